What follows belongs to an exercise in optimizing a design on an open flow for small area; a production flow would make more cautious choices.
In this exercise RTL edits were held to simulation tests only and were not proved equivalent to the original.
Runs are listed by start time; runs that overlapped did not see each other's results, and the first one shown may already differ from the original design.
The series may have gaps, and a smaller design here may also do less where the tests do not look.
The clock input has no modelled driver; a real chip could not lean on it and would need a root buffer or a full tree.

==> design/flow/design.v <==
`default_nettype none
module fifo #(
   parameter DEPTH = 8,
   parameter WORD_WIDTH = 8
)(
   input wire clk,
   input wire rst,
   output wire wr_ready,
   input wire wr_valid,
   input wire [WORD_WIDTH-1:0] wr_data,
   input wire rd_ready,
   output wire rd_valid,
   output wire [WORD_WIDTH-1:0] rd_data
);
   localparam PTRLEN = $clog2(DEPTH);  
   reg [PTRLEN:0] rd_ptr, wr_ptr;
   wire [PTRLEN-1:0] rd_addr = rd_ptr[PTRLEN-1:0];
   wire [PTRLEN-1:0] wr_addr = wr_ptr[PTRLEN-1:0];
   reg [WORD_WIDTH-1:0] mem [0:DEPTH-1];
   wire [PTRLEN:0] level = wr_ptr - rd_ptr;
   wire empty = (level == 0);
   wire full = (level == {1'b1, {(PTRLEN){1'b0}}});
   always @(posedge clk or negedge rst) begin
      if (~rst) begin
         rd_ptr <= 0;
         wr_ptr <= 0;
         for (integer i = 0; i < DEPTH; i++) begin
            mem[i] <= 0;
         end
      end else begin
         if (rd_ready && rd_valid) begin
            rd_ptr <= rd_ptr + 1;
         end
         if (wr_ready && wr_valid) begin
            mem[wr_addr] <= wr_data;
            wr_ptr <= wr_ptr + 1;
         end
      end
   end
   assign rd_valid = !empty;
   assign wr_ready = !full;
   assign rd_data = mem[rd_addr];
endmodule
`default_nettype none
module serdes #(
   parameter WORD_WIDTH = 8,
   parameter PACKET_WIDTH = 9  
) (
   input wire clk,
   input wire rst,
   output reg ready,
   input wire valid,
   input wire [PACKET_WIDTH-1:0] data,
   output wire sd,
   output wire cs,
   output wire sck,
   output wire rs
);
localparam BIT_PTR_MAX = (1 << $clog2(WORD_WIDTH)) - 1;
localparam RSEL_MSB = PACKET_WIDTH-1;
reg [$clog2(WORD_WIDTH)-1:0] bit_ptr, bit_ptr_nxt;
reg [PACKET_WIDTH-1:0] frame, frame_nxt;
wire last_bit = bit_ptr == 0;
localparam IDLE = 2'b00;
localparam ACTIVE = 2'b01;
reg [1:0] state, state_nxt;
always @(posedge clk or negedge rst) begin
   if (~rst) begin
      bit_ptr <= BIT_PTR_MAX;  
      frame <= 0;
      state <= IDLE;
   end else begin
      bit_ptr <= bit_ptr_nxt;
      frame <= frame_nxt;
      state <= state_nxt;
   end
end
always @(*) begin
   state_nxt = state;
   frame_nxt = frame;
   bit_ptr_nxt = bit_ptr;
   ready = 1'b0;
   case (state)
      IDLE: begin
         ready = 1'b1;
         if (valid && ready) begin
            state_nxt = ACTIVE;
            frame_nxt = data;
         end
      end
      ACTIVE: begin
         if (last_bit) begin
            bit_ptr_nxt = BIT_PTR_MAX;
            ready = 1'b1;
            if (valid && ready)  
               frame_nxt = data;
            else
               state_nxt = IDLE;
         end else begin
            bit_ptr_nxt = bit_ptr - 1;
         end
      end
   endcase
end
assign sd = frame[bit_ptr];
assign rs = frame[RSEL_MSB];
assign cs = !(state == ACTIVE);
assign sck = ~cs;  
endmodule
`default_nettype none
module decoder #(
   parameter WORD_WIDTH = 8,
   parameter PACKET_WIDTH = 9
)(
   input wire clk,
   input wire rst,
   input wire en,
   input wire upstream_wait,
   input wire ready,
   output wire valid,
   output wire [PACKET_WIDTH-1:0] data,
   output wire last_page
);
localparam INITSEQ_SIZE  =  22;
localparam ARG_MSB       =  2;
localparam STALL_CTR_WIDTH = 24;
localparam [(INITSEQ_SIZE*8)-1:0] INITSEQ = {
   8'h01, (8'b1 << 7) ,
   8'h11 , (8'b1 << 7) ,
   8'h2A  , 8'd4     , 8'h00, 8'h28, 8'h01, 8'h17 ,
   8'h2B  , 8'd4     , 8'h00, 8'h35, 8'h00, 8'hbb,
   8'h21  , (8'b1 << 6),
   8'h13  , (8'b1 << 6),
   8'h29 , (8'b1 << 6)
};
localparam IDLE          = 3'b000;
localparam CMD           = 3'b001;
localparam ARGS          = 3'b010;
localparam STALL         = 3'b011;
localparam UPSTREAM_WAIT = 3'b100;
reg [2:0] state, state_nxt;
reg [ARG_MSB:0] arg_ctr, arg_ctr_nxt;
reg [$clog2(INITSEQ_SIZE)-1:0] ptr, ptr_nxt;
reg [STALL_CTR_WIDTH-1:0] stall_ctr, stall_ctr_nxt;
localparam PTR_WIDTH = $clog2(INITSEQ_SIZE);
localparam [((1 << PTR_WIDTH)*8)-1:0] INITSEQ_PAD = {{(((1 << PTR_WIDTH)-INITSEQ_SIZE)*8){1'b0}}, INITSEQ};
wire [PTR_WIDTH-1:0] meta_idx = ptr - 1'b1;
wire [PTR_WIDTH-1:0] arg_idx  = ptr - arg_ctr;
wire [WORD_WIDTH-1:0] meta               = INITSEQ_PAD[WORD_WIDTH*meta_idx+:WORD_WIDTH];
wire [$clog2(INITSEQ_SIZE)-1:0] ptr_page_end = ptr - 1 - meta[ARG_MSB:0];
wire stall                               = meta[7] | meta[6];
reg [PACKET_WIDTH-1:0] frame;
reg frame_valid;
always @(*) begin
   state_nxt = state;
   arg_ctr_nxt = arg_ctr;
   ptr_nxt = ptr;
   stall_ctr_nxt = stall_ctr;
   frame = 0;
   frame_valid = 1'b0;
   case (state)
      IDLE: if (en) state_nxt = CMD;
      CMD: begin
         frame = {1'b0, INITSEQ_PAD[WORD_WIDTH*ptr+:WORD_WIDTH]};
         frame_valid = 1'b1;
         if (meta[ARG_MSB:0] == 0) begin  
            state_nxt = UPSTREAM_WAIT;
         end else begin
            state_nxt = ARGS;
            arg_ctr_nxt = meta[ARG_MSB:0];
         end
      end
      ARGS: begin
         frame = {1'b1, INITSEQ_PAD[WORD_WIDTH*arg_idx+:WORD_WIDTH]};
         frame_valid = 1'b1;
         if (arg_ctr == 0) begin
            state_nxt = UPSTREAM_WAIT;
         end else
            arg_ctr_nxt = arg_ctr - 1;
      end
      STALL: begin
         stall_ctr_nxt = stall_ctr - 1;
         if (stall_ctr == 0) state_nxt = last_page ? IDLE : CMD;
      end
      UPSTREAM_WAIT: begin
         if (!upstream_wait) begin
            state_nxt = stall ? STALL : (last_page ? IDLE : CMD);
            stall_ctr_nxt = meta[7] ? 24'd600000 : (meta[6] ? 24'd30000 : 0);
            ptr_nxt = ptr_page_end - 1;  
         end
      end
   endcase
end
always @(posedge clk or negedge rst) begin
   if (~rst) begin
      state <= IDLE;
      arg_ctr <= 0;
      ptr <= INITSEQ_SIZE - 1;
      stall_ctr <= 0;
   end else begin
      state <= state_nxt;
      arg_ctr <= arg_ctr_nxt;
      ptr <= ptr_nxt;
      stall_ctr <= stall_ctr_nxt;
   end
end
assign data      = frame;
assign valid     = frame_valid;
assign last_page = ptr_page_end == 0;
endmodule
`default_nettype none
module stall #(
   parameter CTR_WIDTH = 24
) (
   input wire clk,
   input wire  rst,
   input wire [CTR_WIDTH-1:0] cycles,
   input wire en,
   output wire done
);
reg stalling;
reg [CTR_WIDTH-1:0] ctr;
wire last = ctr == 0;
always @(posedge clk or negedge rst) begin
   if (~rst) begin
      stalling <= 1'b0;
      ctr <= 0;
   end else begin
      if (en && (!stalling || last)) begin  
         stalling <= 1'b1;
         ctr <= cycles - 1;
      end else if (stalling) begin
         if (last)
            stalling <= 0;
         else
            ctr <= ctr - 1;
      end
   end
end
assign done = last && stalling;
endmodule
`default_nettype none
module ram_writer #(
   parameter WORD_WIDTH = 8,
   parameter PACKET_WIDTH = 9
)(
   input wire clk,
   input wire rst,
   output reg valid,
   input wire ready,
   output reg [PACKET_WIDTH-1:0] data,
   input wire en,
   output reg done
);
localparam IDLE = 2'b00;
localparam CMD = 2'b01;
localparam DATA = 2'b10;
localparam RED = {{6{1'b1}}, 2'b00};
localparam GREEN = {8{1'b0}};
localparam BLUE = {8{1'b0}};
localparam DATA_MAX_CNT = 3*135*120;  
reg [1:0] state, state_nxt;
reg [$clog2(DATA_MAX_CNT)-1:0] data_ctr, data_ctr_nxt;
always @(*) begin
   state_nxt = state;
   data_ctr_nxt = data_ctr;
   valid = 1'b1;
   done = 1'b0;
   data = 0;
   case (state)
      IDLE: begin
         if (en) state_nxt = CMD;
         valid = 1'b0;
      end
      CMD: begin
         if (ready) begin  
            state_nxt = DATA;
            data_ctr_nxt = DATA_MAX_CNT - 1;
            data = {1'b0, 8'h2C};  
         end
      end
      DATA: begin
         if (ready) begin
            data_ctr_nxt = data_ctr - 1;
            case (data_ctr % 3)
               2'b00: data = {1'b1, BLUE};
               2'b01: data = {1'b1, GREEN};
               2'b10: data = {1'b1, RED};
            endcase
         end
         if (data_ctr == 0) begin
            state_nxt = IDLE;
            done = 1'b1;
         end
      end
   endcase
end
always @(posedge clk or negedge rst) begin
   if (~rst) begin
      state <= IDLE;
      data_ctr <= 0;
   end else begin
      state <= state_nxt;
      data_ctr <= data_ctr_nxt;
   end
end
endmodule
`default_nettype none
module lcd_st7789v3 (
   input  wire clk,
   input  wire rst,
   output wire lcd_rst,
   output wire lcd_rs,
   output wire lcd_sd,
   output wire lcd_sck,
   output wire lcd_cs
);
localparam STALL_CTR_WIDTH = 24;
localparam WORD_WIDTH      = 9;
localparam DRIVER_RESET   = 3'b000;
localparam DRIVER_START   = 3'b001;
localparam DRIVER_HWRST   = 3'b010;
localparam DRIVER_INITSEQ = 3'b011;
localparam DRIVER_WRMEM   = 3'b100;
localparam DRIVER_IDLE    = 3'b101;
reg[2:0] state, state_nxt;
reg io_rst;
wire io_rs;
wire io_sd;
wire io_cs;
wire io_sck;
wire fifo_wr_ready;
wire fifo_rd_valid;
wire [WORD_WIDTH-1:0] fifo_rd_data;
wire serdes_ready;
wire decoder_valid;
wire decoder_last_page;
reg decoder_en;
wire decoder_upstream_wait = fifo_rd_valid || !serdes_ready;  
wire [WORD_WIDTH-1:0] decoder_data;
wire [WORD_WIDTH-1:0] ram_writer_data;
wire ram_writer_valid;
wire ram_writer_done;
reg ram_writer_en;
wire [WORD_WIDTH-1:0] fifo_wr_data = state == DRIVER_INITSEQ ? decoder_data : ram_writer_data;
wire fifo_wr_valid = state == DRIVER_INITSEQ ? decoder_valid : ram_writer_valid;
fifo #(.WORD_WIDTH(WORD_WIDTH)) f0 (
   .clk     (clk),
   .rst     (rst),
   .wr_ready(fifo_wr_ready),
   .wr_valid(fifo_wr_valid),
   .wr_data (fifo_wr_data),
   .rd_ready(serdes_ready),
   .rd_valid(fifo_rd_valid),
   .rd_data (fifo_rd_data)
);
serdes #(.PACKET_WIDTH(WORD_WIDTH)) ser0 (
   .clk  (clk),
   .rst  (rst),
   .ready(serdes_ready),
   .valid(fifo_rd_valid),
   .data (fifo_rd_data),
   .sd   (io_sd),
   .cs   (io_cs),
   .sck  (io_sck),
   .rs   (io_rs)
);
decoder #(.PACKET_WIDTH(WORD_WIDTH)) d0 (
.clk              (clk),
   .rst           (rst),
   .en            (decoder_en),
   .upstream_wait (decoder_upstream_wait),
   .valid         (decoder_valid),
   .ready         (fifo_wr_ready),
   .data          (decoder_data),
   .last_page     (decoder_last_page)
);
reg stall_en;
reg [STALL_CTR_WIDTH-1:0] stall_cycles;
wire stall_done;
stall s0 (
   .clk   (clk),
   .rst   (rst),
   .en    (stall_en),
   .cycles(stall_cycles),
   .done  (stall_done)
);
ram_writer #(.PACKET_WIDTH(WORD_WIDTH)) rw0 (
   .clk   (clk),
   .rst   (rst),
   .en    (ram_writer_en),
   .done  (ram_writer_done),
   .ready (fifo_wr_ready),
   .valid (ram_writer_valid),
   .data  (ram_writer_data)
);
always @(*) begin
   state_nxt = state;
   stall_en = 0;
   stall_cycles = 0;
   decoder_en = 1'b0;
   ram_writer_en = 1'b0;
   io_rst = 1'b1;
   case (state)
      DRIVER_RESET: begin
         state_nxt = DRIVER_START;
         stall_en = 1'b1;
         stall_cycles = 24'd600000;
      end
      DRIVER_START: begin
         if (stall_done) begin
            state_nxt = DRIVER_HWRST;
            stall_en = 1'b1;
            stall_cycles = 24'd60;
         end
      end
      DRIVER_HWRST: begin
         io_rst = 1'b0;
         if (stall_done) begin
            state_nxt = DRIVER_INITSEQ;
            decoder_en = 1'b1;
         end
      end
      DRIVER_INITSEQ: begin
         if (decoder_last_page && !decoder_upstream_wait) begin
            state_nxt = DRIVER_WRMEM;
            ram_writer_en = 1'b1;
         end
      end
      DRIVER_WRMEM: begin
         if (ram_writer_done) state_nxt = DRIVER_IDLE;
      end
      DRIVER_IDLE: begin
      end
   endcase
end
always @(posedge clk or negedge rst) begin
   if (~rst) begin
      state <= DRIVER_RESET;
   end else begin
      state <= state_nxt;
   end
end
assign lcd_rst = io_rst;
assign lcd_rs = io_rs;
assign lcd_sd = io_sd;
assign lcd_cs = io_cs;
assign lcd_sck = io_sck;
endmodule
==> design/flow/run.sh <==
#!/bin/bash
# synth_recipe.tcl (not shown) runs the flow's synth.tcl, then flattens the netlist and writes it again
# the make line also repeats each setting of config.mk as NAME=value (left out here)
make -C /OpenROAD-flow-scripts/flow DESIGN_CONFIG=/design/flow/config.mk WORK_HOME=/design/flow/orfs CLKGATE_MAP_FILE= SYNTH_SCRIPT=/design/flow/synth_recipe.tcl finish
==> design/flow/config.mk <==
export PLATFORM = sky130hd
export DESIGN_NAME = lcd_st7789v3
export DESIGN_NICKNAME = lcd_st7789v3
export VERILOG_FILES = /design/flow/design.v
export SDC_FILE = /design/flow/constraint.sdc
export NUM_CORES = 4
export LEC_CHECK = 0
export CAP_MARGIN = 20
export CORE_MARGIN = 2
export CORE_UTILIZATION = 40
export SLEW_MARGIN = 20
==> design/flow/constraint.sdc <==
create_clock -name core_clock -period 12.0 [get_ports {clk}]
set_input_delay 2.4000 -clock core_clock [delete_from_list [all_inputs] [get_ports {clk}]]
set_output_delay 2.4000 -clock core_clock [all_outputs]
set_load 0.01 [all_outputs]
==> tab_implementation.tex, run 1 <==
\begin{tabular}{lr}
\hline
Metric & Value \\
\hline
\multicolumn{2}{l}{\textbf{Clocking}} \\
\quad Number of H-tree branching levels & 4 \\
\quad Hold buffer count at CTS & 0 \\
\quad Root buffer cell & sky130\_fd\_sc\_hd\_\_clkbuf\_16 \\
\quad Clock net sink count & 174 \\
\quad Setup Buffers After CTS & 0 \\
\quad Clk Latency, worst-skew pair & 0.44 ns \\
\quad Clock Tree Buf Depth & 2 \\
\quad PostCTS Resize Cnt & 0 \\
\quad TritonCTS clock tree & done \\
\quad Inserted Clock Buffers & 17 \\
\quad Clock-pin transition on the worst setup and hold timing paths & 0.08 ns \\
\multicolumn{2}{l}{\textbf{Synthesis}} \\
\quad Syn. warnings & 7 \\
\quad Mean Syn Cell Area & 8.110 sq um \\
\quad Sequential fraction of the synthesis area & 31.99\% \\
\quad Unique masters post-synth & 108 \\
\quad Dominant combinational cell family by area after synthesis & simple AND/OR/NAND/NOR gates \\
\quad Count of state elements after synthesis & 174 \\
\quad Synthesized instance count & 1681 \\
\quad Area fraction in and, or, nand and nor cells after synthesis & 26.25\% \\
\quad Synthesized-area fraction occupied by ao, oa, aoi and oai cells & 23.59\% \\
\quad Post-synth net total & 1729 \\
\quad FFs w/ async S/R, synth & 100.0\% \\
\quad Post-synth EDFFs & 0 \\
\quad Proportion of synthesized area in mux cells & 4.763\% \\
\quad Commonest register cell after synthesis & sky130\_fd\_sc\_hd\_\_dfrtp\_1 \\
\quad Post-synthesis xor/xnor area fraction & 3.276\% \\
\quad Synth Area in Adders & 4.479\% \\
\quad Mapped Area & 0.01363 sq mm \\
\multicolumn{2}{l}{\textbf{Detailed routing}} \\
\quad Wire length per cell after detailed routing & 17.32 um \\
\quad Remaining routing DRC violations & 0 \\
\quad Total wirelength of the detailed-routed design & 35780 um \\
\quad Via density per instance & 5.901 \\
\quad Router iterations before antenna repair & 6 \\
\quad Post-route antenna net violation count & 0 \\
\quad Via count & 12190 \\
\quad Number of DRC violations after detailed-routing iteration 0 & 1178 \\
\multicolumn{2}{l}{\textbf{Layout}} \\
\quad Post-layout nets & 1653 \\
\quad Layout cells sized above 1 & 9.703\% \\
\quad Area added between synthesis and finish & 5.617\% \\
\quad Storage element area & 0.004362 sq mm \\
\quad Total area of multi-input combinational cells & 0.008503 sq mm \\
\quad Post-route design area & 0.01440 sq mm \\
\quad Filler instances & 3386 \\
\quad Antenna cell count & 0 \\
\quad Most frequent cells in the layout & sky130\_fd\_sc\_hd\_\_nand2\_1 (204), sky130\_fd\_sc\_hd\_\_nor2\_1 (178), sky130\_fd\_sc\_hd\_\_dfrtp\_1 (168), sky130\_fd\_sc\_hd\_\_a21oi\_1 (136), sky130\_fd\_sc\_hd\_\_o21ai\_0 (96) \\
\quad Commonest non-fill, non-tap cell in the layout & sky130\_fd\_sc\_hd\_\_nand2\_1 \\
\multicolumn{2}{l}{\textbf{Setup path}} \\
\quad Crit path launch type & flip-flop \\
\quad Standard cell with the maximum stage delay on the critical path & sky130\_fd\_sc\_hd\_\_dfrtp\_1 \\
\quad Setup slack, reg-to-reg & 1.95 ns \\
\quad CP required & 12.31 ns \\
\quad Number of cells on the worst reg-to-reg path & 28 \\
\quad Launch point of the worst path & rw0.data\_ctr[14] \\
\quad Worst-path maximum fanout & 26 \\
\quad Slowest Stage Delay on Critical Path & 0.76 ns \\
\quad Data arrival at the endpoint of the critical path & 10.36 ns \\
\quad CP Class & reg -> reg \\
\quad Capturing element type of the critical path & flip-flop \\
\quad Worst r2r dst & f0.mem[0][8] \\
\quad R2r startpoint & rw0.data\_ctr[14] \\
\quad Most numerous cell on the critical path & sky130\_fd\_sc\_hd\_\_ha\_1 \\
\multicolumn{2}{l}{\textbf{Placed design}} \\
\quad Detailed-placement wirelength estimate & 24840 um \\
\quad Port Buf Inserts & 6 \\
\quad Placer Congestion & 0.8461 \\
\quad Post-placement cell area & 0.01380 sq mm \\
\multicolumn{2}{l}{\textbf{Global routing}} \\
\quad Total gr overflow & 0 \\
\quad Pin count of the biggest net entering global routing & 79 \\
\quad Number of global-route vias before repair & 11900 \\
\quad First-pass GRT wire length & 60980 um \\
\quad Initial antenna violation count & 0 \\
\quad Total routing usage reported by global routing & 20.64\% \\
\multicolumn{2}{l}{\textbf{Floorplan}} \\
\quad Floorplan core area & 0.03353 sq mm \\
\quad Initial core utilization & 40.66\% \\
\quad DIE AREA & 0.03558 sq mm \\
\quad Die extent in y & 188.6 um \\
\quad Die outline width & 188.6 um \\
\quad Row Count & 67 \\
\quad Number of I/O pins & 7 \\
\multicolumn{2}{l}{\textbf{Hold path}} \\
\quad Hold WC Path Type & reg -> reg \\
\quad Depth of the worst hold-timing path & 2 \\
\quad Terminating pin of the worst hold path & f0.mem[6][1] \\
\quad Hold Path Origin & f0.mem[6][1] \\
\multicolumn{2}{l}{\textbf{Timing}} \\
\quad Largest clock skew in the final design & 0.01359 ns \\
\quad Final hold violation count & 0 \\
\quad Rel. slew slack & 29.73\% \\
\quad Setup Total Neg Slack & 0 ns \\
\quad Pin slew with the least headroom to its limit & 1.048 ns \\
\quad Fraction of the cycle the final worst path needs & 83.74\% \\
\quad Clock period minus final worst setup slack & 10.05 ns \\
\quad RSZ-0062 raised after global routing & false \\
\quad Setup-failing EPs final & 0 \\
\quad Final-report max-slew violation count & 0 \\
\quad Maximum achievable frequency & 99.51 MHz \\
\multicolumn{2}{l}{\textbf{Run status}} \\
\quad Run status & complete, no violations \\
\multicolumn{2}{l}{\textbf{Flow run}} \\
\quad Number of maximum-capacitance violations & 0 \\
\hline
\end{tabular}
kinds of logic (layout without fill, tap and decap cells):
kind of cell / count (synthesis) / after routing
AND/OR/NAND/NOR: 698 / 698
AO/OA/AOI/OAI: 479 / 479
flip-flops: 174 / 174
buffers and inverters: 172 / 109
multiplexers: 59 / 59
XOR/XNOR: 51 / 51
adder cells (fa/ha/maj): 48 / 48
routing by layer:
layer	vias up	track usage, %	routed length, um
li1	5953	-	-
met1	5918	28.21	16840
met2	278	33.88	16730
met3	43	2.663	1459
met4	0	6.641	745
met5	-	0	0
state kept, by name, summed over array words and instances, names as in the netlist, 3 cells and up:
signal and cells:
f0.mem 72, ser0.frame 9, d0.ptr 5, d0.stall_ctr 24
state 3, f0.wr_ptr 4, ser0.bit_ptr 3, d0.arg_ctr 3
rw0.data_ctr 16, f0.rd_ptr 4, s0.ctr 24, d0.state 3
layout make-up:
| type | instances | area share (%) |
|---|---|---|
| clock buffers | 18 | 2.981 |
| repair buffers | 19 | 1.104 |
| clock inverters | 14 | 1.164 |
| well taps | 448 | 3.893 |
| multi-input cells | 1335 | 59.05 |
| inverters | 58 | 1.512 |
| flip-flops and latches | 174 | 30.29 |
through the flow:
| stage | util [%] | instances | setup WS [ns] | hold slack (ns) |
|---|---|---|---|---|
| floorplan | - | 1681 | 3.633 | 0.4411 |
| global placement | 41.15 | 2034 | 2.048 | 0.4571 |
| detailed placement | 41.15 | 2034 | 1.789 | 0.4637 |
| CTS | 42.93 | 2066 | 1.744 | 0.4809 |
| global route | 42.94 | 2066 | 1.344 | 0.5059 |
| finish | 42.94 | 2066 | 1.951 | 0.4775 |
Yosys cell counts, drive strengths merged (17+ instances only):
cell type	number	area [sq um]
nand2	205	772.0
nor2	179	671.9
dfrtp	168	4204
a21oi	137	696.9
o21ai	131	655.6
nor3	78	531.8
clkbuf	76	285.3
nand3	62	345.3
inv	54	202.7
a211oi	45	377.9
ha	44	550.5
xnor2	43	376.6
buf	38	267.8
mux2i	30	300.3
and3	27	168.9
mux2	27	304.0
a31oi	20	146.4
nor4	18	112.6
and2	17	106.4
nand4	17	106.4
how the worst max path moves through the flow:
stage | end | slack (ns) | depth (start not counted)
3_5_place_dp | f0.mem[0][8] | 1.79 | 28
2_1_floorplan | f0.mem[0][3] | 3.63 | 38
5_1_grt | f0.mem[0][8] | 1.34 | 28
3_3_place_gp | f0.mem[4][8] | 2.05 | 28
4_1_cts | f0.mem[0][8] | 1.74 | 28
6_report | f0.mem[0][8] | 1.95 | 28
worst max-delay path, delay by kind of cell, from the launching register on:
kind,cells,cell delay (ns)
AO/OA/AOI/OAI,9,3.11
adder cells (fa/ha/maj),3,0.94
flip-flops,1,0.76
multiplexers,1,0.39
AND/OR/NAND/NOR,15,4.69
Power of run 1 is not shown: the default activity estimate is doubtful for this run.
==> run 2, diff against run 1 <==
==> design/flow/design.v (replaced) <==
`default_nettype none
module lcd_st7789v3 (input wire clk, input wire rst, output wire lcd_rst, output wire lcd_rs,
  output wire lcd_sd, output wire lcd_sck, output wire lcd_cs);
reg [17:0] V; reg [1:0] d; reg [2:0] L;
wire [22:0] c = {V,d,L};
wire run = ~V[17];
always @(posedge clk or negedge rst)
  if (~rst) begin V <= 18'd38613; d <= 2'd1; L <= 3'd1; end
  else if (run) begin
    L <= L + 3'd1;
    if (L == 3'd7) begin
      d <= (d == 2'd2) ? 2'd0 : d + 2'd1;
      if (d == 2'd2) V <= V + 1'b1;
    end
  end
wire pix = c >= 23'd3675912 && run;
wire cmd = (c >= 23'd2035712 && c <= 23'd2035719) || (c >= 23'd2835723 && c <= 23'd2835730) || (c >= 23'd3635734 && c <= 23'd3635797) || (c >= 23'd3635808 && c <= 23'd3635863) || (c >= 23'd3635874 && c <= 23'd3635881) || (c >= 23'd3675885 && c <= 23'd3675892) || (c >= 23'd3675904 && c <= 23'd3675911);
assign lcd_rst = ~(c >= 23'd2035626 && c <= 23'd2035701);
assign lcd_cs = ~(pix | cmd);
assign lcd_sck = ~lcd_cs;
reg csd, crs;
always @(*) begin
  case (c[8:0])
    9'd0: begin csd = 1'b0; crs = 1'b0; end
    9'd1: begin csd = 1'b0; crs = 1'b0; end
    9'd2: begin csd = 1'b0; crs = 1'b0; end
    9'd3: begin csd = 1'b0; crs = 1'b0; end
    9'd4: begin csd = 1'b0; crs = 1'b0; end
    9'd5: begin csd = 1'b0; crs = 1'b0; end
    9'd6: begin csd = 1'b0; crs = 1'b0; end
    9'd7: begin csd = 1'b1; crs = 1'b0; end
    9'd22: begin csd = 1'b0; crs = 1'b0; end
    9'd23: begin csd = 1'b0; crs = 1'b0; end
    9'd32: begin csd = 1'b1; crs = 1'b0; end
    9'd33: begin csd = 1'b0; crs = 1'b0; end
    9'd34: begin csd = 1'b1; crs = 1'b0; end
    9'd35: begin csd = 1'b0; crs = 1'b0; end
    9'd36: begin csd = 1'b1; crs = 1'b0; end
    9'd37: begin csd = 1'b0; crs = 1'b0; end
    9'd38: begin csd = 1'b0; crs = 1'b1; end
    9'd39: begin csd = 1'b0; crs = 1'b1; end
    9'd40: begin csd = 1'b0; crs = 1'b1; end
    9'd41: begin csd = 1'b0; crs = 1'b1; end
    9'd42: begin csd = 1'b0; crs = 1'b1; end
    9'd43: begin csd = 1'b0; crs = 1'b1; end
    9'd44: begin csd = 1'b0; crs = 1'b1; end
    9'd45: begin csd = 1'b1; crs = 1'b1; end
    9'd46: begin csd = 1'b0; crs = 1'b1; end
    9'd47: begin csd = 1'b0; crs = 1'b1; end
    9'd48: begin csd = 1'b1; crs = 1'b1; end
    9'd49: begin csd = 1'b0; crs = 1'b1; end
    9'd50: begin csd = 1'b1; crs = 1'b1; end
    9'd51: begin csd = 1'b0; crs = 1'b1; end
    9'd52: begin csd = 1'b0; crs = 1'b1; end
    9'd53: begin csd = 1'b0; crs = 1'b1; end
    9'd54: begin csd = 1'b0; crs = 1'b1; end
    9'd55: begin csd = 1'b0; crs = 1'b1; end
    9'd64: begin csd = 1'b0; crs = 1'b1; end
    9'd65: begin csd = 1'b0; crs = 1'b1; end
    9'd66: begin csd = 1'b0; crs = 1'b1; end
    9'd67: begin csd = 1'b0; crs = 1'b1; end
    9'd68: begin csd = 1'b0; crs = 1'b1; end
    9'd69: begin csd = 1'b0; crs = 1'b1; end
    9'd70: begin csd = 1'b0; crs = 1'b1; end
    9'd71: begin csd = 1'b0; crs = 1'b1; end
    9'd72: begin csd = 1'b0; crs = 1'b1; end
    9'd73: begin csd = 1'b0; crs = 1'b1; end
    9'd74: begin csd = 1'b0; crs = 1'b1; end
    9'd75: begin csd = 1'b1; crs = 1'b1; end
    9'd76: begin csd = 1'b0; crs = 1'b1; end
    9'd77: begin csd = 1'b0; crs = 1'b1; end
    9'd78: begin csd = 1'b0; crs = 1'b1; end
    9'd79: begin csd = 1'b0; crs = 1'b1; end
    9'd80: begin csd = 1'b1; crs = 1'b1; end
    9'd81: begin csd = 1'b0; crs = 1'b1; end
    9'd82: begin csd = 1'b1; crs = 1'b1; end
    9'd83: begin csd = 1'b0; crs = 1'b1; end
    9'd84: begin csd = 1'b1; crs = 1'b1; end
    9'd85: begin csd = 1'b0; crs = 1'b1; end
    9'd96: begin csd = 1'b0; crs = 1'b0; end
    9'd97: begin csd = 1'b0; crs = 1'b0; end
    9'd98: begin csd = 1'b1; crs = 1'b0; end
    9'd99: begin csd = 1'b0; crs = 1'b0; end
    9'd100: begin csd = 1'b1; crs = 1'b0; end
    9'd101: begin csd = 1'b0; crs = 1'b0; end
    9'd102: begin csd = 1'b1; crs = 1'b0; end
    9'd103: begin csd = 1'b1; crs = 1'b0; end
    9'd104: begin csd = 1'b0; crs = 1'b1; end
    9'd105: begin csd = 1'b0; crs = 1'b1; end
    9'd106: begin csd = 1'b0; crs = 1'b1; end
    9'd107: begin csd = 1'b0; crs = 1'b1; end
    9'd108: begin csd = 1'b0; crs = 1'b1; end
    9'd109: begin csd = 1'b0; crs = 1'b1; end
    9'd110: begin csd = 1'b0; crs = 1'b1; end
    9'd111: begin csd = 1'b0; crs = 1'b1; end
    9'd112: begin csd = 1'b0; crs = 1'b1; end
    9'd113: begin csd = 1'b0; crs = 1'b1; end
    9'd114: begin csd = 1'b1; crs = 1'b1; end
    9'd115: begin csd = 1'b1; crs = 1'b1; end
    9'd116: begin csd = 1'b0; crs = 1'b1; end
    9'd117: begin csd = 1'b1; crs = 1'b1; end
    9'd118: begin csd = 1'b0; crs = 1'b1; end
    9'd119: begin csd = 1'b1; crs = 1'b1; end
    9'd128: begin csd = 1'b0; crs = 1'b1; end
    9'd129: begin csd = 1'b0; crs = 1'b1; end
    9'd130: begin csd = 1'b0; crs = 1'b1; end
    9'd131: begin csd = 1'b0; crs = 1'b1; end
    9'd132: begin csd = 1'b0; crs = 1'b1; end
    9'd133: begin csd = 1'b0; crs = 1'b1; end
    9'd134: begin csd = 1'b0; crs = 1'b1; end
    9'd135: begin csd = 1'b0; crs = 1'b1; end
    9'd136: begin csd = 1'b0; crs = 1'b1; end
    9'd137: begin csd = 1'b0; crs = 1'b1; end
    9'd138: begin csd = 1'b0; crs = 1'b1; end
    9'd139: begin csd = 1'b0; crs = 1'b1; end
    9'd140: begin csd = 1'b0; crs = 1'b1; end
    9'd141: begin csd = 1'b1; crs = 1'b1; end
    9'd142: begin csd = 1'b0; crs = 1'b1; end
    9'd143: begin csd = 1'b0; crs = 1'b1; end
    9'd144: begin csd = 1'b0; crs = 1'b1; end
    9'd145: begin csd = 1'b0; crs = 1'b1; end
    9'd146: begin csd = 1'b1; crs = 1'b1; end
    9'd147: begin csd = 1'b0; crs = 1'b1; end
    9'd148: begin csd = 1'b1; crs = 1'b1; end
    9'd149: begin csd = 1'b0; crs = 1'b1; end
    9'd150: begin csd = 1'b1; crs = 1'b1; end
    9'd151: begin csd = 1'b1; crs = 1'b1; end
    9'd162: begin csd = 1'b0; crs = 1'b0; end
    9'd163: begin csd = 1'b0; crs = 1'b0; end
    9'd164: begin csd = 1'b1; crs = 1'b0; end
    9'd165: begin csd = 1'b0; crs = 1'b0; end
    9'd166: begin csd = 1'b0; crs = 1'b0; end
    9'd167: begin csd = 1'b0; crs = 1'b0; end
    9'd168: begin csd = 1'b0; crs = 1'b0; end
    9'd169: begin csd = 1'b1; crs = 1'b0; end
    9'd237: begin csd = 1'b0; crs = 1'b0; end
    9'd238: begin csd = 1'b0; crs = 1'b0; end
    9'd239: begin csd = 1'b0; crs = 1'b0; end
    9'd240: begin csd = 1'b1; crs = 1'b0; end
    9'd241: begin csd = 1'b0; crs = 1'b0; end
    9'd242: begin csd = 1'b0; crs = 1'b0; end
    9'd243: begin csd = 1'b1; crs = 1'b0; end
    9'd244: begin csd = 1'b1; crs = 1'b0; end
    9'd256: begin csd = 1'b0; crs = 1'b0; end
    9'd257: begin csd = 1'b0; crs = 1'b0; end
    9'd258: begin csd = 1'b1; crs = 1'b0; end
    9'd259: begin csd = 1'b0; crs = 1'b0; end
    9'd260: begin csd = 1'b1; crs = 1'b0; end
    9'd261: begin csd = 1'b1; crs = 1'b0; end
    9'd262: begin csd = 1'b0; crs = 1'b0; end
    9'd263: begin csd = 1'b0; crs = 1'b0; end
    9'd267: begin csd = 1'b0; crs = 1'b0; end
    9'd268: begin csd = 1'b0; crs = 1'b0; end
    9'd269: begin csd = 1'b0; crs = 1'b0; end
    9'd270: begin csd = 1'b1; crs = 1'b0; end
    9'd271: begin csd = 1'b0; crs = 1'b0; end
    9'd272: begin csd = 1'b0; crs = 1'b0; end
    9'd273: begin csd = 1'b0; crs = 1'b0; end
    9'd274: begin csd = 1'b1; crs = 1'b0; end
    default: begin csd = 1'bx; crs = 1'bx; end
  endcase
end
assign lcd_sd = pix ? (d == 2'd1 && ~(L[2] & L[1])) : csd;
assign lcd_rs = pix | crs;
endmodule
==> tab_implementation.tex, run 2 <==
\begin{tabular}{lr}
\hline
Metric & Value \\
\hline
\multicolumn{2}{l}{\textbf{Run status}} \\
\quad Run status & complete, no violations \\
\multicolumn{2}{l}{\textbf{Synthesis}} \\
\quad Mapped Area & 0.002459 sq mm \\
\quad Post-synth EDFFs & 0 \\
\quad Synthesized instance count & 297 \\
\quad Syn. warnings & 1 \\
\quad Count of state elements after synthesis & 23 \\
\quad FFs w/ async S/R, synth & 100.0\% \\
\quad Unique masters post-synth & 69 \\
\quad Sequential fraction of the synthesis area & 23.97\% \\
\quad Commonest register cell after synthesis & sky130\_fd\_sc\_hd\_\_dfrtp\_1 \\
\quad Cell types with the highest counts after synthesis & sky130\_fd\_sc\_hd\_\_nand2\_1 (30), sky130\_fd\_sc\_hd\_\_o21ai\_0 (19), sky130\_fd\_sc\_hd\_\_nor2\_1 (18) \\
\quad Library cell with the highest instance count after synthesis & sky130\_fd\_sc\_hd\_\_nand2\_1 \\
\quad Mean Syn Cell Area & 8.278 sq um \\
\quad Cell taking the most area after synthesis & sky130\_fd\_sc\_hd\_\_dfrtp\_1 \\
\quad Top cell type's share of synthesized area & 12.21\% \\
\quad Cell types occupying the most area after synthesis & sky130\_fd\_sc\_hd\_\_dfrtp\_1 (12\%), sky130\_fd\_sc\_hd\_\_dfstp\_2 (12\%), sky130\_fd\_sc\_hd\_\_ha\_1 (5.6\%) \\
\quad Post-synth net total & 310 \\
\multicolumn{2}{l}{\textbf{Clocking}} \\
\quad PostCTS Resize Cnt & 0 \\
\quad Clock net sink count & 23 \\
\quad Clock Tree Buf Depth & 2 \\
\quad Clk Latency, worst-skew pair & 0.27 ns \\
\quad TritonCTS clock tree & done \\
\quad Root buffer cell & sky130\_fd\_sc\_hd\_\_clkbuf\_8 \\
\quad Hold buffer count at CTS & 0 \\
\quad Inserted Clock Buffers & 3 \\
\quad Number of H-tree branching levels & 1 \\
\quad Setup Buffers After CTS & 0 \\
\quad Clock-pin transition on the worst setup and hold timing paths & 0.09 ns \\
\multicolumn{2}{l}{\textbf{Floorplan}} \\
\quad DIE AREA & 0.006790 sq mm \\
\quad Die outline width & 82.40 um \\
\quad Number of I/O pins & 7 \\
\quad Row Count & 28 \\
\quad Floorplan core area & 0.005921 sq mm \\
\quad Initial core utilization & 41.53\% \\
\quad Die extent in y & 82.40 um \\
\multicolumn{2}{l}{\textbf{Detailed routing}} \\
\quad Remaining routing DRC violations & 0 \\
\quad Via density per instance & 6.372 \\
\quad Total wirelength of the detailed-routed design & 6640 um \\
\quad Router iterations before antenna repair & 5 \\
\quad Via count & 2243 \\
\quad Wire length per cell after detailed routing & 18.86 um \\
\quad Post-route antenna net violation count & 0 \\
\quad Number of DRC violations after detailed-routing iteration 0 & 169 \\
\multicolumn{2}{l}{\textbf{Global routing}} \\
\quad Total gr overflow & 0 \\
\quad Total routing usage reported by global routing & 20.74\% \\
\quad Initial antenna violation count & 0 \\
\quad First-pass GRT wire length & 10700 um \\
\quad Pin count of the biggest net entering global routing & 27 \\
\quad Number of global-route vias before repair & 2044 \\
\multicolumn{2}{l}{\textbf{Timing}} \\
\quad Final hold violation count & 0 \\
\quad Worst hold slack across all endpoints & 0.5565 ns \\
\quad Largest clock skew in the final design & 0.005506 ns \\
\quad Rel. slew slack & 49.42\% \\
\quad Fraction of the cycle the final worst path needs & 47.76\% \\
\quad Final-report max-slew violation count & 0 \\
\quad Maximum achievable frequency & 174.5 MHz \\
\quad Setup Total Neg Slack & 0 ns \\
\quad RSZ-0062 raised after global routing & false \\
\quad Pin slew with the least headroom to its limit & 0.7587 ns \\
\quad Setup-failing EPs final & 0 \\
\quad Clock period minus final worst setup slack & 5.731 ns \\
\multicolumn{2}{l}{\textbf{Hold path}} \\
\quad Hold WC Path Type & reg -> reg \\
\multicolumn{2}{l}{\textbf{Layout}} \\
\quad Most frequent cells in the layout & sky130\_fd\_sc\_hd\_\_nand2\_1 (30), sky130\_fd\_sc\_hd\_\_o21ai\_0 (19), sky130\_fd\_sc\_hd\_\_nor2\_1 (18) \\
\quad Antenna cell count & 0 \\
\quad Post-layout nets & 291 \\
\quad Area added between synthesis and finish & 0.00008135\% \\
\quad Commonest non-fill, non-tap cell in the layout & sky130\_fd\_sc\_hd\_\_nand2\_1 \\
\quad Filler instances & 605 \\
\quad Layout cells sized above 1 & 12.27\% \\
\quad Registers with the highest flip-flop counts & V x18, L x3, d x2 \\
\quad Top reg by flops & V \\
\quad Flip-flop count of the largest register, all copies and words added & 18 \\
\multicolumn{2}{l}{\textbf{Flow run}} \\
\quad Number of maximum-capacitance violations & 0 \\
\multicolumn{2}{l}{\textbf{Setup path}} \\
\quad CP required & 9.60 ns \\
\quad Data arrival at the endpoint of the critical path & 3.33 ns \\
\quad Crit path launch type & flip-flop \\
\quad CP Class & reg -> out \\
\quad Capturing element type of the critical path & primary output \\
\quad Worst-path maximum fanout & 14 \\
\multicolumn{2}{l}{\textbf{Placed design}} \\
\quad Placer Congestion & 0.9229 \\
\quad Port Buf Inserts & 6 \\
\quad Detailed-placement wirelength estimate & 4682 um \\
\hline
\end{tabular}
## run 2: cell types whose count changed after synthesis, moves of 42 or more
cell	previous run	this run
sky130_fd_sc_hd__dfrtp_1	168	12
sky130_fd_sc_hd__nor3_1	51	7
sky130_fd_sc_hd__nor2_1	179	18
sky130_fd_sc_hd__nand3_1	55	13
sky130_fd_sc_hd__nand2_1	204	30
sky130_fd_sc_hd__o21ai_0	96	19
sky130_fd_sc_hd__inv_1	54	9
sky130_fd_sc_hd__a21oi_1	136	12
sky130_fd_sc_hd__clkbuf_1	76	6
## run 2: cells by family (layout without fill, tap and decap cells)
family                     count (synthesis)  after routing  share of synthesized area [%]
AOI/OAI and AO/OA                         77             77                          22.65
adders and majority gates                 11             11                          5.598
and+or+nand+nor                          124            124                          29.72
xor gates and xnor gates                  17             17                          6.056
buffers and inverters                     40             20                          9.821
DFF                                       23             23                          23.97
muxes                                      5              5                          2.188
## run 2: cell type report
class | instances | area (sq um) | area share, %
tap | 75 | 93.84 | 3.817
sequential | 23 | 589.3 | 23.97
timing repair buffer | 7 | 67.56 | 2.748
clock buffer | 3 | 41.29 | 1.679
clock inverter | 1 | 5.005 | 0.2036
inverter | 9 | 33.78 | 1.374
multi-input combinational | 234 | 1628 | 66.21
## run 2: stage by stage
step	instances	worst slack [ns]	util, %	cell area (sq um)
CTS	352	6.326	41.53	2459
global placement	348	6.709	40.74	2412
floorplan	297	7.386	-	2459
finish	352	6.269	41.53	2459
global route	352	6.084	41.53	2459
detailed placement	348	6.651	40.74	2412
## run 2: worst max-delay path: stages (launching register included)
cell and delay, ns:
sky130_fd_sc_hd__dfrtp_1 0.61, sky130_fd_sc_hd__inv_1 0.21, sky130_fd_sc_hd__ha_1 0.35, sky130_fd_sc_hd__nor2b_1 0.14, sky130_fd_sc_hd__o21ai_0 0.09, sky130_fd_sc_hd__a31o_2 0.26
sky130_fd_sc_hd__a2111oi_0 0.54, sky130_fd_sc_hd__nor4_1 0.12, sky130_fd_sc_hd__o22ai_1 0.16, sky130_fd_sc_hd__clkdlybuf4s50_1 0.56
## run 2: per-layer routing
layer	routed length [um]	part of all wire (%)	vias to the layer above	global-route usage [%]
met3	387	5.8	8	2.826
met1	2980	45	1072	28.64
met5	0	0	-	0
met2	3221	49	106	34.19
met4	50	0.75	0	4.833
li1	-	-	1057	-
## run 2: path summary, 6_finish.rpt
kind,slack (ns),cells after the start,end,startpoint
min reg2reg,0.56,1,V[6],V[6]
min in group asynchronous,2.48,2,V[5],rst
min,0.56,1,V[6],V[6]
max in group asynchronous,9.23,2,L[0],rst
max,6.27,9,lcd_sd,L[1]
max reg2reg,9.32,7,V[14],L[2]
Power of run 2 is not shown: the default activity estimate is doubtful for this run.
==> run 3, diff against run 2 <==
==> design/flow/design.v (replaced) <==
`default_nettype none
module lcd_st7789v3 (input wire clk, input wire rst, output wire lcd_rst, output wire lcd_rs,
  output wire lcd_sd, output wire lcd_sck, output wire lcd_cs);
reg [17:0] V; reg [1:0] d; reg [2:0] L;
wire [22:0] c = {V,d,L};
wire [17:0] cy; wire [16:0] s;
assign cy[0] = (&L) & d[1];
genvar i;
generate for (i = 0; i < 17; i = i + 1) begin : g_inc
  assign {cy[i+1], s[i]} = V[i] + cy[i];
end endgenerate
always @(posedge clk or negedge rst)
  if (~rst) begin V <= 18'd38613; d <= 2'd1; L <= 3'd1; end
  else begin
    L <= L + 3'd1;
    if (&L) d <= {d[0], ~(d[0] | d[1])};
    V <= {V[17] | cy[17], s};
  end
wire n0 = c[0];
wire n1 = c[1] | n0;
wire n2 = c[2] & n1;
wire n3 = ~c[0];
wire n4 = ~c[1] & n3;
wire n5 = ~c[2] | n4;
wire n6 = ~c[3] | n5;
wire n7 = c[4] ? n2 : n6;
wire n8 = ~c[5] | n7;
wire n9 = ~c[6] | n8;
wire n10 = ~c[7] | n9;
wire n11 = ~c[8] & n10;
wire n12 = ~c[9] | n11;
wire n13 = ~c[10] | n12;
wire n14 = ~c[11] & n13;
wire n15 = ~c[12] | n14;
wire n16 = ~c[13] & n15;
wire n17 = ~c[14] & n16;
wire n18 = ~c[15] & n17;
wire n19 = ~c[16] & n18;
wire n20 = ~c[17] & n19;
wire n21 = ~c[18] & n20;
wire n22 = c[1];
wire n23 = c[2] | n22;
wire n24 = ~c[1];
wire n25 = ~c[2] & n24;
wire n26 = c[3] ? n23 : n25;
wire n27 = c[4] | n26;
wire n28 = c[5] & n27;
wire n29 = c[6] | n28;
wire n30 = c[2] & n22;
wire n31 = c[4] & n30;
wire n32 = ~c[5] & n31;
wire n33 = ~c[2] | n24;
wire n34 = ~c[4] | n33;
wire n35 = ~c[5] & n34;
wire n36 = c[6] ? n32 : n35;
wire n37 = c[7] ? n29 : n36;
wire n38 = c[8] | n37;
wire n39 = ~c[9] | n38;
wire n40 = c[10] | n39;
wire n41 = ~c[11] | n40;
wire n42 = ~c[12] | n41;
wire n43 = ~c[13] | n42;
wire n44 = ~c[14] | n43;
wire n45 = c[15] | n44;
wire n46 = ~c[16] | n45;
wire n47 = ~c[17] | n46;
wire n48 = ~c[18] | n47;
wire n49 = c[19] ? n21 : n48;
wire n50 = c[1] & n0;
wire n51 = c[2] | n50;
wire n52 = ~c[1] | n3;
wire n53 = ~c[2] & n52;
wire n54 = ~c[3] | n53;
wire n55 = c[4] ? n51 : n54;
wire n56 = c[5] | n55;
wire n57 = c[6] | n56;
wire n58 = c[7] | n57;
wire n59 = ~c[8] | n58;
wire n60 = c[9] | n59;
wire n61 = ~c[10] | n60;
wire n62 = c[11] | n61;
wire n63 = c[12] | n62;
wire n64 = c[13] | n63;
wire n65 = ~c[14] | n64;
wire n66 = c[15] | n65;
wire n67 = ~c[16] | n66;
wire n68 = ~c[17] | n67;
wire n69 = c[18] | n68;
wire n70 = ~c[19] | n69;
wire n71 = c[20] ? n49 : n70;
wire n72 = c[3];
wire n73 = c[4] | n72;
wire n74 = c[5] | n73;
wire n75 = c[6] | n74;
wire n76 = c[7] | n75;
wire n77 = c[8] | n76;
wire n78 = c[9] | n77;
wire n79 = c[10] | n78;
wire n80 = c[11] | n79;
wire n81 = ~c[12] | n80;
wire n82 = c[13] | n81;
wire n83 = c[14] | n82;
wire n84 = c[15] | n83;
wire n85 = ~c[16] | n84;
wire n86 = ~c[17] | n85;
wire n87 = ~c[18] | n86;
wire n88 = ~c[19] | n87;
wire n89 = c[21] ? n71 : n88;
wire n90 = c[22] | n89;
wire n91 = c[5] & n31;
wire n92 = ~c[3] | n25;
wire n93 = ~c[4] & n92;
wire n94 = ~c[5] | n93;
wire n95 = c[6] ? n91 : n94;
wire n96 = ~c[7] | n95;
wire n97 = ~c[8] | n96;
wire n98 = ~c[9] | n97;
wire n99 = ~c[10] | n98;
wire n100 = ~c[11] | n99;
wire n101 = c[12] | n100;
wire n102 = c[13] | n101;
wire n103 = c[14] | n102;
wire n104 = c[15] | n103;
wire n105 = ~c[16] | n104;
wire n106 = ~c[17] | n105;
wire n107 = ~c[18] | n106;
wire n108 = ~c[19] | n107;
wire n109 = c[21] | n108;
wire n110 = c[22] | n109;
wire n111 = c[3] & n33;
wire n112 = c[1] & n3;
wire n113 = c[2] ? n24 : n112;
wire n114 = c[3] ? n33 : n113;
wire n115 = ~c[4] & n114;
wire n116 = c[5] ? n111 : n115;
wire n117 = c[6] ? n111 : n116;
wire n118 = c[7] ? n111 : n117;
wire n119 = c[1] ? n0 : n3;
wire n120 = c[2] ? n4 : n119;
wire n121 = c[8] ? n118 : n120;
wire n122 = c[11] ? n111 : n121;
wire n123 = c[13] ? n111 : n122;
wire n124 = c[14] ? n111 : n123;
wire n125 = c[15] ? n111 : n124;
wire n126 = c[16] ? n111 : n125;
wire n127 = c[17] ? n111 : n126;
wire n128 = c[18] ? n111 : n127;
wire n129 = ~c[1] & n0;
wire n130 = c[2] ? n4 : n129;
wire n131 = c[1] | n3;
wire n132 = c[2] ? n131 : n112;
wire n133 = c[2] & n129;
wire n134 = c[3] & n133;
wire n135 = c[4] ? n132 : n134;
wire n136 = c[5] ? n130 : n135;
wire n137 = c[2] ? n0 : n22;
wire n138 = ~c[3] & n132;
wire n139 = c[4] ? n137 : n138;
wire n140 = ~c[2] & n50;
wire n141 = c[3] & n140;
wire n142 = c[4] ? n3 : n141;
wire n143 = c[5] ? n139 : n142;
wire n144 = ~c[2] & n3;
wire n145 = c[2] ? n4 : n3;
wire n146 = c[3] ? n133 : n145;
wire n147 = c[4] ? n144 : n146;
wire n148 = c[6] ? n143 : n147;
wire n149 = c[7] ? n136 : n148;
wire n150 = c[19] ? n128 : n149;
wire n151 = c[20] ? n150 : n112;
wire n152 = c[2] & n50;
wire n153 = c[21] ? n151 : n152;
wire n154 = c[8] & n76;
wire n155 = c[11] | n154;
wire n156 = c[13] | n155;
wire n157 = c[14] | n156;
wire n158 = c[15] | n157;
wire n159 = c[16] | n158;
wire n160 = c[17] | n159;
wire n161 = c[18] | n160;
wire n162 = ~c[5];
wire n163 = ~c[5] | n73;
wire n164 = c[3] | n30;
wire n165 = c[4] | n164;
wire n166 = c[5] & n165;
wire n167 = c[6] ? n163 : n166;
wire n168 = c[7] ? n162 : n167;
wire n169 = c[19] ? n161 : n168;
wire n170 = c[20] & n169;
wire n171 = c[21] & n170;
assign lcd_cs = n90;
assign lcd_sck = ~lcd_cs;
assign lcd_rst = n110;
assign lcd_sd = n153;
assign lcd_rs = n171;
endmodule
==> tab_implementation.tex, run 3 <==
\begin{tabular}{lr}
\hline
Metric & Value \\
\hline
\multicolumn{2}{l}{\textbf{Clocking}} \\
\quad PostCTS Resize Cnt & 0 \\
\quad Clk Latency, worst-skew pair & 0.27 ns \\
\quad Hold buffer count at CTS & 0 \\
\quad TritonCTS clock tree & done \\
\quad Clock net sink count & 23 \\
\quad Number of H-tree branching levels & 1 \\
\quad Setup Buffers After CTS & 0 \\
\quad Clock-pin transition on the worst setup and hold timing paths & 0.09 ns \\
\quad Inserted Clock Buffers & 3 \\
\quad Root buffer cell & sky130\_fd\_sc\_hd\_\_clkbuf\_8 \\
\quad Clock Tree Buf Depth & 2 \\
\multicolumn{2}{l}{\textbf{Run status}} \\
\quad Run status & complete, no violations \\
\multicolumn{2}{l}{\textbf{Layout}} \\
\quad Top reg by flops & V \\
\quad Antenna cell count & 0 \\
\quad Flip-flop count of the largest register, all copies and words added & 18 \\
\quad Area added between synthesis and finish & 7.137\% \\
\quad Most frequent cells in the layout & sky130\_fd\_sc\_hd\_\_ha\_1 (24), sky130\_fd\_sc\_hd\_\_nand2\_1 (15), sky130\_fd\_sc\_hd\_\_nor2\_1 (14), sky130\_fd\_sc\_hd\_\_dfrtp\_1 (12), sky130\_fd\_sc\_hd\_\_dfstp\_2 (11) \\
\quad Commonest non-fill, non-tap cell in the layout & sky130\_fd\_sc\_hd\_\_ha\_1 \\
\quad Registers with the highest flip-flop counts & V x18, L x3, d x2 \\
\quad Layout cells sized above 1 & 13.58\% \\
\quad Post-layout nets & 189 \\
\multicolumn{2}{l}{\textbf{Floorplan}} \\
\quad Initial core utilization & 42.46\% \\
\quad Die extent in y & 66.81 um \\
\quad Number of I/O pins & 7 \\
\quad Row Count & 22 \\
\quad Die outline width & 66.81 um \\
\quad DIE AREA & 0.004463 sq mm \\
\quad Floorplan core area & 0.003716 sq mm \\
\multicolumn{2}{l}{\textbf{Detailed routing}} \\
\quad Number of DRC violations after detailed-routing iteration 0 & 60 \\
\quad Remaining routing DRC violations & 0 \\
\quad Via count & 1213 \\
\quad Router iterations before antenna repair & 4 \\
\quad Via density per instance & 5.776 \\
\quad Post-route antenna net violation count & 0 \\
\quad Wire length per cell after detailed routing & 15.91 um \\
\quad Total wirelength of the detailed-routed design & 3342 um \\
\multicolumn{2}{l}{\textbf{Hold path}} \\
\quad Terminating pin of the worst hold path & L[0] \\
\quad Depth of the worst hold-timing path & 1 \\
\quad Hold WC Path Type & reg -> reg \\
\quad Hold Path Origin & L[0] \\
\multicolumn{2}{l}{\textbf{Global routing}} \\
\quad Number of global-route vias before repair & 1215 \\
\quad Initial antenna violation count & 0 \\
\quad First-pass GRT wire length & 5816 um \\
\quad Pin count of the biggest net entering global routing & 24 \\
\quad Total gr overflow & 0 \\
\quad Total routing usage reported by global routing & 17.40\% \\
\multicolumn{2}{l}{\textbf{Timing}} \\
\quad Setup-failing EPs final & 0 \\
\quad Pin slew with the least headroom to its limit & 0.5066 ns \\
\quad Fraction of the cycle the final worst path needs & 42.32\% \\
\quad Maximum achievable frequency & 196.9 MHz \\
\quad Clock period minus final worst setup slack & 5.079 ns \\
\quad Largest clock skew in the final design & 0.005299 ns \\
\quad RSZ-0062 raised after global routing & false \\
\quad Rel. slew slack & 66.23\% \\
\quad Final hold violation count & 0 \\
\quad Final-report max-slew violation count & 0 \\
\quad Setup Total Neg Slack & 0 ns \\
\multicolumn{2}{l}{\textbf{Synthesis}} \\
\quad Top cell type's share of synthesized area & 19.03\% \\
\quad Syn. warnings & 1 \\
\quad Mean Syn Cell Area & 9.923 sq um \\
\quad Unique masters post-synth & 46 \\
\quad Count of state elements after synthesis & 23 \\
\quad Cell taking the most area after synthesis & sky130\_fd\_sc\_hd\_\_dfrtp\_1 \\
\quad FFs w/ async S/R, synth & 100.0\% \\
\quad Library cell with the highest instance count after synthesis & sky130\_fd\_sc\_hd\_\_ha\_1 \\
\quad Commonest register cell after synthesis & sky130\_fd\_sc\_hd\_\_dfrtp\_1 \\
\quad Mapped Area & 0.001578 sq mm \\
\quad Cell types with the highest counts after synthesis & sky130\_fd\_sc\_hd\_\_ha\_1 (24), sky130\_fd\_sc\_hd\_\_nand2\_1 (15), sky130\_fd\_sc\_hd\_\_nor2\_1 (14), sky130\_fd\_sc\_hd\_\_dfrtp\_1 (12), sky130\_fd\_sc\_hd\_\_dfstp\_2 (11) \\
\quad Sequential fraction of the synthesis area & 37.35\% \\
\quad Cell types occupying the most area after synthesis & sky130\_fd\_sc\_hd\_\_dfrtp\_1 (19\%), sky130\_fd\_sc\_hd\_\_ha\_1 (19\%), sky130\_fd\_sc\_hd\_\_dfstp\_2 (18\%) \\
\quad Post-synth EDFFs & 0 \\
\quad Post-synth net total & 185 \\
\quad Synthesized instance count & 159 \\
\multicolumn{2}{l}{\textbf{Setup path}} \\
\quad Setup slack, reg-to-reg & 7.67 ns \\
\quad Number of cells on the worst reg-to-reg path & 21 \\
\quad Worst-path maximum fanout & 16 \\
\quad Capturing element type of the critical path & primary output \\
\quad CP required & 9.60 ns \\
\quad R2r startpoint & L[1] \\
\quad CP Class & reg -> out \\
\quad Data arrival at the endpoint of the critical path & 2.68 ns \\
\quad Worst r2r dst & V[17] \\
\quad Crit path launch type & flip-flop \\
\multicolumn{2}{l}{\textbf{Placed design}} \\
\quad Detailed-placement wirelength estimate & 2495 um \\
\quad Placer Congestion & 0.8548 \\
\quad Port Buf Inserts & 6 \\
\multicolumn{2}{l}{\textbf{Flow run}} \\
\quad Number of maximum-capacitance violations & 0 \\
\hline
\end{tabular}
-- run 3: worst max-delay path by stage --
stage                     start  endpoint  depth (start not counted)
after floorplan            L[0]    lcd_sd                          7
after CTS                  L[2]    lcd_cs                          9
final                      L[2]    lcd_cs                          9
after global routing       L[2]   lcd_sck                          9
after detailed placement   L[2]    lcd_cs                          9
after global placement     L[2]    lcd_cs                          9
-- run 3: cell families (layout without fill, tap and decap cells) --
family | Yosys count | count (layout) | share of synthesized area (%)
xor gates and xnor gates | 1 | 1 | 0.5552
and+or+nand+nor | 60 | 60 | 20.22
buffers and inverters | 14 | 17 | 4.916
AOI/OAI and AO/OA | 33 | 33 | 15.23
adders and majority gates | 24 | 24 | 19.03
DFF | 23 | 23 | 37.35
muxes | 4 | 4 | 2.696
-- run 3: stage by stage --
stage | std cells | setup slack (ns) | area, sq um | util, % | hold slack, ns
after floorplan | 159 | 7.923 | 1578 | - | 0.4765
after global placement | 206 | 7.313 | 1647 | 44.31 | 0.5135
after detailed placement | 206 | 7.243 | 1647 | 44.31 | 0.5454
after CTS | 210 | 6.915 | 1695 | 45.62 | 0.5671
after global routing | 210 | 6.699 | 1690 | 45.49 | 0.5842
final | 210 | 6.921 | 1690 | 45.49 | 0.5610
-- run 3: critical path: stages (launching register included) --
cell,delay (ns)
sky130_fd_sc_hd__dfrtp_1,0.55
sky130_fd_sc_hd__inv_1,0.23
sky130_fd_sc_hd__nand2_1,0.08
sky130_fd_sc_hd__ha_1,0.27
sky130_fd_sc_hd__nand2b_1,0.05
sky130_fd_sc_hd__a21o_1,0.18
sky130_fd_sc_hd__a221oi_1,0.27
sky130_fd_sc_hd__o211ai_1,0.14
sky130_fd_sc_hd__and2_1,0.17
sky130_fd_sc_hd__clkdlybuf4s50_1,0.47
-- run 3: layout make-up --
type,instances,area (sq um)
multi-input cells,122,910.9
inverters,7,26.28
fillers,380,2026
flip-flops and latches,23,589.3
well taps,48,60.06
clock inverters,1,7.507
clock buffers,3,41.29
repair buffers,6,55.05
-- run 3: routing by layer --
metal | global-route usage [%] | part of all wire, % | vias to the layer above
met5 | 0 | 0 | -
met4 | 5.612 | 1.8 | 0
met3 | 4.054 | 3.5 | 6
met2 | 29.13 | 48 | 23
met1 | 22.06 | 46 | 604
li1 | - | - | 580
Power of run 3 is not shown: the default activity estimate is doubtful for this run.
==> run 4, diff against run 3 <==
==> design/flow/design.v (replaced) <==
`default_nettype none
module lcd_st7789v3 (input wire clk, input wire rst, output wire lcd_rst, output wire lcd_rs,
  output wire lcd_sd, output wire lcd_sck, output wire lcd_cs);
reg [2:0] e; reg [14:0] Qh; reg [1:0] dq; reg [2:0] Lq;
wire [22:0] c = {e,Qh,dq,Lq};
wire [15:0] cy; wire [14:0] s;
assign cy[0] = (&Lq) & dq[1];
genvar i;
generate for (i = 0; i < 15; i = i + 1) begin : g_inc
  assign {cy[i+1], s[i]} = Qh[i] + cy[i];
end endgenerate
wire z = cy[15];
wire [3:0] ce; wire [2:0] es;
assign ce[0] = z & (e != 3'd7);
generate for (i = 0; i < 3; i = i + 1) begin : g_ph
  assign {ce[i+1], es[i]} = e[i] + ce[i];
end endgenerate
reg [19:0] kq;
always @(*) begin
  case (e[2:0])
    3'd0: kq = {15'd7767, 2'd1, 3'd5};
    3'd1: kq = {15'd7765, 2'd2, 3'd5};
    3'd2: kq = {15'd32765, 2'd2, 3'd6};
    3'd3: kq = {15'd32767, 2'd1, 3'd6};
    3'd4: kq = {15'd31517, 2'd0, 3'd2};
    3'd5: kq = {15'd16568, 2'd1, 3'd0};
    3'd6: kq = {15'd0, 2'd0, 3'd0};
    default: kq = 20'd0;
  endcase
end
wire [19:0] kz = z ? kq : 20'd0;
always @(posedge clk or negedge rst)
  if (~rst) begin e <= 3'd0; Qh <= 15'd7765; dq <= 2'd0; Lq <= 3'd1; end
  else begin
    Lq <= (Lq + 3'd1) | kz[2:0];
    dq <= ((&Lq) ? {dq[0], ~(dq[0] | dq[1])} : dq) | kz[4:3];
    Qh <= s | kz[19:5];
    e <= es;
  end
wire n0 = c[20];
wire n1 = c[0];
wire n2 = c[1] | n1;
wire n3 = c[2] & n2;
wire n4 = ~c[0];
wire n5 = ~c[1] & n4;
wire n6 = ~c[2] | n5;
wire n7 = c[3] ? n3 : n6;
wire n8 = ~c[4] & n7;
wire n9 = ~c[5] | n8;
wire n10 = ~c[6] | n9;
wire n11 = ~c[7] | n10;
wire n12 = ~c[8] | n11;
wire n13 = ~c[9] | n12;
wire n14 = ~c[10] | n13;
wire n15 = ~c[11] | n14;
wire n16 = ~c[12] | n15;
wire n17 = ~c[13] | n16;
wire n18 = ~c[14] | n17;
wire n19 = ~c[15] | n18;
wire n20 = c[21] ? n0 : n19;
wire n21 = ~c[6];
wire n22 = ~c[7] | n21;
wire n23 = ~c[8] | n22;
wire n24 = ~c[9] | n23;
wire n25 = ~c[10] | n24;
wire n26 = ~c[11] | n25;
wire n27 = ~c[12] | n26;
wire n28 = ~c[13] | n27;
wire n29 = ~c[14] | n28;
wire n30 = ~c[15] | n29;
wire n31 = ~c[16] | n30;
wire n32 = ~c[17] | n31;
wire n33 = ~c[18] | n32;
wire n34 = ~c[19] | n33;
wire n35 = ~c[4];
wire n36 = ~c[5] | n35;
wire n37 = ~c[6] | n36;
wire n38 = ~c[7] | n37;
wire n39 = ~c[8] | n38;
wire n40 = ~c[9] | n39;
wire n41 = ~c[10] | n40;
wire n42 = ~c[11] | n41;
wire n43 = ~c[12] | n42;
wire n44 = ~c[13] | n43;
wire n45 = ~c[14] | n44;
wire n46 = ~c[15] | n45;
wire n47 = ~c[16] | n46;
wire n48 = ~c[17] | n47;
wire n49 = ~c[18] | n48;
wire n50 = ~c[19] | n49;
wire n51 = c[21] ? n34 : n50;
wire n52 = c[22] ? n20 : n51;
wire n53 = c[1];
wire n54 = c[2] & n53;
wire n55 = c[3] & n54;
wire n56 = c[4] | n55;
wire n57 = c[5] & n56;
wire n58 = ~c[1];
wire n59 = ~c[2] & n58;
wire n60 = ~c[3] & n59;
wire n61 = ~c[4] & n60;
wire n62 = ~c[5] | n61;
wire n63 = c[6] ? n57 : n62;
wire n64 = ~c[7] | n63;
wire n65 = ~c[8] | n64;
wire n66 = ~c[9] | n65;
wire n67 = ~c[10] | n66;
wire n68 = ~c[11] | n67;
wire n69 = ~c[12] | n68;
wire n70 = ~c[13] | n69;
wire n71 = ~c[14] | n70;
wire n72 = ~c[15] | n71;
wire n73 = ~c[16] | n72;
wire n74 = ~c[17] | n73;
wire n75 = ~c[18] | n74;
wire n76 = ~c[19] | n75;
wire n77 = c[20] | n76;
wire n78 = c[21] | n77;
wire n79 = ~c[2] | n58;
wire n80 = c[3] & n79;
wire n81 = c[1] & n4;
wire n82 = c[2] ? n58 : n81;
wire n83 = c[1] ? n1 : n4;
wire n84 = c[2] ? n5 : n83;
wire n85 = c[4] ? n82 : n84;
wire n86 = c[1] & n1;
wire n87 = c[2] ? n86 : n81;
wire n88 = c[20] ? n85 : n87;
wire n89 = c[21] ? n80 : n88;
wire n90 = c[1] | n4;
wire n91 = c[2] ? n90 : n81;
wire n92 = ~c[1] & n1;
wire n93 = c[2] & n92;
wire n94 = c[3] & n93;
wire n95 = c[4] ? n91 : n94;
wire n96 = c[2] ? n1 : n53;
wire n97 = ~c[3] & n91;
wire n98 = c[4] ? n96 : n97;
wire n99 = c[5] ? n95 : n98;
wire n100 = c[2] ? n4 : n81;
wire n101 = c[4] ? n100 : n94;
wire n102 = c[2] ? n5 : n81;
wire n103 = c[2] & n86;
wire n104 = c[3] ? n103 : n100;
wire n105 = c[4] ? n102 : n104;
wire n106 = c[5] ? n101 : n105;
wire n107 = c[20] ? n99 : n106;
wire n108 = c[20] ? n86 : n103;
wire n109 = c[21] ? n107 : n108;
wire n110 = c[22] ? n89 : n109;
wire n111 = c[21];
wire n112 = c[3];
wire n113 = c[4] | n112;
wire n114 = c[5] | n113;
wire n115 = c[21] & n114;
wire n116 = c[22] ? n111 : n115;
assign lcd_cs = n52;
assign lcd_sck = ~lcd_cs;
assign lcd_rst = n78;
assign lcd_sd = n110;
assign lcd_rs = n116;
endmodule
==> design/flow/flow/run.sh (new file) <==
#!/bin/bash
# Own flow: the standard synthesis; then the logic between the flip-flops re-mapped for area with
# a few ABC scripts (the flip-flops are left as the standard synthesis made them), keeping the
# smallest; then the standard layout, with buf_1 port buffers and a clock tree without dummy loads.
set -uo pipefail
F=$(cd "$(dirname "$0")" && pwd)
R=orfs/results/$FLOW_PLATFORM/lcd_st7789v3/base
YOSYS=$FLOW_HOME/../tools/install/yosys/bin/yosys
export REMAP_LIB=$FLOW_HOME/platforms/$FLOW_PLATFORM/lib/sky130_fd_sc_hd__tt_025C_1v80.lib
export REMAP_DONTUSE=$(sed -n '/DONT_USE_CELLS/,/^$/p' $FLOW_HOME/platforms/$FLOW_PLATFORM/config.mk | grep -o 'sky130_fd_sc_hd__[a-z0-9_]*' | tr '\n' ' ')

CTS_ARGS_OWN="-sink_clustering_enable -dont_use_dummy_load -root_buf sky130_fd_sc_hd__clkbuf_8 -buf_list sky130_fd_sc_hd__clkbuf_8"
bash standard.sh synth > synth.log 2>&1 || { echo "standard synthesis failed"; exit 1; }
cp $R/1_2_yosys.v std_1_2_yosys.v

best=std_1_2_yosys.v
bestA=1e9
for s in "$F"/abc_*.script; do
  n=$(basename "$s" .script)
  REMAP_IN=std_1_2_yosys.v REMAP_OUT=$n.v REMAP_ABC="$s" REMAP_STAT=$n.stat \
    $YOSYS -c "$F/remap.tcl" > remap_$n.log 2>&1 || { echo "$n failed"; continue; }
  a=$(sed -n "s/.*Chip area for module.*: \([0-9.]*\).*/\1/p" $n.stat)
  echo "$n area $a"
  if [[ -n "$a" ]] && awk "BEGIN{exit !($a < $bestA)}"; then bestA=$a; best=$n.v; fi
done
echo "using $best ($bestA)"
cp $best $R/1_2_yosys.v
touch $R/1_2_yosys.v

bash standard.sh "BUFFER_PORTS_ARGS=-buffer_cell sky130_fd_sc_hd__buf_1" \
  "CTS_ARGS=${CTS_ARGS_OWN}" finish > layout.log 2>&1 \
  || { echo "layout failed"; tail -20 layout.log; exit 1; }
==> design/flow/flow/abc_01.script (new file) <==
strash
dc2
balance
rewrite
refactor
balance
rewrite
rewrite -z
balance
refactor -z
rewrite -z
balance
balance
rewrite
refactor
balance
rewrite
rewrite -z
balance
refactor -z
rewrite -z
balance
dch -f
amap
==> design/flow/flow/abc_02.script (new file) <==
strash
dc2
balance
rewrite
refactor
balance
rewrite
rewrite -z
balance
refactor -z
rewrite -z
balance
dch
amap
==> design/flow/flow/abc_03.script (new file) <==
strash
dc2
balance
rewrite
refactor
balance
rewrite
rewrite -z
balance
refactor -z
rewrite -z
balance
dch -f
amap -F 5 -A 10 -C 1000
==> design/flow/flow/abc_04.script (new file) <==
strash
dc2
balance
rewrite
refactor
balance
rewrite
rewrite -z
balance
refactor -z
rewrite -z
balance
dch -f
amap
==> design/flow/flow/abc_05.script (new file) <==
strash
dc2
balance
rewrite
refactor
balance
rewrite
rewrite -z
balance
refactor -z
rewrite -z
balance
dch -f
amap -A 50
==> design/flow/flow/abc_06.script (new file) <==
strash
ifraig
scorr
dc2
balance
rewrite
refactor
balance
rewrite
rewrite -z
balance
refactor -z
rewrite -z
balance
dch -f
amap
==> design/flow/flow/abc_07.script (new file) <==
strash
balance -l
resub -K 6 -l
rewrite -l
resub -K 6 -N 2 -l
refactor -l
resub -K 8 -l
balance -l
resub -K 8 -N 2 -l
rewrite -l
resub -K 10 -l
rewrite -z -l
resub -K 10 -N 2 -l
balance -l
resub -K 12 -l
refactor -z -l
resub -K 12 -N 2 -l
rewrite -z -l
balance -l
dch -f
amap
==> design/flow/flow/abc_08.script (new file) <==
strash
dc2
balance
rewrite
refactor
balance
rewrite
rewrite -z
balance
refactor -z
rewrite -z
balance
dch -f
map -a
==> design/flow/flow/abc_09.script (new file) <==
strash
dc2
balance
rewrite
refactor
balance
rewrite
rewrite -z
balance
refactor -z
rewrite -z
balance
dch -f
map -a
mfs -a
map -a
==> design/flow/flow/remap.tcl (new file) <==
# Re-map the combinational logic of the standard synthesis netlist for area.
# The flip-flops are kept as they are (same instances, names and cells); only the gates between them change.
# env: REMAP_IN, REMAP_OUT, REMAP_ABC (ABC script), REMAP_LIB, REMAP_DONTUSE, REMAP_STAT
yosys read_verilog $::env(REMAP_IN)
yosys read_liberty -ignore_miss_func $::env(REMAP_LIB)
yosys hierarchy -top $::env(FLOW_TOP)
yosys blackbox sky130_fd_sc_hd__df* {*}[expr {[info exists ::env(REMAP_KEEP)] ? $::env(REMAP_KEEP) : ""}]
yosys flatten
yosys opt -purge
set du {}
foreach c $::env(REMAP_DONTUSE) { lappend du -dont_use $c }
yosys abc -liberty $::env(REMAP_LIB) {*}$du -script $::env(REMAP_ABC)
yosys opt_clean -purge
# drop the net names left by flattening the cell models (e.g. _12_.SUM)
yosys select -set nets w:* i:* o:* %u %d
yosys rename -hide @nets
yosys read_liberty -lib -overwrite $::env(REMAP_LIB)
yosys hilomap -singleton -hicell sky130_fd_sc_hd__conb_1 HI -locell sky130_fd_sc_hd__conb_1 LO
yosys insbuf -buf sky130_fd_sc_hd__buf_1 A X
yosys check -assert -mapped
yosys tee -o $::env(REMAP_STAT) stat -liberty $::env(REMAP_LIB)
yosys write_verilog -noattr -nohex -nodec $::env(REMAP_OUT)
==> design/flow/standard.sh (new file) <==
#!/bin/bash
# synth_recipe.tcl (not shown) runs the flow's synth.tcl, then flattens the netlist and writes it again
# the make line also repeats each setting of config.mk as NAME=value (left out here)
make -C /OpenROAD-flow-scripts/flow DESIGN_CONFIG=/design/flow/config.mk WORK_HOME=/design/flow/orfs CLKGATE_MAP_FILE= SYNTH_SCRIPT=/design/flow/synth_recipe.tcl "${@:-finish}"
removed: design/flow/run.sh
==> tab_implementation.tex, run 4 <==
\begin{tabular}{lr}
\hline
Metric & Value \\
\hline
\multicolumn{2}{l}{\textbf{Floorplan}} \\
\quad Number of I/O pins & 7 \\
\quad DIE AREA & 0.003565 sq mm \\
\quad Floorplan core area & 0.003003 sq mm \\
\quad Die extent in y & 59.71 um \\
\quad Row Count & 20 \\
\quad Initial core utilization & 41.33\% \\
\quad Die outline width & 59.71 um \\
\multicolumn{2}{l}{\textbf{Setup path}} \\
\quad Data arrival at the endpoint of the critical path & 2.29 ns \\
\quad CP required & 9.60 ns \\
\quad Critical Path, Cell by Cell & clkinv\_1 -> nor2\_1 -> nand2\_1 -> clkinv\_1 -> nand2\_1 -> a211oi\_1 -> o21ai\_0 -> nand3\_1 -> a21oi\_1 -> o31ai\_1 -> buf\_1 \\
\quad Slowest Stage Delay on Critical Path & 0.39 ns \\
\quad Standard cell with the maximum stage delay on the critical path & sky130\_fd\_sc\_hd\_\_dfrtp\_1 \\
\quad Capturing element type of the critical path & primary output \\
\quad CP Class & reg -> out \\
\quad Worst-path maximum fanout & 6 \\
\quad Crit path launch type & flip-flop \\
\multicolumn{2}{l}{\textbf{Layout}} \\
\quad Antenna cell count & 0 \\
\quad Layout cells sized above 1 & 7.831\% \\
\quad Non-filler instance count after layout & 199 \\
\quad Top reg by flops & Qh \\
\quad Final core occ & 45.08\% \\
\quad Commonest non-fill, non-tap cell in the layout & sky130\_fd\_sc\_hd\_\_nor2\_1 \\
\quad Area added between synthesis and finish & 9.073\% \\
\quad Post-layout nets & 170 \\
\quad Flip-flop count of the largest register, all copies and words added & 15 \\
\quad Registers with the highest flip-flop counts & Qh x15, Lq x3, e x3 \\
\quad Most frequent cells in the layout & sky130\_fd\_sc\_hd\_\_nor2\_1 (33), sky130\_fd\_sc\_hd\_\_o21ai\_0 (22), sky130\_fd\_sc\_hd\_\_clkinv\_1 (18), sky130\_fd\_sc\_hd\_\_dfrtp\_1 (14), sky130\_fd\_sc\_hd\_\_nand2\_1 (12) \\
\multicolumn{2}{l}{\textbf{Timing}} \\
\quad Final-report max-slew violation count & 0 \\
\quad RSZ-0062 raised after global routing & false \\
\quad Final hold violation count & 0 \\
\quad Fraction of the cycle the final worst path needs & 39.11\% \\
\quad Pin slew with the least headroom to its limit & 0.8978 ns \\
\quad Maximum achievable frequency & 213.1 MHz \\
\quad Rel. slew slack & 39.52\% \\
\quad Clock period minus final worst setup slack & 4.693 ns \\
\quad Setup Total Neg Slack & 0 ns \\
\quad Setup-failing EPs final & 0 \\
\quad Largest clock skew in the final design & 0.01059 ns \\
\multicolumn{2}{l}{\textbf{Clocking}} \\
\quad TritonCTS clock tree & done \\
\quad Clock-pin transition on the worst setup and hold timing paths & 0.08 ns \\
\quad Clock net sink count & 23 \\
\quad Setup Buffers After CTS & 0 \\
\quad Clock Tree Buf Depth & 2 \\
\quad Root buffer cell & sky130\_fd\_sc\_hd\_\_clkbuf\_8 \\
\quad Clk Latency, worst-skew pair & 0.27 ns \\
\quad Number of H-tree branching levels & 1 \\
\quad PostCTS Resize Cnt & 0 \\
\quad Hold buffer count at CTS & 0 \\
\quad Inserted Clock Buffers & 3 \\
\multicolumn{2}{l}{\textbf{Hold path}} \\
\quad Hold WC Path Type & reg -> reg \\
\multicolumn{2}{l}{\textbf{Run status}} \\
\quad Run status & complete, no violations \\
\multicolumn{2}{l}{\textbf{Detailed routing}} \\
\quad Via density per instance & 5.910 \\
\quad Via count & 1176 \\
\quad Wire length per cell after detailed routing & 14.99 um \\
\quad Total wirelength of the detailed-routed design & 2984 um \\
\quad Remaining routing DRC violations & 0 \\
\quad Router iterations before antenna repair & 4 \\
\quad Number of DRC violations after detailed-routing iteration 0 & 46 \\
\quad Post-route antenna net violation count & 0 \\
\multicolumn{2}{l}{\textbf{Synthesis}} \\
\quad Syn. warnings & 1 \\
\quad Mean Syn Cell Area & 7.956 sq um \\
\quad Post-synth net total & 158 \\
\quad Synthesized instance count & 156 \\
\quad Mapped Area & 0.001241 sq mm \\
\multicolumn{2}{l}{\textbf{Global routing}} \\
\quad Total routing usage reported by global routing & 19.24\% \\
\quad Pin count of the biggest net entering global routing & 24 \\
\quad First-pass GRT wire length & 5057 um \\
\quad Initial antenna violation count & 0 \\
\quad Total gr overflow & 0 \\
\quad Number of global-route vias before repair & 1145 \\
\multicolumn{2}{l}{\textbf{Placed design}} \\
\quad Detailed-placement wirelength estimate & 2252 um \\
\quad Placer Congestion & 0.9421 \\
\quad Placed Cells incl. Taps & 196 \\
\quad Port Buf Inserts & 6 \\
\multicolumn{2}{l}{\textbf{Flow run}} \\
\quad Number of maximum-capacitance violations & 0 \\
\hline
\end{tabular}
-- run 4: metrics by stage --
step | setup slack (ns) | instance area (sq um) | hold slack, ns
2_1_floorplan | 7.890 | 1241 | 0.4679
3_3_place_gp | 7.679 | 1313 | 0.4901
3_5_place_dp | 7.636 | 1313 | 0.4979
4_1_cts | 7.328 | 1354 | 0.5184
5_1_grt | 7.059 | 1354 | 0.5495
6_report | 7.307 | 1354 | 0.5122
-- run 4: layout make-up --
class	instances	area [sq um]
clock buffers	3	41.29
fillers	298	1649
inverters	18	67.56
multi-input cells	115	586.8
flip-flops and latches	23	586.8
well taps	33	41.29
repair buffers	7	30.03
-- run 4: per-layer routing --
metal  share of wire (%)  wire length, um  GRT usage, %
met1                  43             1280         24.17
met2                  49             1455         32.14
met3                 5.3              159         3.247
met4                 3.0               89         8.889
met5                   0                0             0
-- run 4: critical path: cells and delay by family (launching register included) --
kind | cells | cell delay, ns
simple gates | 4 | 0.70
compound gates | 4 | 0.47
flops | 1 | 0.39
buf+inv | 3 | 0.46
-- run 4: worst paths after layout --
kind	start	endpoint	slack, ns	cells past startpoint
min in group asynchronous	rst	Qh[7]	2.08	2
max in group asynchronous	rst	Qh[11]	9.62	2
max	Lq[1]	lcd_sd	7.31	11
min reg2reg	Lq[0]	Lq[0]	0.51	1
min	Lq[0]	Lq[0]	0.51	1
max reg2reg	Lq[1]	Qh[7]	8.96	10
Power of run 4 is not shown: the default activity estimate is doubtful for this run.
==> run 5, diff against run 4 <==
--- a/design/flow/flow/run.sh
+++ b/design/flow/flow/run.sh
@@ -28,5 +28,5 @@
 touch $R/1_2_yosys.v
 
 bash standard.sh "BUFFER_PORTS_ARGS=-buffer_cell sky130_fd_sc_hd__buf_1" \
-  "CTS_ARGS=${CTS_ARGS_OWN}" finish > layout.log 2>&1 \
+  "CTS_ARGS=${CTS_ARGS_OWN}" "POST_CTS_TCL=$F/post_cts.tcl" finish > layout.log 2>&1 \
   || { echo "layout failed"; tail -20 layout.log; exit 1; }
==> design/flow/flow/abc_10.script (new file) <==
strash
dc2
balance
rewrite
refactor
balance
rewrite
rewrite -z
balance
refactor -z
rewrite -z
balance
balance
rewrite
refactor
balance
rewrite
rewrite -z
balance
refactor -z
rewrite -z
balance
balance
rewrite
refactor
balance
rewrite
rewrite -z
balance
refactor -z
rewrite -z
balance
dch -f
amap
==> design/flow/flow/abc_11.script (new file) <==
strash
balance -l
resub -K 6 -l
rewrite -l
resub -K 6 -N 2 -l
refactor -l
resub -K 8 -l
balance -l
resub -K 8 -N 2 -l
rewrite -l
resub -K 10 -l
rewrite -z -l
resub -K 10 -N 2 -l
balance -l
resub -K 12 -l
refactor -z -l
resub -K 12 -N 2 -l
rewrite -z -l
balance -l
balance
rewrite
refactor
balance
rewrite
rewrite -z
balance
refactor -z
rewrite -z
balance
dch -f
amap
==> design/flow/flow/abc_12.script (new file) <==
strash
dc2
balance -l
resub -K 6 -l
rewrite -l
resub -K 6 -N 2 -l
refactor -l
resub -K 8 -l
balance -l
resub -K 8 -N 2 -l
rewrite -l
resub -K 10 -l
rewrite -z -l
resub -K 10 -N 2 -l
balance -l
resub -K 12 -l
refactor -z -l
resub -K 12 -N 2 -l
rewrite -z -l
balance -l
dch -f
amap
==> design/flow/flow/abc_13.script (new file) <==
strash
dc2
balance
rewrite
refactor
balance
rewrite
rewrite -z
balance
refactor -z
rewrite -z
balance
dch -f
map -a
strash
dch -f
amap
==> design/flow/flow/abc_14.script (new file) <==
strash
dc2
balance
rewrite
refactor
balance
rewrite
rewrite -z
balance
refactor -z
rewrite -z
balance
dch -f
amap
strash
dc2
balance
rewrite
refactor
balance
rewrite
rewrite -z
balance
refactor -z
rewrite -z
balance
dch -f
amap
==> design/flow/flow/abc_15.script (new file) <==
strash
fraig
dc2
balance
rewrite
refactor
balance
rewrite
rewrite -z
balance
refactor -z
rewrite -z
balance
dch -f
amap
==> design/flow/flow/abc_16.script (new file) <==
strash
dc2
balance
rewrite
refactor
balance
rewrite
rewrite -z
balance
refactor -z
rewrite -z
balance
&get -n
&deepsyn -T 20 -S 1
&put
dch -f
amap
==> design/flow/flow/abc_17.script (new file) <==
strash
dc2
balance
rewrite
refactor
balance
rewrite
rewrite -z
balance
refactor -z
rewrite -z
balance
&get -n
&deepsyn -T 20 -S 7
&put
dch -f
map -a
==> design/flow/flow/abc_18.script (new file) <==
strash
dc2
balance
rewrite
refactor
balance
rewrite
rewrite -z
balance
refactor -z
rewrite -z
balance
dch -f
amap -A 10
==> design/flow/flow/abc_19.script (new file) <==
strash
dc2
balance
rewrite
refactor
balance
rewrite
rewrite -z
balance
refactor -z
rewrite -z
balance
dch -f
amap -F 20
==> design/flow/flow/abc_20.script (new file) <==
strash
dc2
balance
rewrite
refactor
balance
rewrite
rewrite -z
balance
refactor -z
rewrite -z
balance
dc2
balance
rewrite
refactor
balance
rewrite
rewrite -z
balance
refactor -z
rewrite -z
balance
dch -f
amap
==> design/flow/flow/abc_21.script (new file) <==
strash
dc2
balance
rewrite
refactor
balance
rewrite
rewrite -z
balance
refactor -z
rewrite -z
balance
dch -f
map -a -F 20 -A 20
==> design/flow/flow/post_cts.tcl (new file) <==
set block [ord::get_db_block]
foreach inst [$block getInsts] {
  if {![string match clkbuf_0_* [$inst getName]]} continue
  set loads 0
  set only_bufs 1
  foreach it [[[$inst findITerm X] getNet] getITerms] {
    if {[$it isOutputSignal]} continue
    incr loads
    if {![string match *clkbuf* [[[$it getInst] getMaster] getName]]} { set only_bufs 0 }
  }
  if {$only_bufs && $loads <= 4} {
    puts "post_cts: removing root clock buffer [$inst getName] ($loads loads)"
    remove_buffers [$inst getName]
  }
}
detailed_placement
check_placement -verbose
==> tab_implementation.tex, run 5 <==
\begin{tabular}{lr}
\hline
Metric & Value \\
\hline
\multicolumn{2}{l}{\textbf{Detailed routing}} \\
\quad Via density per instance & 5.751 \\
\quad Via count & 1133 \\
\quad Router iterations before antenna repair & 4 \\
\quad Wire length per cell after detailed routing & 14.26 um \\
\quad Number of DRC violations after detailed-routing iteration 0 & 74 \\
\quad Total wirelength of the detailed-routed design & 2810 um \\
\quad Remaining routing DRC violations & 0 \\
\quad Post-route antenna net violation count & 0 \\
\multicolumn{2}{l}{\textbf{Setup path}} \\
\quad Critical Path, Cell by Cell & nand2\_1 -> nor3\_1 -> clkinv\_1 -> or4b\_1 -> buf\_1 \\
\quad Crit path launch type & flip-flop \\
\quad Capturing element type of the critical path & primary output \\
\quad Data arrival at the endpoint of the critical path & 2.18 ns \\
\quad Standard cell with the maximum stage delay on the critical path & sky130\_fd\_sc\_hd\_\_dfstp\_2 \\
\quad Worst-path maximum fanout & 4 \\
\quad CP Class & reg -> out \\
\quad Setup slack, reg-to-reg & 9.11 ns \\
\quad Number of cells on the worst reg-to-reg path & 10 \\
\quad Worst r2r dst & Qh[14] \\
\quad CP required & 9.60 ns \\
\quad Slowest Stage Delay on Critical Path & 0.56 ns \\
\quad R2r startpoint & Lq[1] \\
\multicolumn{2}{l}{\textbf{Global routing}} \\
\quad Met2 layer usage reported by global route & 30.61\% \\
\quad Total routing usage reported by global routing & 17.97\% \\
\quad Met3 usage & 1.965\% \\
\quad Total gr overflow & 0 \\
\quad First-pass GRT wire length & 4850 um \\
\quad Number of global-route vias before repair & 1083 \\
\quad GRT Max-Usage Layer & met2 \\
\quad Pin count of the biggest net entering global routing & 24 \\
\quad Initial antenna violation count & 0 \\
\quad Met1 track demand over resource in global routing & 24.72\% \\
\multicolumn{2}{l}{\textbf{Timing}} \\
\quad Maximum achievable frequency & 218.5 MHz \\
\quad Pin slew with the least headroom to its limit & 0.9643 ns \\
\quad Fraction of the cycle the final worst path needs & 38.14\% \\
\quad RSZ-0062 raised after global routing & false \\
\quad Setup Total Neg Slack & 0 ns \\
\quad Final hold violation count & 0 \\
\quad Largest clock skew in the final design & 0.002896 ns \\
\quad Clock period minus final worst setup slack & 4.577 ns \\
\quad Rel. slew slack & 35.03\% \\
\quad Setup-failing EPs final & 0 \\
\quad Final-report max-slew violation count & 0 \\
\multicolumn{2}{l}{\textbf{Floorplan}} \\
\quad Die extent in y & 59.62 um \\
\quad Row Count & 20 \\
\quad Floorplan core area & 0.003003 sq mm \\
\quad Initial core utilization & 41.21\% \\
\quad Number of I/O pins & 7 \\
\quad Die outline width & 59.62 um \\
\quad DIE AREA & 0.003555 sq mm \\
\multicolumn{2}{l}{\textbf{Synthesis}} \\
\quad Syn. warnings & 1 \\
\quad Mean Syn Cell Area & 7.983 sq um \\
\quad Synthesized instance count & 155 \\
\quad Mapped Area & 0.001237 sq mm \\
\quad Post-synth net total & 157 \\
\multicolumn{2}{l}{\textbf{Clocking}} \\
\quad Clk Latency, worst-skew pair & 0.14 ns \\
\quad Clock-pin transition on the worst setup and hold timing paths & 0.07 ns \\
\quad Clock net sink count & 23 \\
\multicolumn{2}{l}{\textbf{Layout}} \\
\quad Top reg by flops & Qh \\
\quad Commonest non-fill, non-tap cell in the layout & sky130\_fd\_sc\_hd\_\_nor2\_1 \\
\quad Registers with the highest flip-flop counts & Qh x15, Lq x3, e x3 \\
\quad Most frequent cells in the layout & sky130\_fd\_sc\_hd\_\_nor2\_1 (33), sky130\_fd\_sc\_hd\_\_clkinv\_1 (17), sky130\_fd\_sc\_hd\_\_o21ai\_0 (15), sky130\_fd\_sc\_hd\_\_dfrtp\_1 (14), sky130\_fd\_sc\_hd\_\_nand2\_1 (12) \\
\quad Flip-flop count of the largest register, all copies and words added & 15 \\
\quad Post-layout nets & 168 \\
\quad Layout cells sized above 1 & 7.317\% \\
\quad Antenna cell count & 0 \\
\quad Area added between synthesis and finish & 7.988\% \\
\quad Filler instances & 298 \\
\multicolumn{2}{l}{\textbf{Hold path}} \\
\quad Depth of the worst hold-timing path & 1 \\
\quad Terminating pin of the worst hold path & Lq[0] \\
\quad Hold Path Origin & Lq[0] \\
\quad Hold WC Path Type & reg -> reg \\
\multicolumn{2}{l}{\textbf{Placed design}} \\
\quad Placer Congestion & 0.9785 \\
\quad Port Buf Inserts & 6 \\
\quad Detailed-placement wirelength estimate & 2190 um \\
\multicolumn{2}{l}{\textbf{Run status}} \\
\quad Run status & complete, no violations \\
\multicolumn{2}{l}{\textbf{Flow run}} \\
\quad Number of maximum-capacitance violations & 0 \\
\hline
\end{tabular}
-- run 5: worst max path at each step --
stage	from	end	slack [ns]	cells after the start
2_1_floorplan	Lq[1]	lcd_sd	7.95	6
3_5_place_dp	Qh[6]	lcd_rst	7.58	5
5_1_grt	Lq[1]	lcd_sd	7.27	10
6_report	Qh[6]	lcd_rst	7.42	5
3_3_place_gp	Qh[6]	lcd_rst	7.61	5
-- run 5: area by class of cell --
cell class                      instances  area (sq um)  share of cell area [%]
Inverter                               17         63.81                   4.775
Timing Repair Buffer                    7         30.03                   2.247
Sequential cell                        23         586.8                   43.91
Tap cell                               33         41.29                   3.090
Multi-Input combinational cell        115         586.8                   43.91
Clock buffer                            2         27.53                   2.060
-- run 5: stage by stage --
| stage | utilization, % | hold slack, ns | setup slack, ns | instance area [sq um] | std cells |
|---|---|---|---|---|---|
| 2_1_floorplan | - | 0.4670 | 7.950 | 1237 | 155 |
| 3_3_place_gp | 43.58 | 0.4913 | 7.609 | 1309 | 195 |
| 3_5_place_dp | 43.58 | 0.4947 | 7.582 | 1309 | 195 |
| 5_1_grt | 44.50 | 0.5274 | 7.273 | 1336 | 197 |
| 6_report | 44.50 | 0.5162 | 7.423 | 1336 | 197 |
-- run 5: layer usage --
| metal | wire length [um] | up-vias | share of wire (%) |
|---|---|---|---|
| met5 | 0 | - | 0 |
| met4 | 23 | 0 | 0.82 |
| met3 | 106 | 2 | 3.8 |
| met2 | 1319 | 26 | 47 |
| met1 | 1361 | 534 | 48 |
| li1 | - | 571 | - |
-- run 5: worst max-delay path: cells and delay by family, from the launching register on --
kind,cells,cell delay [ns]
buffers and inverters,2,0.39
flip-flops,1,0.56
AND/OR/NAND/NOR,3,1.09
Power of run 5 is not shown: the default activity estimate is doubtful for this run.
==> run 6, diff against run 5 <==
==> design/flow/design.v (replaced) <==
`default_nettype none
module lcd_st7789v3 (input wire clk, input wire rst, output wire lcd_rst, output wire lcd_rs,
  output wire lcd_sd, output wire lcd_sck, output wire lcd_cs);
reg [2:0] e; reg [14:0] Qh; reg [1:0] dq; reg [2:0] Lq;
wire [22:0] c = {e,Qh,dq,Lq};
wire [15:0] cy; wire [14:0] s;
assign cy[0] = (&Lq) & dq[1];
genvar i;
generate for (i = 0; i < 15; i = i + 1) begin : g_inc
  assign {cy[i+1], s[i]} = Qh[i] + cy[i];
end endgenerate
wire z = cy[15];
wire [3:0] ce; wire [2:0] es;
assign ce[0] = z & (e != 3'd7);
generate for (i = 0; i < 3; i = i + 1) begin : g_ph
  assign {ce[i+1], es[i]} = e[i] + ce[i];
end endgenerate
reg [19:0] kq;
always @(*) begin
  case (e[2:0])
    3'd0: kq = {15'd7767, 2'd1, 3'd5};
    3'd1: kq = {15'd7765, 2'd2, 3'd5};
    3'd2: kq = {15'd32765, 2'd2, 3'd6};
    3'd3: kq = {15'd32767, 2'd1, 3'd6};
    3'd4: kq = {15'd31517, 2'd0, 3'd2};
    3'd5: kq = {15'd16568, 2'd1, 3'd0};
    3'd6: kq = {15'd0, 2'd0, 3'd0};
    3'd7: kq = {15'd0, 2'd0, 3'd0};
    default: kq = 20'd0;
  endcase
end
wire [19:0] kz = z ? kq : 20'd0;
always @(posedge clk or negedge rst)
  if (~rst) begin e <= 3'd0; Qh <= 15'd7765; dq <= 2'd0; Lq <= 3'd1; end
  else begin
    Lq <= ((Lq + 3'd1) | kz[2:0]);
    dq <= (((&Lq) ? {dq[0], ~(dq[0] | dq[1])} : dq) | kz[4:3]);
    Qh <= (s | kz[19:5]);
    e <= es;
  end
wire tail = &Qh[14:2];
wire n0 = c[20];
wire n1 = c[0];
wire n2 = c[1] | n1;
wire n3 = c[2] & n2;
wire n4 = ~c[0];
wire n5 = ~c[1] & n4;
wire n6 = ~c[2] | n5;
wire n7 = c[3] ? n3 : n6;
wire n8 = ~c[4] & n7;
wire n9 = ~c[5] | n8;
wire n10 = ~c[6] | n9;
wire n11 = c[21] ? n0 : n10;
wire n12 = ~c[6];
wire n13 = ~c[4];
wire n14 = ~c[5] | n13;
wire n15 = ~c[6] | n14;
wire n16 = c[21] ? n12 : n15;
wire n17 = c[22] ? n11 : n16;
wire n18 = ~c[22] | n0;
wire n19 = c[1];
wire n20 = c[2] & n19;
wire n21 = c[3] & n20;
wire n22 = c[4] | n21;
wire n23 = c[5] & n22;
wire n24 = ~c[1];
wire n25 = ~c[2] & n24;
wire n26 = ~c[3] & n25;
wire n27 = ~c[4] & n26;
wire n28 = ~c[5] | n27;
wire n29 = c[6] ? n23 : n28;
wire n30 = c[20] | n29;
wire n31 = c[21] | n30;
wire n32 = ~c[2] | n24;
wire n33 = ~c[5] & n1;
wire n34 = ~c[20] & n33;
wire n35 = c[5] & n1;
wire n36 = c[1] ? n34 : n35;
wire n37 = c[2] & n36;
wire n38 = c[22] ? n32 : n37;
wire n39 = c[5] | n1;
wire n40 = c[5] & n4;
wire n41 = c[20] ? n39 : n40;
wire n42 = ~c[5];
wire n43 = ~c[5] & n4;
wire n44 = c[20] ? n42 : n43;
wire n45 = c[4] ? n41 : n44;
wire n46 = c[5] ? n4 : n1;
wire n47 = c[20] ? n46 : n4;
wire n48 = c[4] ? n47 : n43;
wire n49 = c[1] ? n45 : n48;
wire n50 = ~c[5] | n4;
wire n51 = c[20] ? n50 : n4;
wire n52 = c[4] ? n51 : n43;
wire n53 = c[1] & n52;
wire n54 = c[2] ? n49 : n53;
wire n55 = ~c[22] & n54;
wire n56 = c[3] ? n38 : n55;
wire n57 = ~c[20] & n1;
wire n58 = c[4] ? n0 : n4;
wire n59 = c[1] ? n57 : n58;
wire n60 = c[4] ? n4 : n1;
wire n61 = ~c[4] & n4;
wire n62 = c[1] ? n60 : n61;
wire n63 = c[2] ? n59 : n62;
wire n64 = c[1] & n1;
wire n65 = c[20] & n1;
wire n66 = c[1] & n65;
wire n67 = c[2] ? n64 : n66;
wire n68 = c[22] ? n63 : n67;
wire n69 = c[21] ? n56 : n68;
wire n70 = c[21];
wire n71 = c[3];
wire n72 = c[4] | n71;
wire n73 = c[5] | n72;
wire n74 = c[21] & n73;
wire n75 = c[22] ? n70 : n74;
assign lcd_cs = (tail ? n17 : n18);
assign lcd_sck = ~lcd_cs;
assign lcd_rst = (tail ? n31 : 1'b1);
assign lcd_sd = n69;
assign lcd_rs = n75;
endmodule
--- a/design/flow/flow/run.sh
+++ b/design/flow/flow/run.sh
@@ -28,5 +28,6 @@
 touch $R/1_2_yosys.v
 
 bash standard.sh "BUFFER_PORTS_ARGS=-buffer_cell sky130_fd_sc_hd__buf_1" \
-  "CTS_ARGS=${CTS_ARGS_OWN}" "POST_CTS_TCL=$F/post_cts.tcl" finish > layout.log 2>&1 \
+  "CTS_ARGS=${CTS_ARGS_OWN}" "POST_CTS_TCL=$F/post_cts.tcl" \
+  "POST_GLOBAL_PLACE_TCL=$F/post_gpl.tcl" finish > layout.log 2>&1 \
   || { echo "layout failed"; tail -20 layout.log; exit 1; }
==> design/flow/flow/post_gpl.tcl (new file) <==
# The reset input's port buffer drives the reset pin of every flip-flop. Timing-driven placement puts a
# second, larger buffer after it for that fanout. Instead, make the port buffer itself a buf_2 (enough for
# the load; repair_design still checks it later) and remove the second buffer.
set clk_ports {}
foreach clk [all_clocks] { foreach src [get_property $clk sources] { lappend clk_ports [get_name $src] } }
set block [ord::get_db_block]
proc loads_of {net} {
  set r {}
  foreach it [$net getITerms] { if {[$it isInputSignal]} { lappend r [$it getInst] } }
  return $r
}
foreach bterm [$block getBTerms] {
  if {[$bterm getIoType] ne "INPUT" || [lsearch -exact $clk_ports [$bterm getName]] >= 0} continue
  set l [loads_of [$bterm getNet]]
  if {[llength $l] != 1} continue
  set pbuf [lindex $l 0]
  if {![string match *buf* [[$pbuf getMaster] getName]]} continue
  set extra {}
  foreach c [loads_of [[$pbuf findITerm X] getNet]] {
    if {[string match *buf* [[$c getMaster] getName]]} { lappend extra [$c getName] }
  }
  if {[llength $extra] == 1} {
    puts "post_gpl: [$bterm getName]: removing [lindex $extra 0]; port buffer [$pbuf getName] -> buf_2"
    remove_buffers $extra
    replace_cell [$pbuf getName] sky130_fd_sc_hd__buf_2
  }
}
removed: design/flow/flow/abc_16.script
removed: design/flow/flow/abc_17.script
==> tab_implementation.tex, run 6 <==
\begin{tabular}{lr}
\hline
Metric & Value \\
\hline
\multicolumn{2}{l}{\textbf{Layout}} \\
\quad Commonest non-fill, non-tap cell in the layout & sky130\_fd\_sc\_hd\_\_nor2\_1 \\
\quad Final core occ & 44.21\% \\
\quad Post-route design area & 0.001328 sq mm \\
\quad Area added between synthesis and finish & 7.497\% \\
\quad Registers with the highest flip-flop counts & Qh x15, Lq x3, e x3 \\
\quad Flip-flop count of the largest register, all copies and words added & 15 \\
\quad Most frequent cells in the layout & sky130\_fd\_sc\_hd\_\_nor2\_1 (32), sky130\_fd\_sc\_hd\_\_o21ai\_0 (23), sky130\_fd\_sc\_hd\_\_clkinv\_1 (17), sky130\_fd\_sc\_hd\_\_dfrtp\_1 (14), sky130\_fd\_sc\_hd\_\_dfstp\_2 (9) \\
\quad Filler instances & 293 \\
\quad Layout cells sized above 1 & 7.595\% \\
\quad Top reg by flops & Qh \\
\quad Post-layout nets & 162 \\
\quad Antenna cell count & 0 \\
\multicolumn{2}{l}{\textbf{Setup path}} \\
\quad Number of buffer and inverter instances along the worst setup path & 4 \\
\quad CP Class & reg -> out \\
\quad Crit path launch type & flip-flop \\
\quad Slowest Stage Delay on Critical Path & 0.45 ns \\
\quad Family of cells with the greatest summed delay on the critical path & simple AND/OR/NAND/NOR gates \\
\quad Critical Path, Cell by Cell & clkinv\_1 -> nor2\_1 -> clkinv\_1 -> nor2\_1 -> clkinv\_1 -> nor4\_1 -> nor4\_1 -> o32ai\_1 -> buf\_1 \\
\quad Worst-path maximum fanout & 6 \\
\quad Most numerous cell on the critical path & sky130\_fd\_sc\_hd\_\_clkinv\_1 \\
\quad Data arrival at the endpoint of the critical path & 2.45 ns \\
\quad Capturing element type of the critical path & primary output \\
\quad CP required & 9.60 ns \\
\quad Standard cell with the maximum stage delay on the critical path & sky130\_fd\_sc\_hd\_\_dfrtp\_1 \\
\multicolumn{2}{l}{\textbf{Placed design}} \\
\quad Port Buf Inserts & 6 \\
\quad Detailed-placement wirelength estimate & 2208 um \\
\quad Post-placement cell area & 0.001300 sq mm \\
\multicolumn{2}{l}{\textbf{Synthesis}} \\
\quad Synthesized instance count & 150 \\
\quad Mapped Area & 0.001235 sq mm \\
\quad Mean Syn Cell Area & 8.233 sq um \\
\quad Post-synth net total & 152 \\
\quad Syn. warnings & 1 \\
\multicolumn{2}{l}{\textbf{Global routing}} \\
\quad Number of global-route vias before repair & 1108 \\
\quad Pin count of the biggest net entering global routing & 24 \\
\quad Total gr overflow & 0 \\
\quad Total routing usage reported by global routing & 18.60\% \\
\quad First-pass GRT wire length & 5009 um \\
\quad Initial antenna violation count & 0 \\
\multicolumn{2}{l}{\textbf{Detailed routing}} \\
\quad Remaining routing DRC violations & 0 \\
\quad Post-route antenna net violation count & 0 \\
\quad Via count & 1152 \\
\quad Router iterations before antenna repair & 4 \\
\quad Wire length per cell after detailed routing & 15.50 um \\
\quad Via density per instance & 6.031 \\
\quad Number of DRC violations after detailed-routing iteration 0 & 65 \\
\quad Total wirelength of the detailed-routed design & 2961 um \\
\multicolumn{2}{l}{\textbf{Floorplan}} \\
\quad Row Count & 20 \\
\quad Die outline width & 59.57 um \\
\quad DIE AREA & 0.003548 sq mm \\
\quad Initial core utilization & 41.12\% \\
\quad Floorplan core area & 0.003003 sq mm \\
\quad Number of I/O pins & 7 \\
\quad Die extent in y & 59.57 um \\
\multicolumn{2}{l}{\textbf{Timing}} \\
\quad RSZ-0062 raised after global routing & false \\
\quad Final hold violation count & 0 \\
\quad Fraction of the cycle the final worst path needs & 40.40\% \\
\quad Setup-failing EPs final & 0 \\
\quad Pin slew with the least headroom to its limit & 0.6876 ns \\
\quad Setup Total Neg Slack & 0 ns \\
\quad Rel. slew slack & 53.68\% \\
\quad Largest clock skew in the final design & 0.009945 ns \\
\quad Clock period minus final worst setup slack & 4.848 ns \\
\quad Maximum achievable frequency & 206.3 MHz \\
\quad Final-report max-slew violation count & 0 \\
\multicolumn{2}{l}{\textbf{Hold path}} \\
\quad Hold WC Path Type & reg -> reg \\
\multicolumn{2}{l}{\textbf{Flow run}} \\
\quad Number of maximum-capacitance violations & 0 \\
\multicolumn{2}{l}{\textbf{Clocking}} \\
\quad Clock-pin transition on the worst setup and hold timing paths & 0.08 ns \\
\quad Clock net sink count & 23 \\
\quad Clk Latency, worst-skew pair & 0.14 ns \\
\multicolumn{2}{l}{\textbf{Run status}} \\
\quad Run status & complete, no violations \\
\hline
\end{tabular}
[run 6: stage by stage]
stage                     std cells  hold WS, ns  setup slack, ns
final                           191       0.5090            7.152
after global routing            191       0.5423            6.969
after detailed placement        189       0.4919            7.457
after global placement          190       0.4983            7.634
after floorplan                 150       0.4665            7.774
[run 6: path summary, 6_finish.rpt]
kind | start | to | slack, ns | cells after the start
worst min-delay path | Lq[0] | Lq[0] | 0.51 | 1
worst max-delay path | Lq[1] | lcd_sd | 7.15 | 9
max in group asynchronous | rst | Qh[4] | 9.41 | 1
worst min register to register | Lq[0] | Lq[0] | 0.51 | 1
min in group asynchronous | rst | Qh[8] | 2.22 | 1
worst max register to register | Lq[1] | Qh[13] | 7.62 | 19
[run 6: cell type report]
class	instances	area, sq um	share of cell area [%]
Clock buffer	2	27.53	2.074
Sequential cell	23	586.8	44.20
Inverter	17	63.81	4.807
Timing Repair Buffer	6	23.77	1.791
Multi-Input combinational cell	110	584.3	44.02
Tap cell	33	41.29	3.110
[run 6: metal layers]
| layer | global-route usage [%] | wire length (um) |
|---|---|---|
| met1 | 25.34 | 1398 |
| met2 | 29.98 | 1328 |
| met3 | 3.057 | 160 |
| met4 | 6.349 | 73 |
| met5 | 0 | 0 |
Power of run 6 is not shown: the default activity estimate is doubtful for this run.

-- port drivers added, routing unchanged --
How much do the figures lean on ideal ports? The routed layouts below were timed once more, with nothing changed but the port constraints.
Step 1 sets driving cells, clkbuf_16 on the clock port and buf_2 on the other inputs (assumed; they add their load-dependent delay and slew).
Step 2 times the ports against the registers' clock, not the clock port: input delays grow and output delays shrink by t, the midpoint of the rising clock arrivals with the driver on.
Three values: ideal ports, drivers, drivers and shift; two values: the first two.
| run | t, ns | setup slack, ns | worst setup path after step 2 |
|---|---|---|---|
| run 1 | 0.491 | 1.951 / 1.951 / 1.951 | register to register |
| run 2 | 0.298 | 6.269 / 6.240 / 6.538 | register to output |
| run 3 | 0.296 | 6.921 / 6.895 / 7.191 | register to output |
| run 4 | 0.284 | 7.307 / 7.284 / 7.568 | register to output |
| run 5 | 0.165 | 7.423 / 7.392 / 7.556 | register to output |
| run 6 | 0.171 | 7.152 / 7.120 / 7.291 | register to output |
After both steps every run listed still meets setup and hold.
